Context: an optimization exercise on an open-source flow, tuned for small area, a short achievable clock period and few clock cycles. The choices shown serve that exercise and are no tape-out recipe. Function was checked by simulation only, so behaviour that the tests miss may differ from the original. Runs are listed by start time; runs that overlapped did not see each other's results, and the first one shown may already differ from the original design. Some runs may be left out. An edit can pass the tests and still lose a function that they never use. Power and IR drop assume default switching activity.

==> design.v <==
module program_counter (
  input logic [63:0] PC_in,
  input logic clk,
  input logic reset,
  input logic stall,
  output logic [63:0] PC_out
);
  always_ff @(posedge clk)
    if (reset)
      PC_out <= 64'd0;
    else if (!stall)
      PC_out <= PC_in;
endmodule
module adder (
  input logic [63:0] p,
  input logic [63:0] q,
  output logic [63:0] out
);
  assign out = p + q;
endmodule
module twox1Mux (
  input logic [63:0] A, B,
  input logic SEL,
  output logic [63:0] Y
);
  always_comb begin
    if (SEL == 0)
      Y = A;
    else
      Y = B;
  end
endmodule
module IFID (
  input logic clk,
  input logic reset,
  input logic [31:0] instruction,
  input logic [63:0] A,  
  input logic flush,
  input logic IFIDWrite,
  output logic [31:0] inst,  
  output logic [63:0] a_out
);
  always_ff @(posedge clk) begin
    if (reset || flush) begin
      inst <= 32'b0;
      a_out <= 64'b0;
    end else if (!IFIDWrite) begin
      inst <= instruction;
      a_out <= A;
    end
  end
endmodule
module Parser(
  input [31:0] instruction,
  output [6:0] opcode,
  output [4:0] rd,
  output [2:0] funct3,
  output [4:0] rs1,
  output [4:0] rs2,
  output [6:0] funct7
  );
  assign opcode = instruction[6:0];
  assign rd = instruction[11:7];
  assign funct3 = instruction[14:12];
  assign rs1 = instruction[19:15];
  assign rs2 = instruction[24:20];
  assign funct7 = instruction[31:25];
endmodule
module registerFile (
  input logic clk,
  input logic reset,
  input logic [4:0] rs1,
  input logic [4:0] rs2,
  input logic [4:0] rd,
  input logic [63:0] writedata,
  input logic reg_write,
  output logic [63:0] readdata1,
  output logic [63:0] readdata2
);
  logic [63:0] registers [31:1];
  always @(*) begin
    if (reset) begin
      readdata1 = 64'd0;
      readdata2 = 64'd0;
    end else begin
      if (rs1 == 5'd0)
        readdata1 = 64'd0;
      else if (reg_write && rd == rs1)
        readdata1 = writedata;
      else
        readdata1 = registers[rs1];
      if (rs2 == 5'd0)
        readdata2 = 64'd0;
      else if (reg_write && rd == rs2)
        readdata2 = writedata;
      else
        readdata2 = registers[rs2];
    end
  end
  always_ff @(posedge clk) begin
    if (reg_write && rd != 5'd0)
      registers[rd] <= writedata;
  end
endmodule
module data_extractor (
  input logic [31:0] instruction,
  output logic [63:0] imm_data
);
  logic [11:0] imm12;
  always @(*) begin
    case (instruction[6:5])
      2'b00:
        imm12 = instruction[31:20];
      2'b01:
        imm12 = {instruction[31:25], instruction[11:7]};
      2'b11:
        imm12 = {instruction[31], instruction[7], instruction[30:25], instruction[11:8]};
      default:
        imm12 = 12'd0;
    endcase
    imm_data = {{52{imm12[11]}}, imm12};
  end
endmodule
module CU(
  input logic [6:0] opcode,
  input logic stall,
  output logic branch,
  output logic memread,
  output logic memtoreg,
  output logic memwrite,
  output logic aluSrc,
  output logic regwrite,
  output logic [1:0] Aluop
);
  always_comb begin
    case (opcode)
      7'b0000011:  
        begin
          aluSrc = 1'b1;
          memtoreg = 1'b1;
          regwrite = 1'b1;
          memread = 1'b1;
          memwrite = 1'b0;
          branch = 1'b0;
          Aluop = 2'b00;
        end
      7'b0100011:  
        begin
          aluSrc = 1'b1;
          memtoreg = 1'b0;
          regwrite = 1'b0;
          memread = 1'b0;
          memwrite = 1'b1;
          branch = 1'b0;
          Aluop = 2'b00;
        end
      7'b0110011:  
        begin
          aluSrc = 1'b0;
          memtoreg = 1'b0;
          regwrite = 1'b1;
          memread = 1'b0;
          memwrite = 1'b0;
          branch = 1'b0;
          Aluop = 2'b10;
        end
      7'b1100011:   
        begin
          aluSrc = 1'b0;
          memtoreg = 1'b0;
          regwrite = 1'b0;
          memread = 1'b0;
          memwrite = 1'b0;
          branch = 1'b1;
          Aluop = 2'b01;
        end
      7'b0010011:
        begin
          aluSrc = 1'b1;
          memtoreg = 1'b0;
          regwrite = 1'b1;
          memread = 1'b0;
          memwrite = 1'b0;
          branch = 1'b0;
          Aluop = 2'b00;
        end
      default:
        begin
          aluSrc = 1'b0;
          memtoreg = 1'b0;
          regwrite = 1'b0;
          memread = 1'b0;
          memwrite = 1'b0;
          branch = 1'b0;
          Aluop = 2'b00;
        end
    endcase
    if (stall == 1'b1) begin
      aluSrc = 1'b0;
      memtoreg = 1'b0;
      regwrite = 1'b0;
      memread = 1'b0;
      memwrite = 1'b0;
      branch = 1'b0;
      Aluop = 2'b00;
    end
  end
endmodule
module IDEX(
  input logic clk,
  input logic reset,
  input [3:0] funct4_in,  
  input [63:0] A_in,     
  input [63:0] readdata1_in,  
  input [63:0] readdata2_in,  
  input [63:0] imm_data_in,    
  input [4:0] rs1_in,   
  input [4:0] rs2_in,   
  input [4:0] rd_in,    
  input branch_in,
  input memread_in,
  input memtoreg_in,
  input memwrite_in,
  input aluSrc_in,
  input regwrite_in,  
  input [1:0] Aluop_in,
  input flush,
  output logic [63:0] a,
  output logic [4:0] rs1,
  output logic [4:0] rs2,
  output logic [4:0] rd,
  output logic [63:0] imm_data,
  output logic [63:0] readdata1,  
  output logic [63:0] readdata2,  
  output logic [3:0] funct4_out,
  output logic Branch,
  output logic Memread,
  output logic Memtoreg,
  output logic Memwrite,
  output logic Regwrite,
  output logic Alusrc,
  output logic [1:0] aluop
);
  always_ff @(posedge clk) begin
    if (reset || flush) begin
      a <= 64'b0;
      rs1 <= 5'b0;
      rs2 <= 5'b0;
      rd <= 5'b0;
      imm_data <= 64'b0;
      readdata1 <= 64'b0;
      readdata2 <= 64'b0;
      funct4_out <= 4'b0;
      Branch <= 1'b0;
      Memread <= 1'b0;
      Memtoreg <= 1'b0;
      Memwrite <= 1'b0;
      Regwrite <= 1'b0;
      Alusrc <= 1'b0;
      aluop <= 2'b0;
    end else begin
      a <= A_in;
      rs1 <= rs1_in;
      rs2 <= rs2_in;
      rd <= rd_in;
      imm_data <= imm_data_in;
      readdata1 <= readdata1_in;
      readdata2 <= readdata2_in;
      funct4_out <= funct4_in;
      Branch <= branch_in;
      Memread <= memread_in;
      Memtoreg <= memtoreg_in;
      Memwrite <= memwrite_in;
      Regwrite <= regwrite_in;
      Alusrc <= aluSrc_in;
      aluop <= Aluop_in;
    end
  end
endmodule
module Alu64 (
  input logic [63:0] a, b,
  input logic [3:0] ALuop,
  output logic [63:0] Result,
  output logic zero
);
  always_comb begin
    case (ALuop)
      4'b0000: Result = a & b;
      4'b0001: Result = a | b;
      4'b0010: Result = a + b;
      4'b0110: Result = a - b;
      4'b1100: Result = ~(a | b);  
      default: Result = 64'b0;  
    endcase
    zero = (Result == 64'b0) ? 1 : 0;
  end
endmodule
module alu_control (
  input logic [1:0] Aluop,
  input logic [3:0] funct,
  output logic [3:0] operation
);
  always_comb begin
    case (Aluop)
      2'b01: operation = 4'b0110;
      2'b00: operation = 4'b0010;
      2'b10: begin
        case (funct)
          4'b0000: operation = 4'b0010;
          4'b0111: operation = 4'b0000;
          4'b1000: operation = 4'b0110;
          4'b0110: operation = 4'b0001;
          default: operation = 4'b0000;  
        endcase
      end
      default: operation = 4'b0000;  
    endcase
  end
endmodule
module ThreebyOneMux (
  input logic [63:0] a,
  input logic [63:0] b,
  input logic [63:0] c,
  input logic [1:0] sel,
  output logic [63:0] out
);
  always_comb begin
    case (sel)
      2'b00: out = a;
      2'b01: out = b;
      2'b10: out = c;
      default: out = 64'b0;  
    endcase
  end
endmodule
module EXMEM (
  input logic clk, reset,
  input logic [63:0] Adder_out,      
  input logic [63:0] Result_in_alu,  
  input logic Zero_in,               
  input logic [63:0] writedata_in,    
  input logic [4:0] Rd_in,            
  input logic branch_in, memread_in, memtoreg_in, memwrite_in, regwrite_in,  
  input logic flush, 
  input logic addermuxselect_in,
  output logic [63:0] Adderout,
  output logic zero,
  output logic [63:0] result_out_alu,
  output logic [63:0] writedata_out,
  output logic [4:0] rd,
  output logic Branch, Memread, Memtoreg, Memwrite, Regwrite,
  output logic addermuxselect
);
  always_ff @(posedge clk) begin
    if (reset || flush) begin
      Adderout <= 64'b0;
      zero <= 1'b0;
      result_out_alu <= 63'b0;
      writedata_out <= 64'b0;
      rd <= 5'b0;
      Branch <= 1'b0;
      Memread <= 1'b0;
      Memtoreg <= 1'b0;
      Memwrite <= 1'b0;
      Regwrite <= 1'b0;
      addermuxselect <= 1'b0;
    end else begin
      Adderout <= Adder_out;
      zero <= Zero_in;
      result_out_alu <= Result_in_alu;
      writedata_out <= writedata_in;
      rd <= Rd_in;
      Branch <= branch_in;
      Memread <= memread_in;
      Memtoreg <= memtoreg_in;
      Memwrite <= memwrite_in;
      Regwrite <= regwrite_in;
      addermuxselect <= addermuxselect_in;
    end
  end
endmodule
module MEMWB (
  input logic clk, reset,
  input logic [63:0] read_data_in,
  input logic [63:0] result_alu_in,  
  input logic [4:0] Rd_in,  
  input logic memtoreg_in, regwrite_in,  
  output logic [63:0] readdata,  
  output logic [63:0] result_alu_out,  
  output logic [4:0] rd,
  output logic Memtoreg, Regwrite
);
  always_ff @(posedge clk)
    if (reset)
      begin
        readdata <= 64'b0;
        result_alu_out <= 64'b0;
        rd <= 5'b0;
        Memtoreg <= 1'b0;
        Regwrite <= 1'b0;
      end
    else
      begin
        readdata <= read_data_in;
        result_alu_out <= result_alu_in;
        rd <= Rd_in;
        Memtoreg <= memtoreg_in;
        Regwrite <= regwrite_in;
      end
endmodule
module branching_unit (
   input logic [2:0] funct3,
   input logic [63:0] readData1,
   input logic [63:0] b,
   output logic addermuxselect
);
  always_comb begin
    case (funct3)
      3'b000:
        addermuxselect = (readData1 == b) ? 1'b1 : 1'b0;
		3'b001:
        addermuxselect = (readData1 != b) ? 1'b1 : 1'b0;
      3'b100:
        addermuxselect = (readData1 < b) ? 1'b1 : 1'b0;
      3'b101:
        addermuxselect = (readData1 > b) ? 1'b1 : 1'b0;
      default:
        addermuxselect = 1'b0;
    endcase
  end
endmodule
module ForwardingUnit (
  input logic [4:0] RS_1,  
  input logic [4:0] RS_2,  
  input logic [4:0] rdMem,  
  input logic [4:0] rdWb,  
  input logic regWrite_Wb,  
  input logic regWrite_Mem,  
  output logic [1:0] Forward_A,
  output logic [1:0] Forward_B
);
  always_comb begin
    if ((rdMem == RS_1) && (regWrite_Mem != 0 && rdMem != 0))
      Forward_A = 2'b10;
    else begin
      if ((rdWb == RS_1) && (regWrite_Wb != 0 && rdWb != 0) && !((rdMem == RS_1) && (regWrite_Mem != 0 && rdMem != 0)))
        Forward_A = 2'b01;
      else
        Forward_A = 2'b00;
    end
    if ((rdMem == RS_2) && (regWrite_Mem != 0 && rdMem != 0))
      Forward_B = 2'b10;
    else begin
      if ((rdWb == RS_2) && (regWrite_Wb != 0 && rdWb != 0) && !((regWrite_Mem != 0 && rdMem != 0) && (rdMem == RS_2)))
        Forward_B = 2'b01;
      else
        Forward_B = 2'b00;
    end
  end
endmodule
module hazard_detection_unit (
  input logic Memread,
  input logic [31:0] inst,
  input logic [4:0] Rd,
  input logic Regwrite,       
  input logic [4:0] rdMem,    
  input logic memreadMem,     
  output logic stall
);
  logic is_branch;
  logic ex_hit, mem_hit;
  assign is_branch = (inst[6:0] == 7'b1100011);
  assign ex_hit  = (Rd != 5'd0) && ((Rd == inst[19:15]) || (Rd == inst[24:20]));
  assign mem_hit = (rdMem != 5'd0) && ((rdMem == inst[19:15]) || (rdMem == inst[24:20]));
  always_comb begin
    if (Memread && ((Rd == inst[19:15]) || (Rd == inst[24:20])))
      stall = 1'b1;
    else if (is_branch && Regwrite && ex_hit)
      stall = 1'b1;
    else if (is_branch && memreadMem && mem_hit)
      stall = 1'b1;
    else
      stall = 1'b0;
  end
endmodule
module pipeline_flush (
  input logic branch,
  output logic flush
);
  always_comb begin
    if (branch == 1'b1)
      flush = 1'b1;
    else
      flush = 1'b0;
  end
endmodule
module CPU(
	input logic clk,
	input logic reset,
	output logic [63:0] imem_addr,
	input logic [31:0] imem_rdata,
	output logic [63:0] dmem_addr,
	output logic [63:0] dmem_wdata,
	output logic dmem_we,
	output logic dmem_re,
	input logic [63:0] dmem_rdata
);
  logic [63:0] pc_in;
  logic [63:0] pc_out;
  logic [63:0] adderout1;
  logic [63:0] adderout2;
  logic [31:0] instruction;
  logic [31:0] inst_ifid_out;
  logic [6:0] opcode;
  logic [4:0] rd, rs1, rs2;
  logic [2:0] funct3;
  logic [6:0] funct7;
  logic [63:0] random;
  logic [63:0] imm_data;
  logic regwrite_memwb_out;
  logic [63:0] readdata1, readdata2;
  logic [63:0] write_data;
  logic branch;
  logic memread;
  logic memtoreg;
  logic memwrite;
  logic ALUsrc;
  logic regwrite;
  logic [1:0] ALUop;
  logic [63:0] a1;
  logic [4:0] RS1;
  logic [4:0] RS2;
  logic [4:0] RD;
  logic [63:0] d, M1, M2;
  logic Branch;
  logic Memread;
  logic Memtoreg;
  logic Memwrite;
  logic Regwrite;
  logic Alusrc;
  logic [1:0] aluop;
  logic [3:0] funct4_out;
  logic [63:0] threeby1_out1;
  logic [63:0] threeby1_out2;
  logic [63:0]  alu_64_b;
  logic [63:0] AluResult;
  logic zero;
  logic [3:0] operation;
  logic [63:0] readdata;
  logic [63:0] write_Data;
  logic [63:0] exmem_out_adder;
  logic exmem_out_zero;
  logic [63:0] exmem_out_result;
  logic [4:0] exmemrd;
  logic BRANCH,MEMREAD,MEMTOREG,MEMEWRITE,REGWRITE;  
  logic[63:0] muxin1,muxin2;
  logic [4:0] memwbrd;
  logic memwb_memtoreg;
  logic memwb_regwrite; 
  logic addermuxselect;
  logic branch_final;
  logic [1:0] forwardA;
  logic [1:0] forwardB;
  logic stall;
  logic flush;
  logic [63:0] br_a, br_b;
  pipeline_flush p_flush
  (
    .branch(addermuxselect & branch),
    .flush(flush)
  );
   hazard_detection_unit hu
  (
    .Memread(Memread),
    .inst(inst_ifid_out),
    .Rd(RD),
    .Regwrite(Regwrite),
    .rdMem(exmemrd),
    .memreadMem(MEMREAD),
    .stall(stall)
  );
 program_counter pc 
  (
    .PC_in(pc_in),
    .stall(stall),
    .clk(clk),
    .reset(reset),
    .PC_out(pc_out)
  );
  assign imem_addr = pc_out;
  assign instruction = imem_rdata;
  adder adder1
  (
    .p(pc_out),
    .q(64'd4),
    .out(adderout1)
  );
  twox1Mux mux2
  (
    .A(adderout1),.B(adderout2),.SEL(branch & addermuxselect),.Y(pc_in)  
  );
  IFID i1 
  (
    .clk(clk),
    .reset(reset),
    .IFIDWrite(stall),
    .instruction(instruction),
    .A(pc_out),
    .inst(inst_ifid_out),
    .a_out(random),
    .flush(flush)
  );
   Parser ip
  (
    .instruction(inst_ifid_out),
    .opcode(opcode),
    .rd(rd),
    .funct3(funct3),
    .rs1(rs1),
    .rs2(rs2),
    .funct7(funct7)
  );
  data_extractor immextr
  (
    .instruction(inst_ifid_out),
    .imm_data(imm_data)
  );
  registerFile regfile 
  (
    .clk(clk),
    .reset(reset),
    .rs1(rs1),
    .rs2(rs2),
    .rd(memwbrd),
    .writedata(write_data),
    .reg_write(memwb_regwrite),
    .readdata1(readdata1),
    .readdata2(readdata2)
  );
  CU cu
  (
    .opcode(opcode),
    .branch(branch),
    .memread(memread),
    .memtoreg(memtoreg),
    .memwrite(memwrite),
    .aluSrc(ALUsrc),
    .regwrite(regwrite),
    .Aluop(ALUop),
    .stall(stall)
  );
  IDEX i2
  (
    .clk(clk),
    .flush(1'b0),
    .reset(reset),
    .funct4_in({inst_ifid_out[30],inst_ifid_out[14:12]}),
    .A_in(random),
    .readdata1_in(readdata1),
    .readdata2_in(readdata2),
    .imm_data_in(imm_data),
    .rs1_in(rs1),.rs2_in(rs2),.rd_in(rd),
    .branch_in(branch),.memread_in(memread),.memtoreg_in(memtoreg),
    .memwrite_in(memwrite),.aluSrc_in(ALUsrc),.regwrite_in(regwrite),.Aluop_in(ALUop),
    .a(a1),.rs1(RS1),.rs2(RS2),.rd(RD),.imm_data(d),.readdata1(M1),.readdata2(M2),
    .funct4_out(funct4_out),.Branch(Branch),.Memread(Memread),.Memtoreg(Memtoreg),
    .Memwrite(Memwrite),.Regwrite(Regwrite),.Alusrc(Alusrc),.aluop(aluop)
  );
  adder adder2
  (
    .p(random),
    .q(imm_data << 1),
    .out(adderout2)
  );
  ThreebyOneMux m1
  (
    .a(M1),.b(write_data),.c(exmem_out_result),.sel(forwardA),.out(threeby1_out1)
  );
  ThreebyOneMux m2
  (
    .a(M2),.b(write_data),.c(exmem_out_result),.sel(forwardB),.out(threeby1_out2)
  );
  twox1Mux mux1
  (
    .A(threeby1_out2),.B(d),.SEL(Alusrc),.Y(alu_64_b)
  );
  Alu64 alu
  (
    .a(threeby1_out1),
    .b(alu_64_b),
    .ALuop(operation),
    .Result(AluResult),
    .zero(zero)
  );
   alu_control ac
  (
    .Aluop(aluop),
    .funct(funct4_out),
    .operation(operation)
  );
   EXMEM i3
  (
    .clk(clk),.reset(reset),.Adder_out(adderout2),.Result_in_alu(AluResult),.Zero_in(zero),.flush(1'b0),
    .writedata_in(threeby1_out2),.Rd_in(RD), .addermuxselect_in(addermuxselect),
    .branch_in(Branch),.memread_in(Memread),.memtoreg_in(Memtoreg),.memwrite_in(Memwrite),.regwrite_in(Regwrite),
    .Adderout( exmem_out_adder),.zero(exmem_out_zero),.result_out_alu(exmem_out_result),.writedata_out(write_Data),
    .rd(exmemrd),.Branch(BRANCH),.Memread(MEMREAD),.Memtoreg(MEMTOREG),.Memwrite(MEMEWRITE),.Regwrite(REGWRITE), .addermuxselect(branch_final)
  );
 assign dmem_addr = exmem_out_result;
 assign dmem_wdata = write_Data;
 assign dmem_we = MEMEWRITE;
 assign dmem_re = MEMREAD;
 assign readdata = dmem_rdata;
   MEMWB i4
  (
    .clk(clk),.reset(reset),.read_data_in(readdata),
    .result_alu_in(exmem_out_result),.Rd_in(exmemrd),.memtoreg_in(MEMTOREG),.regwrite_in(REGWRITE),
    .readdata(muxin1),.result_alu_out(muxin2),.rd(memwbrd),.Memtoreg(memwb_memtoreg),.Regwrite(memwb_regwrite)
  );
   twox1Mux mux3
  (
    .A(muxin2),.B(muxin1),.SEL(memwb_memtoreg),.Y(write_data)
  );
   branching_unit branc
  (
    .funct3(inst_ifid_out[14:12]),.readData1(br_a),.b(br_b),.addermuxselect(addermuxselect)
  );
  ForwardingUnit f1
  (
    .RS_1(RS1),.RS_2(RS2),.rdMem(exmemrd),
    .rdWb(memwbrd),.regWrite_Wb(memwb_regwrite),
    .regWrite_Mem(REGWRITE),
    .Forward_A(forwardA),.Forward_B(forwardB)
  );
  assign br_a = (REGWRITE && exmemrd != 5'd0 && exmemrd == rs1) ? exmem_out_result : readdata1;
  assign br_b = (REGWRITE && exmemrd != 5'd0 && exmemrd == rs2) ? exmem_out_result : readdata2;
 endmodule 
==> run.sh <==
#!/bin/bash
# synth_recipe.tcl (not shown) runs the flow's synth.tcl, then flattens the netlist and writes it again
# the make line also repeats each setting of config.mk as NAME=value (left out here)
make -C /OpenROAD-flow-scripts/flow DESIGN_CONFIG=/design/flow/config.mk WORK_HOME=/design/flow/orfs CLKGATE_MAP_FILE= SYNTH_SCRIPT=/design/flow/synth_recipe.tcl finish
==> config.mk <==
export PLATFORM = sky130hd
export DESIGN_NAME = CPU
export DESIGN_NICKNAME = CPU
export VERILOG_FILES = /design/flow/design.v
export SDC_FILE = /design/flow/constraint.sdc
export NUM_CORES = 4
export LEC_CHECK = 0
export CAP_MARGIN = 20
export CORE_MARGIN = 2
export CORE_UTILIZATION = 40
export SETUP_SLACK_MARGIN = 0.3
export SLEW_MARGIN = 20
==> constraint.sdc <==
create_clock -name core_clock -period 7.0 [get_ports {clk}]
set_input_delay 1.4000 -clock core_clock [delete_from_list [all_inputs] [get_ports {clk}]]
set_output_delay 1.4000 -clock core_clock [all_outputs]
set_load 0.01 [all_outputs]
==> run notes, run 1 <==
outcome=timing/DRC/antenna clean; maxcap violations=0; gr busiest metal=met2; synthesized area=~130000 sq um; CTS hold repair buffers=0; Cells after Synth=~9000; crit-path cells=buf_12 -> buf_12 -> mux4_2 -> mux4_2 -> mux2i_1 -> a211oi_1 -> mux2_2 -> ha_1 -> nand3_1 -> nor3_1 -> a221oi_1 -> o211ai_1 -> a211o_1 -> o21ai_0 -> buf_4 -> o22a_2 -> buf_12 -> or4_1 -> o21ai_0 -> a2111oi_0; # port buffers=291; total power draw=about 37 mW; met1 usage=0.380; Site Rows=between 200 and 250; Ys Warns=16; clk buf depth=4; met2 usage=0.423; critical path class=register to register; first-pass GRT wire length=646000 um; Core Region=321000 sq um; ANT nets after route=0; worst hold margin=between 0.4 and 0.5 ns; final wirelength=462000 um; WP data arrival=7.33 ns; Starting Density=0.402; CTS HTree Levels=5; Most Frequent Cell on Critical Path=buf_12; sequential area share after synthesis=0.555; total negative slack=0 ns; syn avg cell area=14.5 sq um; Root Buffer=clkbuf_16; period utilization=0.943; fmax=152 MHz; final setup fails=0; Peak supply drop=around 0.17 mV; critical path's top delay family=multiplexers; total CTS buffers=about 290; Most used DFF post-synth=edfxtp_1; PD cells=between 200 and 250 nW/um^2; Max Slew Vio Count=0; slowest cell delay on critical path=0.57 ns; synth unique cells=99; Worst-Skew Late Latency=0.90 ns; min-delay src=i1.a_out[57]; Critical Path Start Type=register; largest net degree at the start of global routing=173; area of the multi-input gates=55400 sq um; Comb pwr share=0.125; CP Max Fanout=31; share of layout cells above drive strength 1=0.246; Crit-path slowest cell=mux2i_1; Crit path required time=between 7 and 8 ns; TritonCTS clock tree=done; area occupied by registers=around 72000 sq um; Sw Ratio=0.257; clock share of power=0.410; DR DRC count=0; vias in the first global route=about 86000; via/cell ratio=6.38; nets=about 9600; TritonRoute pass-1 iters=9; die area=approximately 330000 sq um; met3 usage=0.0581; synthesis-to-finish area growth=16.1%; GR Overflow Total=0; Hold/Removal Path Class=register to register; DR vias=roughly 90000; Fin. Hold Viols=0; Yosys reg bits=approximately 2600; CTS Sinks=around 2600; final setup skew=about 0.05 ns; DRT iter0 DRCs=about 11000; Max-slew headroom=0.160; Critical Path End Type=register; clock edge transition at the registers on the reported setup and hold paths=roughly 0.06 ns; Worst-Margin Slew=1.25 ns; WP buf/inv=4; Psw=roughly 9.6 mW; WL/cell=between 30 and 40 um; initial antenna violation count=26; Fillers=between 20000 and 30000; finished layout cell area=roughly 150000 sq um; die height=~570 um; Post-synth ARST share=0; routability cong.=around 0.99; Internal Power=around 28 mW; setup repair after global routing missed its margin=true; post-route minimum period=around 6.6 ns; Post-synth EDFFs=1984; register share of total power=0.465; IO Pins=between 200 and 300; detailed-placement wirelength estimate=285000 um; DIE WIDTH=~570 um; leak pwr=49.8 nW; Total GRT Usage=0.275; final core utilization=0.467; placed inst area=140000 sq um
==> cell usage after synthesis (44+ instances only) <==
master | instances | area (sq um)
nor3_1 | 105 | 526
nand3_1 | 121 | 606
a21o_1 | 117 | 878
mux4_2 | 1131 | 25500
a31oi_1 | 45 | 282
a21oi_1 | 620 | 3100
xnor2_1 | 125 | 1090
nand2_1 | 555 | 2080
dfxtp_1 | 606 | 12100
nand4_1 | 51 | 319
edfxtp_1 | 1984 | 59600
mux2_2 | 134 | 1510
buf_1 | 138 | 518
inv_1 | 69 | 259
xor2_1 | 98 | 858
nor2b_1 | 178 | 1110
and2_1 | 44 | 275
ha_1 | 197 | 2460
clkbuf_1 | 499 | 1870
a211oi_1 | 195 | 1460
o21ai_0 | 254 | 1270
mux2i_1 | 419 | 4190
nor2_1 | 615 | 2310
==> tightest hold or removal path: stages (launching register included) <==
cell     delay, ns
dfxtp_1       0.31
nand2_1       0.05
a21oi_1       0.05
==> through the flow <==
| step | setup slack [ns] | cells |
|---|---|---|
| global placement | -0.443 | 13300 |
| floorplan | 0.308 | 8931 |
| finish | 0.402 | 13900 |
| detailed placement | 0.0806 | 13300 |
| CTS | 0.281 | 13800 |
| global route | 0.285 | 13900 |
==> placed cells by master (no fill, tap or decap), types with 105 or more instances in the layout <==
| cell type | count |
|---|---|
| edfxtp_1 | 1984 |
| mux4_2 | 1131 |
| a21oi_1 | 617 |
| dfxtp_1 | 594 |
| nor2_1 | 579 |
| nand2_1 | 553 |
| mux2i_1 | 407 |
| buf_4 | 375 |
| clkbuf_16 | 305 |
| clkdlybuf4s50_1 | 290 |
| o21ai_0 | 249 |
| a211oi_1 | 194 |
| ha_1 | 191 |
| nor2b_1 | 177 |
| mux2_2 | 134 |
| xnor2_1 | 123 |
| nand3_1 | 118 |
| a21o_1 | 117 |
| nor3_1 | 105 |
==> timing repair <==
action                                  CTS  global route
pin swaps                                 0            18
gates cloned                              0             4
endpoints found under the setup margin   71           114
resized for setup                         4            78
setup buffers                             3            13
==> layout make-up <==
class / count / area share
flip-flops and latches: 2590 / 0.478
multi-input cells: 5601 / 0.369
repair buffers: 774 / 0.0526
clock buffers: 355 / 0.0523
well taps: 4305 / 0.0359
clock inverters: 158 / 0.00996
inverters: 69 / 0.00173
diodes: 14 / 0.000233
==> power by group through the flow <==
stage               combinational (mW)  sequential (mW)  clock (mW)
floorplan                         2.67             17.4           0
detailed placement                4.48             17.7           0
finish                            4.64             17.3        15.3
CTS                               4.51             17.3        15.5
global placement                  4.45             17.7           0
global route                      4.89             17.3        16.1
==> state kept, by name, indices dropped and copies added, names as in the netlist, 2 cells and up, named ones only <==
signal	count
i2.readdata1	64
i2.imm_data	12
i2.rs2	5
i2.rs1	5
regfile.registers	1984
i2.funct4_out	4
i4.result_alu_out	64
i2.aluop	2
pc.PC_out	64
i1.inst	32
i2.rd	5
i2.readdata2	64
i4.rd	5
i3.result_out_alu	64
i4.readdata	64
i3.writedata_out	64
i1.a_out	64
i3.rd	5
==> cells by family after synthesis <==
| family | Yosys count | share of synthesized area |
|---|---|---|
| mux | 1684 | 0.241 |
| xor+xnor | 225 | 0.0155 |
| fa+ha+maj | 207 | 0.0200 |
| flops | 2590 | 0.555 |
| compound gates | 1609 | 0.0789 |
| buf+inv | 742 | 0.0224 |
| simple gates | 1874 | 0.0675 |
==> per-layer routing <==
layer | vias up | share of wire
li1 | 36400 | -
met1 | 45900 | 0.39
met2 | 5253 | 0.45
met3 | 899 | 0.11
met4 | 10 | 0.047
met5 | - | 0.00014
==> worst paths after layout <==
kind | end | slack (ns) | depth (start not counted)
setup reg to reg | pc.PC_out[61] | 0.40 | 20
hold / removal | i1.a_out[57] | 0.45 | 2
hold reg to reg | i1.a_out[57] | 0.45 | 2
setup / recovery | pc.PC_out[61] | 0.40 | 20
Testbench counts, summed over its fixed seeds: cycles 39,766.
==> run 2: too many edits to list; what changed since run 1 <==
design.v: 737 -> 1048 lines; modules unchanged: 0
  ks_in: new, 4 lines
  cmp_gtn: new, 3 lines
  ks_in0: new, 3 lines
  ks_np: new, 4 lines
  ks_np_g: new, 3 lines
  ks_pn: new, 4 lines
  ks_pn_g: new, 3 lines
  ks_inv: new, 3 lines
  ks_xor: new, 3 lines
  ks_xnor: new, 3 lines
  add64: new, 628 lines, shown in part
  cmp64: new, 234 lines
  CPU: edited, 241 -> 146 lines
  rf_read: new, 7 lines
  removed: program_counter, adder, twox1Mux, IFID, Parser, registerFile, data_extractor, CU, IDEX, Alu64, alu_control, ThreebyOneMux, EXMEM, MEMWB, branching_unit, ForwardingUnit, hazard_detection_unit, pipeline_flush
==> module ks_in as of run 2 <==
module ks_in (input logic a, b, output logic gn, tn);
  assign gn = ~(a & b);
  assign tn = ~(a | b);
endmodule
==> module cmp_gtn as of run 2 <==
module cmp_gtn (input logic a, b, output logic y);
  assign y = ~(a & ~b);
endmodule
==> module ks_in0 as of run 2 <==
module ks_in0 (input logic a, b, ci, output logic gn);
  assign gn = ~((a & b) | ((a | b) & ci));
endmodule
==> module ks_np as of run 2 <==
module ks_np (input logic ghn, thn, gln, tln, output logic g, t);
  assign g = ~(ghn & (thn | gln));
  assign t = ~(thn | tln);
endmodule
==> module ks_np_g as of run 2 <==
module ks_np_g (input logic ghn, thn, gln, output logic g);
  assign g = ~(ghn & (thn | gln));
endmodule
==> module ks_pn as of run 2 <==
module ks_pn (input logic gh, th, gl, tl, output logic gn, tn);
  assign gn = ~(gh | (th & gl));
  assign tn = ~(th & tl);
endmodule
==> module ks_pn_g as of run 2 <==
module ks_pn_g (input logic gh, th, gl, output logic gn);
  assign gn = ~(gh | (th & gl));
endmodule
==> module ks_inv as of run 2 <==
module ks_inv (input logic a, output logic y);
  assign y = ~a;
endmodule
==> module ks_xor as of run 2 <==
module ks_xor (input logic a, b, output logic y);
  assign y = a ^ b;
endmodule
==> module ks_xnor as of run 2 <==
module ks_xnor (input logic a, b, output logic y);
  assign y = ~(a ^ b);
endmodule
==> module add64 as of run 2, first 33 of 628 lines <==
module add64 (
  input  logic [63:0] a,
  input  logic [63:0] b,
  input  logic        ci,
  output logic [63:0] s
);
  logic [63:0] x;
  logic g0_0, g0_1, t0_1, g0_2, t0_2, g0_3, t0_3, g0_4;
  logic t0_4, g0_5, t0_5, g0_6, t0_6, g0_7, t0_7, g0_8;
  logic t0_8, g0_9, t0_9, g0_10, t0_10, g0_11, t0_11, g0_12;
  logic t0_12, g0_13, t0_13, g0_14, t0_14, g0_15, t0_15, g0_16;
  logic t0_16, g0_17, t0_17, g0_18, t0_18, g0_19, t0_19, g0_20;
  logic t0_20, g0_21, t0_21, g0_22, t0_22, g0_23, t0_23, g0_24;
  logic t0_24, g0_25, t0_25, g0_26, t0_26, g0_27, t0_27, g0_28;
  logic t0_28, g0_29, t0_29, g0_30, t0_30, g0_31, t0_31, g0_32;
  logic t0_32, g0_33, t0_33, g0_34, t0_34, g0_35, t0_35, g0_36;
  logic t0_36, g0_37, t0_37, g0_38, t0_38, g0_39, t0_39, g0_40;
  logic t0_40, g0_41, t0_41, g0_42, t0_42, g0_43, t0_43, g0_44;
  logic t0_44, g0_45, t0_45, g0_46, t0_46, g0_47, t0_47, g0_48;
  logic t0_48, g0_49, t0_49, g0_50, t0_50, g0_51, t0_51, g0_52;
  logic t0_52, g0_53, t0_53, g0_54, t0_54, g0_55, t0_55, g0_56;
  logic t0_56, g0_57, t0_57, g0_58, t0_58, g0_59, t0_59, g0_60;
  logic t0_60, g0_61, t0_61, g0_62, t0_62, g0_63, t0_63, g1_1;
  logic g1_2, t1_2, g1_3, t1_3, g1_4, t1_4, g1_5, t1_5;
  logic g1_6, t1_6, g1_7, t1_7, g1_8, t1_8, g1_9, t1_9;
  logic g1_10, t1_10, g1_11, t1_11, g1_12, t1_12, g1_13, t1_13;
  logic g1_14, t1_14, g1_15, t1_15, g1_16, t1_16, g1_17, t1_17;
  logic g1_18, t1_18, g1_19, t1_19, g1_20, t1_20, g1_21, t1_21;
  logic g1_22, t1_22, g1_23, t1_23, g1_24, t1_24, g1_25, t1_25;
  logic g1_26, t1_26, g1_27, t1_27, g1_28, t1_28, g1_29, t1_29;
  logic g1_30, t1_30, g1_31, t1_31, g1_32, t1_32, g1_33, t1_33;
  logic g1_34, t1_34, g1_35, t1_35, g1_36, t1_36, g1_37, t1_37;
  logic g1_38, t1_38, g1_39, t1_39, g1_40, t1_40, g1_41, t1_41;
==> module cmp64 as of run 2 <==
module cmp64 (
  input  logic [63:0] a,
  input  logic [63:0] b,
  output logic        gt,
  output logic        eq,
  output logic        lt
);
  logic c0_g0, c0_t0, c0_g1, c0_t1, c0_g2, c0_t2, c0_g3, c0_t3;
  logic c0_g4, c0_t4, c0_g5, c0_t5, c0_g6, c0_t6, c0_g7, c0_t7;
  logic c0_g8, c0_t8, c0_g9, c0_t9, c0_g10, c0_t10, c0_g11, c0_t11;
  logic c0_g12, c0_t12, c0_g13, c0_t13, c0_g14, c0_t14, c0_g15, c0_t15;
  logic c0_g16, c0_t16, c0_g17, c0_t17, c0_g18, c0_t18, c0_g19, c0_t19;
  logic c0_g20, c0_t20, c0_g21, c0_t21, c0_g22, c0_t22, c0_g23, c0_t23;
  logic c0_g24, c0_t24, c0_g25, c0_t25, c0_g26, c0_t26, c0_g27, c0_t27;
  logic c0_g28, c0_t28, c0_g29, c0_t29, c0_g30, c0_t30, c0_g31, c0_t31;
  logic c0_g32, c0_t32, c0_g33, c0_t33, c0_g34, c0_t34, c0_g35, c0_t35;
  logic c0_g36, c0_t36, c0_g37, c0_t37, c0_g38, c0_t38, c0_g39, c0_t39;
  logic c0_g40, c0_t40, c0_g41, c0_t41, c0_g42, c0_t42, c0_g43, c0_t43;
  logic c0_g44, c0_t44, c0_g45, c0_t45, c0_g46, c0_t46, c0_g47, c0_t47;
  logic c0_g48, c0_t48, c0_g49, c0_t49, c0_g50, c0_t50, c0_g51, c0_t51;
  logic c0_g52, c0_t52, c0_g53, c0_t53, c0_g54, c0_t54, c0_g55, c0_t55;
  logic c0_g56, c0_t56, c0_g57, c0_t57, c0_g58, c0_t58, c0_g59, c0_t59;
  logic c0_g60, c0_t60, c0_g61, c0_t61, c0_g62, c0_t62, c0_g63, c0_t63;
  logic c1_g0, c1_t0, c1_g1, c1_t1, c1_g2, c1_t2, c1_g3, c1_t3;
  logic c1_g4, c1_t4, c1_g5, c1_t5, c1_g6, c1_t6, c1_g7, c1_t7;
  logic c1_g8, c1_t8, c1_g9, c1_t9, c1_g10, c1_t10, c1_g11, c1_t11;
  logic c1_g12, c1_t12, c1_g13, c1_t13, c1_g14, c1_t14, c1_g15, c1_t15;
  logic c1_g16, c1_t16, c1_g17, c1_t17, c1_g18, c1_t18, c1_g19, c1_t19;
  logic c1_g20, c1_t20, c1_g21, c1_t21, c1_g22, c1_t22, c1_g23, c1_t23;
  logic c1_g24, c1_t24, c1_g25, c1_t25, c1_g26, c1_t26, c1_g27, c1_t27;
  logic c1_g28, c1_t28, c1_g29, c1_t29, c1_g30, c1_t30, c1_g31, c1_t31;
  logic c2_g0, c2_t0, c2_g1, c2_t1, c2_g2, c2_t2, c2_g3, c2_t3;
  logic c2_g4, c2_t4, c2_g5, c2_t5, c2_g6, c2_t6, c2_g7, c2_t7;
  logic c2_g8, c2_t8, c2_g9, c2_t9, c2_g10, c2_t10, c2_g11, c2_t11;
  logic c2_g12, c2_t12, c2_g13, c2_t13, c2_g14, c2_t14, c2_g15, c2_t15;
  logic c3_g0, c3_t0, c3_g1, c3_t1, c3_g2, c3_t2, c3_g3, c3_t3;
  logic c3_g4, c3_t4, c3_g5, c3_t5, c3_g6, c3_t6, c3_g7, c3_t7;
  logic c4_g0, c4_t0, c4_g1, c4_t1, c4_g2, c4_t2, c4_g3, c4_t3;
  logic c5_g0, c5_t0, c5_g1, c5_t1, c6_g0, c6_t0;
  cmp_gtn u_cg0 (.a(a[0]), .b(b[0]), .y(c0_g0));
  ks_xor u_cx0 (.a(a[0]), .b(b[0]), .y(c0_t0));
  cmp_gtn u_cg1 (.a(a[1]), .b(b[1]), .y(c0_g1));
  ks_xor u_cx1 (.a(a[1]), .b(b[1]), .y(c0_t1));
  cmp_gtn u_cg2 (.a(a[2]), .b(b[2]), .y(c0_g2));
  ks_xor u_cx2 (.a(a[2]), .b(b[2]), .y(c0_t2));
  cmp_gtn u_cg3 (.a(a[3]), .b(b[3]), .y(c0_g3));
  ks_xor u_cx3 (.a(a[3]), .b(b[3]), .y(c0_t3));
  cmp_gtn u_cg4 (.a(a[4]), .b(b[4]), .y(c0_g4));
  ks_xor u_cx4 (.a(a[4]), .b(b[4]), .y(c0_t4));
  cmp_gtn u_cg5 (.a(a[5]), .b(b[5]), .y(c0_g5));
  ks_xor u_cx5 (.a(a[5]), .b(b[5]), .y(c0_t5));
  cmp_gtn u_cg6 (.a(a[6]), .b(b[6]), .y(c0_g6));
  ks_xor u_cx6 (.a(a[6]), .b(b[6]), .y(c0_t6));
  cmp_gtn u_cg7 (.a(a[7]), .b(b[7]), .y(c0_g7));
  ks_xor u_cx7 (.a(a[7]), .b(b[7]), .y(c0_t7));
  cmp_gtn u_cg8 (.a(a[8]), .b(b[8]), .y(c0_g8));
  ks_xor u_cx8 (.a(a[8]), .b(b[8]), .y(c0_t8));
  cmp_gtn u_cg9 (.a(a[9]), .b(b[9]), .y(c0_g9));
  ks_xor u_cx9 (.a(a[9]), .b(b[9]), .y(c0_t9));
  cmp_gtn u_cg10 (.a(a[10]), .b(b[10]), .y(c0_g10));
  ks_xor u_cx10 (.a(a[10]), .b(b[10]), .y(c0_t10));
  cmp_gtn u_cg11 (.a(a[11]), .b(b[11]), .y(c0_g11));
  ks_xor u_cx11 (.a(a[11]), .b(b[11]), .y(c0_t11));
  cmp_gtn u_cg12 (.a(a[12]), .b(b[12]), .y(c0_g12));
  ks_xor u_cx12 (.a(a[12]), .b(b[12]), .y(c0_t12));
  cmp_gtn u_cg13 (.a(a[13]), .b(b[13]), .y(c0_g13));
  ks_xor u_cx13 (.a(a[13]), .b(b[13]), .y(c0_t13));
  cmp_gtn u_cg14 (.a(a[14]), .b(b[14]), .y(c0_g14));
  ks_xor u_cx14 (.a(a[14]), .b(b[14]), .y(c0_t14));
  cmp_gtn u_cg15 (.a(a[15]), .b(b[15]), .y(c0_g15));
  ks_xor u_cx15 (.a(a[15]), .b(b[15]), .y(c0_t15));
  cmp_gtn u_cg16 (.a(a[16]), .b(b[16]), .y(c0_g16));
  ks_xor u_cx16 (.a(a[16]), .b(b[16]), .y(c0_t16));
  cmp_gtn u_cg17 (.a(a[17]), .b(b[17]), .y(c0_g17));
  ks_xor u_cx17 (.a(a[17]), .b(b[17]), .y(c0_t17));
  cmp_gtn u_cg18 (.a(a[18]), .b(b[18]), .y(c0_g18));
  ks_xor u_cx18 (.a(a[18]), .b(b[18]), .y(c0_t18));
  cmp_gtn u_cg19 (.a(a[19]), .b(b[19]), .y(c0_g19));
  ks_xor u_cx19 (.a(a[19]), .b(b[19]), .y(c0_t19));
  cmp_gtn u_cg20 (.a(a[20]), .b(b[20]), .y(c0_g20));
  ks_xor u_cx20 (.a(a[20]), .b(b[20]), .y(c0_t20));
  cmp_gtn u_cg21 (.a(a[21]), .b(b[21]), .y(c0_g21));
  ks_xor u_cx21 (.a(a[21]), .b(b[21]), .y(c0_t21));
  cmp_gtn u_cg22 (.a(a[22]), .b(b[22]), .y(c0_g22));
  ks_xor u_cx22 (.a(a[22]), .b(b[22]), .y(c0_t22));
  cmp_gtn u_cg23 (.a(a[23]), .b(b[23]), .y(c0_g23));
  ks_xor u_cx23 (.a(a[23]), .b(b[23]), .y(c0_t23));
  cmp_gtn u_cg24 (.a(a[24]), .b(b[24]), .y(c0_g24));
  ks_xor u_cx24 (.a(a[24]), .b(b[24]), .y(c0_t24));
  cmp_gtn u_cg25 (.a(a[25]), .b(b[25]), .y(c0_g25));
  ks_xor u_cx25 (.a(a[25]), .b(b[25]), .y(c0_t25));
  cmp_gtn u_cg26 (.a(a[26]), .b(b[26]), .y(c0_g26));
  ks_xor u_cx26 (.a(a[26]), .b(b[26]), .y(c0_t26));
  cmp_gtn u_cg27 (.a(a[27]), .b(b[27]), .y(c0_g27));
  ks_xor u_cx27 (.a(a[27]), .b(b[27]), .y(c0_t27));
  cmp_gtn u_cg28 (.a(a[28]), .b(b[28]), .y(c0_g28));
  ks_xor u_cx28 (.a(a[28]), .b(b[28]), .y(c0_t28));
  cmp_gtn u_cg29 (.a(a[29]), .b(b[29]), .y(c0_g29));
  ks_xor u_cx29 (.a(a[29]), .b(b[29]), .y(c0_t29));
  cmp_gtn u_cg30 (.a(a[30]), .b(b[30]), .y(c0_g30));
  ks_xor u_cx30 (.a(a[30]), .b(b[30]), .y(c0_t30));
  cmp_gtn u_cg31 (.a(a[31]), .b(b[31]), .y(c0_g31));
  ks_xor u_cx31 (.a(a[31]), .b(b[31]), .y(c0_t31));
  cmp_gtn u_cg32 (.a(a[32]), .b(b[32]), .y(c0_g32));
  ks_xor u_cx32 (.a(a[32]), .b(b[32]), .y(c0_t32));
  cmp_gtn u_cg33 (.a(a[33]), .b(b[33]), .y(c0_g33));
  ks_xor u_cx33 (.a(a[33]), .b(b[33]), .y(c0_t33));
  cmp_gtn u_cg34 (.a(a[34]), .b(b[34]), .y(c0_g34));
  ks_xor u_cx34 (.a(a[34]), .b(b[34]), .y(c0_t34));
  cmp_gtn u_cg35 (.a(a[35]), .b(b[35]), .y(c0_g35));
  ks_xor u_cx35 (.a(a[35]), .b(b[35]), .y(c0_t35));
  cmp_gtn u_cg36 (.a(a[36]), .b(b[36]), .y(c0_g36));
  ks_xor u_cx36 (.a(a[36]), .b(b[36]), .y(c0_t36));
  cmp_gtn u_cg37 (.a(a[37]), .b(b[37]), .y(c0_g37));
  ks_xor u_cx37 (.a(a[37]), .b(b[37]), .y(c0_t37));
  cmp_gtn u_cg38 (.a(a[38]), .b(b[38]), .y(c0_g38));
  ks_xor u_cx38 (.a(a[38]), .b(b[38]), .y(c0_t38));
  cmp_gtn u_cg39 (.a(a[39]), .b(b[39]), .y(c0_g39));
  ks_xor u_cx39 (.a(a[39]), .b(b[39]), .y(c0_t39));
  cmp_gtn u_cg40 (.a(a[40]), .b(b[40]), .y(c0_g40));
  ks_xor u_cx40 (.a(a[40]), .b(b[40]), .y(c0_t40));
  cmp_gtn u_cg41 (.a(a[41]), .b(b[41]), .y(c0_g41));
  ks_xor u_cx41 (.a(a[41]), .b(b[41]), .y(c0_t41));
  cmp_gtn u_cg42 (.a(a[42]), .b(b[42]), .y(c0_g42));
  ks_xor u_cx42 (.a(a[42]), .b(b[42]), .y(c0_t42));
  cmp_gtn u_cg43 (.a(a[43]), .b(b[43]), .y(c0_g43));
  ks_xor u_cx43 (.a(a[43]), .b(b[43]), .y(c0_t43));
  cmp_gtn u_cg44 (.a(a[44]), .b(b[44]), .y(c0_g44));
  ks_xor u_cx44 (.a(a[44]), .b(b[44]), .y(c0_t44));
  cmp_gtn u_cg45 (.a(a[45]), .b(b[45]), .y(c0_g45));
  ks_xor u_cx45 (.a(a[45]), .b(b[45]), .y(c0_t45));
  cmp_gtn u_cg46 (.a(a[46]), .b(b[46]), .y(c0_g46));
  ks_xor u_cx46 (.a(a[46]), .b(b[46]), .y(c0_t46));
  cmp_gtn u_cg47 (.a(a[47]), .b(b[47]), .y(c0_g47));
  ks_xor u_cx47 (.a(a[47]), .b(b[47]), .y(c0_t47));
  cmp_gtn u_cg48 (.a(a[48]), .b(b[48]), .y(c0_g48));
  ks_xor u_cx48 (.a(a[48]), .b(b[48]), .y(c0_t48));
  cmp_gtn u_cg49 (.a(a[49]), .b(b[49]), .y(c0_g49));
  ks_xor u_cx49 (.a(a[49]), .b(b[49]), .y(c0_t49));
  cmp_gtn u_cg50 (.a(a[50]), .b(b[50]), .y(c0_g50));
  ks_xor u_cx50 (.a(a[50]), .b(b[50]), .y(c0_t50));
  cmp_gtn u_cg51 (.a(a[51]), .b(b[51]), .y(c0_g51));
  ks_xor u_cx51 (.a(a[51]), .b(b[51]), .y(c0_t51));
  cmp_gtn u_cg52 (.a(a[52]), .b(b[52]), .y(c0_g52));
  ks_xor u_cx52 (.a(a[52]), .b(b[52]), .y(c0_t52));
  cmp_gtn u_cg53 (.a(a[53]), .b(b[53]), .y(c0_g53));
  ks_xor u_cx53 (.a(a[53]), .b(b[53]), .y(c0_t53));
  cmp_gtn u_cg54 (.a(a[54]), .b(b[54]), .y(c0_g54));
  ks_xor u_cx54 (.a(a[54]), .b(b[54]), .y(c0_t54));
  cmp_gtn u_cg55 (.a(a[55]), .b(b[55]), .y(c0_g55));
  ks_xor u_cx55 (.a(a[55]), .b(b[55]), .y(c0_t55));
  cmp_gtn u_cg56 (.a(a[56]), .b(b[56]), .y(c0_g56));
  ks_xor u_cx56 (.a(a[56]), .b(b[56]), .y(c0_t56));
  cmp_gtn u_cg57 (.a(a[57]), .b(b[57]), .y(c0_g57));
  ks_xor u_cx57 (.a(a[57]), .b(b[57]), .y(c0_t57));
  cmp_gtn u_cg58 (.a(a[58]), .b(b[58]), .y(c0_g58));
  ks_xor u_cx58 (.a(a[58]), .b(b[58]), .y(c0_t58));
  cmp_gtn u_cg59 (.a(a[59]), .b(b[59]), .y(c0_g59));
  ks_xor u_cx59 (.a(a[59]), .b(b[59]), .y(c0_t59));
  cmp_gtn u_cg60 (.a(a[60]), .b(b[60]), .y(c0_g60));
  ks_xor u_cx60 (.a(a[60]), .b(b[60]), .y(c0_t60));
  cmp_gtn u_cg61 (.a(a[61]), .b(b[61]), .y(c0_g61));
  ks_xor u_cx61 (.a(a[61]), .b(b[61]), .y(c0_t61));
  cmp_gtn u_cg62 (.a(a[62]), .b(b[62]), .y(c0_g62));
  ks_xor u_cx62 (.a(a[62]), .b(b[62]), .y(c0_t62));
  cmp_gtn u_cg63 (.a(a[63]), .b(b[63]), .y(c0_g63));
  ks_xor u_cx63 (.a(a[63]), .b(b[63]), .y(c0_t63));
  ks_np u_c1_g0 (.ghn(c0_g1), .thn(c0_t1), .gln(c0_g0), .tln(c0_t0), .g(c1_g0), .t(c1_t0));
  ks_np u_c1_g1 (.ghn(c0_g3), .thn(c0_t3), .gln(c0_g2), .tln(c0_t2), .g(c1_g1), .t(c1_t1));
  ks_np u_c1_g2 (.ghn(c0_g5), .thn(c0_t5), .gln(c0_g4), .tln(c0_t4), .g(c1_g2), .t(c1_t2));
  ks_np u_c1_g3 (.ghn(c0_g7), .thn(c0_t7), .gln(c0_g6), .tln(c0_t6), .g(c1_g3), .t(c1_t3));
  ks_np u_c1_g4 (.ghn(c0_g9), .thn(c0_t9), .gln(c0_g8), .tln(c0_t8), .g(c1_g4), .t(c1_t4));
  ks_np u_c1_g5 (.ghn(c0_g11), .thn(c0_t11), .gln(c0_g10), .tln(c0_t10), .g(c1_g5), .t(c1_t5));
  ks_np u_c1_g6 (.ghn(c0_g13), .thn(c0_t13), .gln(c0_g12), .tln(c0_t12), .g(c1_g6), .t(c1_t6));
  ks_np u_c1_g7 (.ghn(c0_g15), .thn(c0_t15), .gln(c0_g14), .tln(c0_t14), .g(c1_g7), .t(c1_t7));
  ks_np u_c1_g8 (.ghn(c0_g17), .thn(c0_t17), .gln(c0_g16), .tln(c0_t16), .g(c1_g8), .t(c1_t8));
  ks_np u_c1_g9 (.ghn(c0_g19), .thn(c0_t19), .gln(c0_g18), .tln(c0_t18), .g(c1_g9), .t(c1_t9));
  ks_np u_c1_g10 (.ghn(c0_g21), .thn(c0_t21), .gln(c0_g20), .tln(c0_t20), .g(c1_g10), .t(c1_t10));
  ks_np u_c1_g11 (.ghn(c0_g23), .thn(c0_t23), .gln(c0_g22), .tln(c0_t22), .g(c1_g11), .t(c1_t11));
  ks_np u_c1_g12 (.ghn(c0_g25), .thn(c0_t25), .gln(c0_g24), .tln(c0_t24), .g(c1_g12), .t(c1_t12));
  ks_np u_c1_g13 (.ghn(c0_g27), .thn(c0_t27), .gln(c0_g26), .tln(c0_t26), .g(c1_g13), .t(c1_t13));
  ks_np u_c1_g14 (.ghn(c0_g29), .thn(c0_t29), .gln(c0_g28), .tln(c0_t28), .g(c1_g14), .t(c1_t14));
  ks_np u_c1_g15 (.ghn(c0_g31), .thn(c0_t31), .gln(c0_g30), .tln(c0_t30), .g(c1_g15), .t(c1_t15));
  ks_np u_c1_g16 (.ghn(c0_g33), .thn(c0_t33), .gln(c0_g32), .tln(c0_t32), .g(c1_g16), .t(c1_t16));
  ks_np u_c1_g17 (.ghn(c0_g35), .thn(c0_t35), .gln(c0_g34), .tln(c0_t34), .g(c1_g17), .t(c1_t17));
  ks_np u_c1_g18 (.ghn(c0_g37), .thn(c0_t37), .gln(c0_g36), .tln(c0_t36), .g(c1_g18), .t(c1_t18));
  ks_np u_c1_g19 (.ghn(c0_g39), .thn(c0_t39), .gln(c0_g38), .tln(c0_t38), .g(c1_g19), .t(c1_t19));
  ks_np u_c1_g20 (.ghn(c0_g41), .thn(c0_t41), .gln(c0_g40), .tln(c0_t40), .g(c1_g20), .t(c1_t20));
  ks_np u_c1_g21 (.ghn(c0_g43), .thn(c0_t43), .gln(c0_g42), .tln(c0_t42), .g(c1_g21), .t(c1_t21));
  ks_np u_c1_g22 (.ghn(c0_g45), .thn(c0_t45), .gln(c0_g44), .tln(c0_t44), .g(c1_g22), .t(c1_t22));
  ks_np u_c1_g23 (.ghn(c0_g47), .thn(c0_t47), .gln(c0_g46), .tln(c0_t46), .g(c1_g23), .t(c1_t23));
  ks_np u_c1_g24 (.ghn(c0_g49), .thn(c0_t49), .gln(c0_g48), .tln(c0_t48), .g(c1_g24), .t(c1_t24));
  ks_np u_c1_g25 (.ghn(c0_g51), .thn(c0_t51), .gln(c0_g50), .tln(c0_t50), .g(c1_g25), .t(c1_t25));
  ks_np u_c1_g26 (.ghn(c0_g53), .thn(c0_t53), .gln(c0_g52), .tln(c0_t52), .g(c1_g26), .t(c1_t26));
  ks_np u_c1_g27 (.ghn(c0_g55), .thn(c0_t55), .gln(c0_g54), .tln(c0_t54), .g(c1_g27), .t(c1_t27));
  ks_np u_c1_g28 (.ghn(c0_g57), .thn(c0_t57), .gln(c0_g56), .tln(c0_t56), .g(c1_g28), .t(c1_t28));
  ks_np u_c1_g29 (.ghn(c0_g59), .thn(c0_t59), .gln(c0_g58), .tln(c0_t58), .g(c1_g29), .t(c1_t29));
  ks_np u_c1_g30 (.ghn(c0_g61), .thn(c0_t61), .gln(c0_g60), .tln(c0_t60), .g(c1_g30), .t(c1_t30));
  ks_np u_c1_g31 (.ghn(c0_g63), .thn(c0_t63), .gln(c0_g62), .tln(c0_t62), .g(c1_g31), .t(c1_t31));
  ks_pn u_c2_g0 (.gh(c1_g1), .th(c1_t1), .gl(c1_g0), .tl(c1_t0), .gn(c2_g0), .tn(c2_t0));
  ks_pn u_c2_g1 (.gh(c1_g3), .th(c1_t3), .gl(c1_g2), .tl(c1_t2), .gn(c2_g1), .tn(c2_t1));
  ks_pn u_c2_g2 (.gh(c1_g5), .th(c1_t5), .gl(c1_g4), .tl(c1_t4), .gn(c2_g2), .tn(c2_t2));
  ks_pn u_c2_g3 (.gh(c1_g7), .th(c1_t7), .gl(c1_g6), .tl(c1_t6), .gn(c2_g3), .tn(c2_t3));
  ks_pn u_c2_g4 (.gh(c1_g9), .th(c1_t9), .gl(c1_g8), .tl(c1_t8), .gn(c2_g4), .tn(c2_t4));
  ks_pn u_c2_g5 (.gh(c1_g11), .th(c1_t11), .gl(c1_g10), .tl(c1_t10), .gn(c2_g5), .tn(c2_t5));
  ks_pn u_c2_g6 (.gh(c1_g13), .th(c1_t13), .gl(c1_g12), .tl(c1_t12), .gn(c2_g6), .tn(c2_t6));
  ks_pn u_c2_g7 (.gh(c1_g15), .th(c1_t15), .gl(c1_g14), .tl(c1_t14), .gn(c2_g7), .tn(c2_t7));
  ks_pn u_c2_g8 (.gh(c1_g17), .th(c1_t17), .gl(c1_g16), .tl(c1_t16), .gn(c2_g8), .tn(c2_t8));
  ks_pn u_c2_g9 (.gh(c1_g19), .th(c1_t19), .gl(c1_g18), .tl(c1_t18), .gn(c2_g9), .tn(c2_t9));
  ks_pn u_c2_g10 (.gh(c1_g21), .th(c1_t21), .gl(c1_g20), .tl(c1_t20), .gn(c2_g10), .tn(c2_t10));
  ks_pn u_c2_g11 (.gh(c1_g23), .th(c1_t23), .gl(c1_g22), .tl(c1_t22), .gn(c2_g11), .tn(c2_t11));
  ks_pn u_c2_g12 (.gh(c1_g25), .th(c1_t25), .gl(c1_g24), .tl(c1_t24), .gn(c2_g12), .tn(c2_t12));
  ks_pn u_c2_g13 (.gh(c1_g27), .th(c1_t27), .gl(c1_g26), .tl(c1_t26), .gn(c2_g13), .tn(c2_t13));
  ks_pn u_c2_g14 (.gh(c1_g29), .th(c1_t29), .gl(c1_g28), .tl(c1_t28), .gn(c2_g14), .tn(c2_t14));
  ks_pn u_c2_g15 (.gh(c1_g31), .th(c1_t31), .gl(c1_g30), .tl(c1_t30), .gn(c2_g15), .tn(c2_t15));
  ks_np u_c3_g0 (.ghn(c2_g1), .thn(c2_t1), .gln(c2_g0), .tln(c2_t0), .g(c3_g0), .t(c3_t0));
  ks_np u_c3_g1 (.ghn(c2_g3), .thn(c2_t3), .gln(c2_g2), .tln(c2_t2), .g(c3_g1), .t(c3_t1));
  ks_np u_c3_g2 (.ghn(c2_g5), .thn(c2_t5), .gln(c2_g4), .tln(c2_t4), .g(c3_g2), .t(c3_t2));
  ks_np u_c3_g3 (.ghn(c2_g7), .thn(c2_t7), .gln(c2_g6), .tln(c2_t6), .g(c3_g3), .t(c3_t3));
  ks_np u_c3_g4 (.ghn(c2_g9), .thn(c2_t9), .gln(c2_g8), .tln(c2_t8), .g(c3_g4), .t(c3_t4));
  ks_np u_c3_g5 (.ghn(c2_g11), .thn(c2_t11), .gln(c2_g10), .tln(c2_t10), .g(c3_g5), .t(c3_t5));
  ks_np u_c3_g6 (.ghn(c2_g13), .thn(c2_t13), .gln(c2_g12), .tln(c2_t12), .g(c3_g6), .t(c3_t6));
  ks_np u_c3_g7 (.ghn(c2_g15), .thn(c2_t15), .gln(c2_g14), .tln(c2_t14), .g(c3_g7), .t(c3_t7));
  ks_pn u_c4_g0 (.gh(c3_g1), .th(c3_t1), .gl(c3_g0), .tl(c3_t0), .gn(c4_g0), .tn(c4_t0));
  ks_pn u_c4_g1 (.gh(c3_g3), .th(c3_t3), .gl(c3_g2), .tl(c3_t2), .gn(c4_g1), .tn(c4_t1));
  ks_pn u_c4_g2 (.gh(c3_g5), .th(c3_t5), .gl(c3_g4), .tl(c3_t4), .gn(c4_g2), .tn(c4_t2));
  ks_pn u_c4_g3 (.gh(c3_g7), .th(c3_t7), .gl(c3_g6), .tl(c3_t6), .gn(c4_g3), .tn(c4_t3));
  ks_np u_c5_g0 (.ghn(c4_g1), .thn(c4_t1), .gln(c4_g0), .tln(c4_t0), .g(c5_g0), .t(c5_t0));
  ks_np u_c5_g1 (.ghn(c4_g3), .thn(c4_t3), .gln(c4_g2), .tln(c4_t2), .g(c5_g1), .t(c5_t1));
  ks_pn u_c6_g0 (.gh(c5_g1), .th(c5_t1), .gl(c5_g0), .tl(c5_t0), .gn(c6_g0), .tn(c6_t0));
  assign gt = ~c6_g0;
  assign eq = ~c6_t0;
  assign lt = c6_g0 & c6_t0;
endmodule
==> module CPU as of run 2 <==
module CPU(
	input logic clk,
	input logic reset,
	output logic [63:0] imem_addr,
	input logic [31:0] imem_rdata,
	output logic [63:0] dmem_addr,
	output logic [63:0] dmem_wdata,
	output logic dmem_we,
	output logic dmem_re,
	input logic [63:0] dmem_rdata
);
  logic [11:1] pc;
  logic [4:0]  x_rd;       
  logic        x_ld, x_st;
  logic [63:0] x_a, x_b;
  logic [11:0] x_imm;
  logic        x_useimm, x_sub, x_logic, x_and;
  logic        x_m_eq, x_m_ne, x_m_lt, x_m_ge, x_m_gt, x_m_le;
  logic [11:1] x_alt;      
  logic        x_fa_m, x_fb_m;
  logic [63:0] m_res, m_wd;
  logic [4:0]  m_rd;
  logic        m_we, m_re;
  logic [63:0] m_val;
  logic [63:0] rf [1:31];
  logic mp;
  logic [31:0] i;
  logic [2:0]  f3;
  logic        f_same, f_pt;
  logic [11:1] f_tgt, pc_inc;
  logic        is_ld, is_st, is_r, is_ai, is_br, wr;
  logic [4:0]  rs1, rs2, rd;
  logic [63:0] r1, r2;
  assign i = imem_rdata;
  assign imem_addr = {52'd0, pc, 1'b0};
  assign f3 = i[14:12];
  assign rs1 = i[19:15];
  assign rs2 = i[24:20];
  assign f_same = (rs1 == rs2);
  assign f_pt = is_br & (f_same ? (f3 == 3'b000) : (i[31] | (f3 == 3'b001)));
  assign f_tgt = pc + {i[7], i[30:25], i[11:8]};
  assign pc_inc = pc + 11'd2;
  always_ff @(posedge clk) begin
    if (reset)
      pc <= 11'd0;
    else if (mp)
      pc <= x_alt;
    else
      pc <= f_pt ? f_tgt : pc_inc;
  end
  assign is_ld = i[0] & ~i[6] & ~i[5] & ~i[4];
  assign is_st = i[0] & ~i[6] &  i[5] & ~i[4];
  assign is_r  = i[0] & ~i[6] &  i[5] &  i[4];
  assign is_ai = i[0] & ~i[6] & ~i[5] &  i[4];
  assign is_br = i[0] &  i[6];
  assign wr = is_ld | is_r | is_ai;
  assign rd = wr ? i[11:7] : 5'd0;
  logic [31:1] sel1, sel2;
  logic [63:0] q1, q2;
  always_comb begin
    for (int k = 1; k < 32; k++) begin
      sel1[k] = (rs1 == 5'(k));
      sel2[k] = (rs2 == 5'(k));
    end
  end
  for (genvar n = 0; n < 64; n++) begin : g_rd
    logic [31:1] col;
    for (genvar k = 1; k < 32; k++) begin : g_col
      assign col[k] = rf[k][n];
    end
    rf_read u_r1 (.d(col), .sel(sel1), .y(q1[n]));
    rf_read u_r2 (.d(col), .sel(sel2), .y(q2[n]));
  end
  assign r1 = (m_rd == rs1 && m_rd != 5'd0) ? m_val : q1;
  assign r2 = (m_rd == rs2 && m_rd != 5'd0) ? m_val : q2;
  always_ff @(posedge clk) begin
    if (reset || mp) begin
      x_rd <= 5'd0;
      x_ld <= 1'b0;
      x_st <= 1'b0;
      x_m_eq <= 1'b0;
      x_m_ne <= 1'b0;
      x_m_lt <= 1'b0;
      x_m_ge <= 1'b0;
      x_m_gt <= 1'b0;
      x_m_le <= 1'b0;
    end else begin
      x_rd <= rd;
      x_ld <= is_ld;
      x_st <= is_st;
      x_m_eq <= is_br & (f3 == 3'b000 ? !f_pt : f3 == 3'b001 ?  f_pt : 1'b0);
      x_m_ne <= is_br & (f3 == 3'b000 ?  f_pt : f3 == 3'b001 ? !f_pt : 1'b0);
      x_m_lt <= is_br & (f3 == 3'b100) & !f_pt;
      x_m_ge <= is_br & (f3 == 3'b100) &  f_pt;
      x_m_gt <= is_br & (f3 == 3'b101) & !f_pt;
      x_m_le <= is_br & (f3 == 3'b101) &  f_pt;
    end
  end
  always_ff @(posedge clk) begin
    x_a <= r1;
    x_b <= r2;
    x_imm <= is_st ? {i[31:25], i[11:7]} : i[31:20];
    x_useimm <= is_ld | is_st | is_ai;
    x_sub <= is_r & i[30] & ~i[13];
    x_logic <= is_r & i[13];
    x_and <= i[12];
    x_alt <= f_pt ? pc_inc : f_tgt;
    x_fa_m <= (x_rd != 5'd0) && (x_rd == rs1);
    x_fb_m <= (x_rd != 5'd0) && (x_rd == rs2);
  end
  logic [63:0] a, b, bi, res;
  logic [63:0] s;
  logic        lt, eq;
  assign a = x_fa_m ? m_val : x_a;
  assign b = x_fb_m ? m_val : x_b;
  assign bi = x_useimm ? {{52{x_imm[11]}}, x_imm} : b;
  add64 u_add (.a(a), .b(bi ^ {64{x_sub}}), .ci(x_sub), .s(s));
  logic        gt;
  cmp64 u_cmp (.a(a), .b(b), .gt(gt), .eq(eq), .lt(lt));
  assign mp = (x_m_eq & eq) | (x_m_ne & ~eq) | (x_m_lt & lt) | (x_m_ge & ~lt) |
              (x_m_gt & gt) | (x_m_le & ~gt);
  assign res = x_logic ? (x_and ? (a & bi) : (a | bi)) : s[63:0];
  always_ff @(posedge clk) begin
    if (reset) begin
      m_rd <= 5'd0;
      m_we <= 1'b0;
      m_re <= 1'b0;
    end else begin
      m_rd <= x_rd;
      m_we <= x_st;
      m_re <= x_ld;
    end
  end
  always_ff @(posedge clk) begin
    m_res <= res;
    m_wd <= b;
  end
  assign dmem_addr = m_res;
  assign dmem_wdata = m_wd;
  assign dmem_we = m_we;
  assign dmem_re = m_re;
  assign m_val = m_re ? dmem_rdata : m_res;
  always_ff @(posedge clk)
    if (m_rd != 5'd0)
      rf[m_rd] <= m_val;
endmodule
==> module rf_read as of run 2 <==
module rf_read (
  input  logic [31:1] d,
  input  logic [31:1] sel,
  output logic        y
);
  assign y = |(d & sel);
endmodule
--- a/config.mk
+++ b/config.mk
@@ -8,5 +8,8 @@
 export CAP_MARGIN = 20
 export CORE_MARGIN = 2
-export CORE_UTILIZATION = 40
-export SETUP_SLACK_MARGIN = 0.3
+export CORE_UTILIZATION = 50
+export CTS_BUF_LIST = sky130_fd_sc_hd__clkbuf_8
+export SETUP_SLACK_MARGIN = 3.3
 export SLEW_MARGIN = 20
+export SYNTH_HIERARCHICAL = 1
+export SYNTH_MINIMUM_KEEP_SIZE = 0
==> run notes, run 2 <==
DR vias=85100; final setup fails=0; syn avg cell area=13.5 sq um; Peak supply drop=about 0.22 mV; routability cong.=a little under 1; PD cells=~320 nW/um^2; WL/cell=40.1 um; Post-synth EDFFs=roughly 2000; setup repair after global routing missed its margin=true; Root Buffer=clkbuf_8; dominant cells by area after synthesis=edfxtp_1 (59%), a22oi_1 (11%), dfxtp_1 (6.2%); critical path class=register to register; post-route minimum period=4.13 ns; Max-slew headroom=0.130; Worst-Skew Late Latency=~1.2 ns; crit path launch=m_re; leak pwr=roughly 42 nW; Total GRT Usage=0.436; most frequent cells in the layout=edfxtp_1 (1984), a22oi_1 (1536), buf_4 (455), clkbuf_8 (439), nand2_1 (358); count leader, synth=edfxtp_1; via/cell ratio=approximately 7.3; period utilization=0.589; register with the most flip-flops=rf; number of flip-flops in the largest register=1984; sequential area share after synthesis=0.648; synth cell count leaders=edfxtp_1 (1984), a22oi_1 (1536), nor2_1 (467); commonest non-fill, non-tap cell in the layout=edfxtp_1; synth unique cells=61; Worst-Margin Slew=1.30 ns; min-delay src=x_st; post-synth top area cell=edfxtp_1; Post-synth ARST share=0; synthesized area=102000 sq um; Yosys reg bits=between 2000 and 2500; Cells after Synth=about 7500; worst r2r src=m_re; Most Frequent Cell on Critical Path=nor2_4; Fin. Hold Viols=0; fmax=242 MHz; final wirelength=~470000 um; Critical Path End Type=register; WP data arrival=between 5 and 6 ns; first-pass GRT wire length=between 600000 and 700000 um; die area=207000 sq um; clk buf depth=4; maxcap violations=0; Max Slew Vio Count=0; ANT nets after route=0; Hold/Removal Path Class=register to register; IO Pins=~290; total negative slack=0 ns; final setup skew=between 0.07 and 0.08 ns; DR DRC count=0; Site Rows=165; CTS Sinks=2300; largest net degree at the start of global routing=just over 80; share of layout cells above drive strength 1=0.257; nets=about 8700; Crit path required time=between 8 and 9 ns; Most used DFF post-synth=edfxtp_1; WP buf/inv=6; CP Max Fanout=8; initial antenna violation count=34; Ys Warns=7; Critical Path Start Type=register; Core Region=a little over 200000 sq um; vias in the first global route=roughly 80000; CTS HTree Levels=5; TritonRoute pass-1 iters=14; Yosys top cell area share=0.585; DIE WIDTH=455 um; crit-path cells=buf_8 -> buf_16 -> mux2i_1 -> buf_4 -> a21o_1 -> inv_2 -> xor2_2 -> nor2_1 -> nand2_2 -> nor2_4 -> nand2_4 -> nor2_4 -> a21oi_4 -> and2_4 -> mux2i_4 -> buf_6 -> nand3_4 -> nor2_4 -> buf_6 -> and3_1 -> a311o_1; worst hold margin=0.448 ns; slowest cell delay on critical path=between 0.4 and 0.5 ns; GR Overflow Total=0; die height=between 400 and 500 um; critical path's top delay family=simple AND/OR/NAND/NOR gates; CTS hold repair buffers=0; TritonCTS clock tree=done; detailed-placement wirelength estimate=277000 um; synthesis-to-finish area growth=22.8%; Starting Density=0.503; # port buffers=about 240; Crit-path slowest cell=dfxtp_4; clock edge transition at the registers on the reported setup and hold paths=approximately 0.06 ns; DRT iter0 DRCs=about 13000; outcome=timing/DRC/antenna clean; total CTS buffers=393
[run 2: layer usage]
metal | up-vias | GRT usage | part of all wire
li1 | 33300 | - | -
met1 | 42000 | 0.534 | 0.34
met2 | 7727 | 0.623 | 0.42
met3 | 2074 | 0.190 | 0.16
met4 | 36 | 0.295 | 0.082
met5 | - | 0.00643 | 0.00091
[run 2: where the power goes]
group	internal, mW	leakage (nW)	switching (mW)	total (mW)
Combinational	3.13	17.3	6.69	9.82
Clock	6.01	4.29	5.64	11.6
Sequential	17.2	20.5	0.720	17.9
[run 2: modules after synthesis, one instance, submodules excluded, a selection]
module | copies in the design | cell area, sq um | flip-flops and latches | cells inside
rf_read | 128 | 154 | 0 | 20
cmp64 | 1 | 13.8 | 0 | 3
ks_pn | 127 | 12.5 | 0 | 2
ks_xor | 150 | 8.76 | 0 | 1
ks_pn_g | 41 | 8.76 | 0 | 1
ks_xnor | 42 | 8.76 | 0 | 1
ks_in | 62 | 7.51 | 0 | 2
ks_np_g | 21 | 5.00 | 0 | 1
ks_inv | 16 | 3.75 | 0 | 1
[run 2: what timing repair did]
item	in CTS	in global routing
setup endpoints to repair	239	131
pin swaps	51	131
gates resized for setup	548	532
gates cloned	7	4
endpoints found under the hold margin	0	0
setup buffers	145	110
[run 2: final timing paths]
kind,to,slack [ns],cells after the start
setup / recovery,pc[5],2.87,21
hold / removal,m_we,0.45,1
setup reg to reg,pc[5],2.87,21
hold reg to reg,m_we,0.45,1
[run 2: layout make-up]
cell class                 count  area, sq um
antenna                       24         60.1
clock buffer                 439         6040
clock inverter               265         1300
fill                       15800        77300
inverter                     155          603
multi-input combinational   4954        39800
sequential                  2300        66000
tap                         2672         3340
timing repair buffer         805         7840
[run 2: cells by family after synthesis]
kind of cell	after synthesis	synth area share
other	1	0.0000368
AOI/OAI and AO/OA	2683	0.209
DFF	2300	0.648
and+or+nand+nor	1708	0.0814
buffers and inverters	346	0.0154
muxes	142	0.0140
adders and majority gates	65	0.00676
xor gates and xnor gates	297	0.0256
[run 2: through the flow]
stage / cells / instance area [sq um] / total power, mW / setup WS (ns) / util
4_1_cts: 11500 / 121000 / 38.1 / 2.94 / 0.600
5_1_grt: 11600 / 125000 / 40.4 / 2.84 / 0.618
3_3_place_gp: 10600 / 110000 / 25.6 / 0.833 / 0.545
6_report: 11600 / 125000 / 39.4 / 2.87 / 0.618
3_5_place_dp: 10600 / 110000 / 25.7 / 0.790 / 0.546
2_1_floorplan: 7594 / 102000 / 21.8 / 2.57 / -
Testbench counts for the RTL of run 2, summed over its fixed seeds: cycles 30,837.
==> inputs of run 3 (changes only) <==
--- a/design.v
+++ b/design.v
@@ -3,6 +3,6 @@
   assign tn = ~(a | b);
 endmodule
-module cmp_gtn (input logic a, b, output logic y);
-  assign y = ~(a & ~b);
+module cmp_gtn (input logic an, bn, output logic y);
+  assign y = an | ~bn;
 endmodule
 module ks_in0 (input logic a, b, ci, output logic gn);
@@ -661,9 +661,8 @@
 endmodule
 module cmp64 (
-  input  logic [63:0] a,
-  input  logic [63:0] b,
-  output logic        gt,
-  output logic        eq,
-  output logic        lt
+  input  logic [63:0] an,
+  input  logic [63:0] bn,
+  output logic        gtn,
+  output logic        eqn
 );
   logic c0_g0, c0_t0, c0_g1, c0_t1, c0_g2, c0_t2, c0_g3, c0_t3;
@@ -699,132 +698,132 @@
   logic c4_g0, c4_t0, c4_g1, c4_t1, c4_g2, c4_t2, c4_g3, c4_t3;
   logic c5_g0, c5_t0, c5_g1, c5_t1, c6_g0, c6_t0;
-  cmp_gtn u_cg0 (.a(a[0]), .b(b[0]), .y(c0_g0));
-  ks_xor u_cx0 (.a(a[0]), .b(b[0]), .y(c0_t0));
-  cmp_gtn u_cg1 (.a(a[1]), .b(b[1]), .y(c0_g1));
-  ks_xor u_cx1 (.a(a[1]), .b(b[1]), .y(c0_t1));
-  cmp_gtn u_cg2 (.a(a[2]), .b(b[2]), .y(c0_g2));
-  ks_xor u_cx2 (.a(a[2]), .b(b[2]), .y(c0_t2));
-  cmp_gtn u_cg3 (.a(a[3]), .b(b[3]), .y(c0_g3));
-  ks_xor u_cx3 (.a(a[3]), .b(b[3]), .y(c0_t3));
-  cmp_gtn u_cg4 (.a(a[4]), .b(b[4]), .y(c0_g4));
-  ks_xor u_cx4 (.a(a[4]), .b(b[4]), .y(c0_t4));
-  cmp_gtn u_cg5 (.a(a[5]), .b(b[5]), .y(c0_g5));
-  ks_xor u_cx5 (.a(a[5]), .b(b[5]), .y(c0_t5));
-  cmp_gtn u_cg6 (.a(a[6]), .b(b[6]), .y(c0_g6));
-  ks_xor u_cx6 (.a(a[6]), .b(b[6]), .y(c0_t6));
-  cmp_gtn u_cg7 (.a(a[7]), .b(b[7]), .y(c0_g7));
-  ks_xor u_cx7 (.a(a[7]), .b(b[7]), .y(c0_t7));
-  cmp_gtn u_cg8 (.a(a[8]), .b(b[8]), .y(c0_g8));
-  ks_xor u_cx8 (.a(a[8]), .b(b[8]), .y(c0_t8));
-  cmp_gtn u_cg9 (.a(a[9]), .b(b[9]), .y(c0_g9));
-  ks_xor u_cx9 (.a(a[9]), .b(b[9]), .y(c0_t9));
-  cmp_gtn u_cg10 (.a(a[10]), .b(b[10]), .y(c0_g10));
-  ks_xor u_cx10 (.a(a[10]), .b(b[10]), .y(c0_t10));
-  cmp_gtn u_cg11 (.a(a[11]), .b(b[11]), .y(c0_g11));
-  ks_xor u_cx11 (.a(a[11]), .b(b[11]), .y(c0_t11));
-  cmp_gtn u_cg12 (.a(a[12]), .b(b[12]), .y(c0_g12));
-  ks_xor u_cx12 (.a(a[12]), .b(b[12]), .y(c0_t12));
-  cmp_gtn u_cg13 (.a(a[13]), .b(b[13]), .y(c0_g13));
-  ks_xor u_cx13 (.a(a[13]), .b(b[13]), .y(c0_t13));
-  cmp_gtn u_cg14 (.a(a[14]), .b(b[14]), .y(c0_g14));
-  ks_xor u_cx14 (.a(a[14]), .b(b[14]), .y(c0_t14));
-  cmp_gtn u_cg15 (.a(a[15]), .b(b[15]), .y(c0_g15));
-  ks_xor u_cx15 (.a(a[15]), .b(b[15]), .y(c0_t15));
-  cmp_gtn u_cg16 (.a(a[16]), .b(b[16]), .y(c0_g16));
-  ks_xor u_cx16 (.a(a[16]), .b(b[16]), .y(c0_t16));
-  cmp_gtn u_cg17 (.a(a[17]), .b(b[17]), .y(c0_g17));
-  ks_xor u_cx17 (.a(a[17]), .b(b[17]), .y(c0_t17));
-  cmp_gtn u_cg18 (.a(a[18]), .b(b[18]), .y(c0_g18));
-  ks_xor u_cx18 (.a(a[18]), .b(b[18]), .y(c0_t18));
-  cmp_gtn u_cg19 (.a(a[19]), .b(b[19]), .y(c0_g19));
-  ks_xor u_cx19 (.a(a[19]), .b(b[19]), .y(c0_t19));
-  cmp_gtn u_cg20 (.a(a[20]), .b(b[20]), .y(c0_g20));
-  ks_xor u_cx20 (.a(a[20]), .b(b[20]), .y(c0_t20));
-  cmp_gtn u_cg21 (.a(a[21]), .b(b[21]), .y(c0_g21));
-  ks_xor u_cx21 (.a(a[21]), .b(b[21]), .y(c0_t21));
-  cmp_gtn u_cg22 (.a(a[22]), .b(b[22]), .y(c0_g22));
-  ks_xor u_cx22 (.a(a[22]), .b(b[22]), .y(c0_t22));
-  cmp_gtn u_cg23 (.a(a[23]), .b(b[23]), .y(c0_g23));
-  ks_xor u_cx23 (.a(a[23]), .b(b[23]), .y(c0_t23));
-  cmp_gtn u_cg24 (.a(a[24]), .b(b[24]), .y(c0_g24));
-  ks_xor u_cx24 (.a(a[24]), .b(b[24]), .y(c0_t24));
-  cmp_gtn u_cg25 (.a(a[25]), .b(b[25]), .y(c0_g25));
-  ks_xor u_cx25 (.a(a[25]), .b(b[25]), .y(c0_t25));
-  cmp_gtn u_cg26 (.a(a[26]), .b(b[26]), .y(c0_g26));
-  ks_xor u_cx26 (.a(a[26]), .b(b[26]), .y(c0_t26));
-  cmp_gtn u_cg27 (.a(a[27]), .b(b[27]), .y(c0_g27));
-  ks_xor u_cx27 (.a(a[27]), .b(b[27]), .y(c0_t27));
-  cmp_gtn u_cg28 (.a(a[28]), .b(b[28]), .y(c0_g28));
-  ks_xor u_cx28 (.a(a[28]), .b(b[28]), .y(c0_t28));
-  cmp_gtn u_cg29 (.a(a[29]), .b(b[29]), .y(c0_g29));
-  ks_xor u_cx29 (.a(a[29]), .b(b[29]), .y(c0_t29));
-  cmp_gtn u_cg30 (.a(a[30]), .b(b[30]), .y(c0_g30));
-  ks_xor u_cx30 (.a(a[30]), .b(b[30]), .y(c0_t30));
-  cmp_gtn u_cg31 (.a(a[31]), .b(b[31]), .y(c0_g31));
-  ks_xor u_cx31 (.a(a[31]), .b(b[31]), .y(c0_t31));
-  cmp_gtn u_cg32 (.a(a[32]), .b(b[32]), .y(c0_g32));
-  ks_xor u_cx32 (.a(a[32]), .b(b[32]), .y(c0_t32));
-  cmp_gtn u_cg33 (.a(a[33]), .b(b[33]), .y(c0_g33));
-  ks_xor u_cx33 (.a(a[33]), .b(b[33]), .y(c0_t33));
-  cmp_gtn u_cg34 (.a(a[34]), .b(b[34]), .y(c0_g34));
-  ks_xor u_cx34 (.a(a[34]), .b(b[34]), .y(c0_t34));
-  cmp_gtn u_cg35 (.a(a[35]), .b(b[35]), .y(c0_g35));
-  ks_xor u_cx35 (.a(a[35]), .b(b[35]), .y(c0_t35));
-  cmp_gtn u_cg36 (.a(a[36]), .b(b[36]), .y(c0_g36));
-  ks_xor u_cx36 (.a(a[36]), .b(b[36]), .y(c0_t36));
-  cmp_gtn u_cg37 (.a(a[37]), .b(b[37]), .y(c0_g37));
-  ks_xor u_cx37 (.a(a[37]), .b(b[37]), .y(c0_t37));
-  cmp_gtn u_cg38 (.a(a[38]), .b(b[38]), .y(c0_g38));
-  ks_xor u_cx38 (.a(a[38]), .b(b[38]), .y(c0_t38));
-  cmp_gtn u_cg39 (.a(a[39]), .b(b[39]), .y(c0_g39));
-  ks_xor u_cx39 (.a(a[39]), .b(b[39]), .y(c0_t39));
-  cmp_gtn u_cg40 (.a(a[40]), .b(b[40]), .y(c0_g40));
-  ks_xor u_cx40 (.a(a[40]), .b(b[40]), .y(c0_t40));
-  cmp_gtn u_cg41 (.a(a[41]), .b(b[41]), .y(c0_g41));
-  ks_xor u_cx41 (.a(a[41]), .b(b[41]), .y(c0_t41));
-  cmp_gtn u_cg42 (.a(a[42]), .b(b[42]), .y(c0_g42));
-  ks_xor u_cx42 (.a(a[42]), .b(b[42]), .y(c0_t42));
-  cmp_gtn u_cg43 (.a(a[43]), .b(b[43]), .y(c0_g43));
-  ks_xor u_cx43 (.a(a[43]), .b(b[43]), .y(c0_t43));
-  cmp_gtn u_cg44 (.a(a[44]), .b(b[44]), .y(c0_g44));
-  ks_xor u_cx44 (.a(a[44]), .b(b[44]), .y(c0_t44));
-  cmp_gtn u_cg45 (.a(a[45]), .b(b[45]), .y(c0_g45));
-  ks_xor u_cx45 (.a(a[45]), .b(b[45]), .y(c0_t45));
-  cmp_gtn u_cg46 (.a(a[46]), .b(b[46]), .y(c0_g46));
-  ks_xor u_cx46 (.a(a[46]), .b(b[46]), .y(c0_t46));
-  cmp_gtn u_cg47 (.a(a[47]), .b(b[47]), .y(c0_g47));
-  ks_xor u_cx47 (.a(a[47]), .b(b[47]), .y(c0_t47));
-  cmp_gtn u_cg48 (.a(a[48]), .b(b[48]), .y(c0_g48));
-  ks_xor u_cx48 (.a(a[48]), .b(b[48]), .y(c0_t48));
-  cmp_gtn u_cg49 (.a(a[49]), .b(b[49]), .y(c0_g49));
-  ks_xor u_cx49 (.a(a[49]), .b(b[49]), .y(c0_t49));
-  cmp_gtn u_cg50 (.a(a[50]), .b(b[50]), .y(c0_g50));
-  ks_xor u_cx50 (.a(a[50]), .b(b[50]), .y(c0_t50));
-  cmp_gtn u_cg51 (.a(a[51]), .b(b[51]), .y(c0_g51));
-  ks_xor u_cx51 (.a(a[51]), .b(b[51]), .y(c0_t51));
-  cmp_gtn u_cg52 (.a(a[52]), .b(b[52]), .y(c0_g52));
-  ks_xor u_cx52 (.a(a[52]), .b(b[52]), .y(c0_t52));
-  cmp_gtn u_cg53 (.a(a[53]), .b(b[53]), .y(c0_g53));
-  ks_xor u_cx53 (.a(a[53]), .b(b[53]), .y(c0_t53));
-  cmp_gtn u_cg54 (.a(a[54]), .b(b[54]), .y(c0_g54));
-  ks_xor u_cx54 (.a(a[54]), .b(b[54]), .y(c0_t54));
-  cmp_gtn u_cg55 (.a(a[55]), .b(b[55]), .y(c0_g55));
-  ks_xor u_cx55 (.a(a[55]), .b(b[55]), .y(c0_t55));
-  cmp_gtn u_cg56 (.a(a[56]), .b(b[56]), .y(c0_g56));
-  ks_xor u_cx56 (.a(a[56]), .b(b[56]), .y(c0_t56));
-  cmp_gtn u_cg57 (.a(a[57]), .b(b[57]), .y(c0_g57));
-  ks_xor u_cx57 (.a(a[57]), .b(b[57]), .y(c0_t57));
-  cmp_gtn u_cg58 (.a(a[58]), .b(b[58]), .y(c0_g58));
-  ks_xor u_cx58 (.a(a[58]), .b(b[58]), .y(c0_t58));
-  cmp_gtn u_cg59 (.a(a[59]), .b(b[59]), .y(c0_g59));
-  ks_xor u_cx59 (.a(a[59]), .b(b[59]), .y(c0_t59));
-  cmp_gtn u_cg60 (.a(a[60]), .b(b[60]), .y(c0_g60));
-  ks_xor u_cx60 (.a(a[60]), .b(b[60]), .y(c0_t60));
-  cmp_gtn u_cg61 (.a(a[61]), .b(b[61]), .y(c0_g61));
-  ks_xor u_cx61 (.a(a[61]), .b(b[61]), .y(c0_t61));
-  cmp_gtn u_cg62 (.a(a[62]), .b(b[62]), .y(c0_g62));
-  ks_xor u_cx62 (.a(a[62]), .b(b[62]), .y(c0_t62));
-  cmp_gtn u_cg63 (.a(a[63]), .b(b[63]), .y(c0_g63));
-  ks_xor u_cx63 (.a(a[63]), .b(b[63]), .y(c0_t63));
+  cmp_gtn u_cg0 (.an(an[0]), .bn(bn[0]), .y(c0_g0));
+  ks_xor u_cx0 (.a(an[0]), .b(bn[0]), .y(c0_t0));
+  cmp_gtn u_cg1 (.an(an[1]), .bn(bn[1]), .y(c0_g1));
+  ks_xor u_cx1 (.a(an[1]), .b(bn[1]), .y(c0_t1));
+  cmp_gtn u_cg2 (.an(an[2]), .bn(bn[2]), .y(c0_g2));
+  ks_xor u_cx2 (.a(an[2]), .b(bn[2]), .y(c0_t2));
+  cmp_gtn u_cg3 (.an(an[3]), .bn(bn[3]), .y(c0_g3));
+  ks_xor u_cx3 (.a(an[3]), .b(bn[3]), .y(c0_t3));
+  cmp_gtn u_cg4 (.an(an[4]), .bn(bn[4]), .y(c0_g4));
+  ks_xor u_cx4 (.a(an[4]), .b(bn[4]), .y(c0_t4));
+  cmp_gtn u_cg5 (.an(an[5]), .bn(bn[5]), .y(c0_g5));
+  ks_xor u_cx5 (.a(an[5]), .b(bn[5]), .y(c0_t5));
+  cmp_gtn u_cg6 (.an(an[6]), .bn(bn[6]), .y(c0_g6));
+  ks_xor u_cx6 (.a(an[6]), .b(bn[6]), .y(c0_t6));
+  cmp_gtn u_cg7 (.an(an[7]), .bn(bn[7]), .y(c0_g7));
+  ks_xor u_cx7 (.a(an[7]), .b(bn[7]), .y(c0_t7));
+  cmp_gtn u_cg8 (.an(an[8]), .bn(bn[8]), .y(c0_g8));
+  ks_xor u_cx8 (.a(an[8]), .b(bn[8]), .y(c0_t8));
+  cmp_gtn u_cg9 (.an(an[9]), .bn(bn[9]), .y(c0_g9));
+  ks_xor u_cx9 (.a(an[9]), .b(bn[9]), .y(c0_t9));
+  cmp_gtn u_cg10 (.an(an[10]), .bn(bn[10]), .y(c0_g10));
+  ks_xor u_cx10 (.a(an[10]), .b(bn[10]), .y(c0_t10));
+  cmp_gtn u_cg11 (.an(an[11]), .bn(bn[11]), .y(c0_g11));
+  ks_xor u_cx11 (.a(an[11]), .b(bn[11]), .y(c0_t11));
+  cmp_gtn u_cg12 (.an(an[12]), .bn(bn[12]), .y(c0_g12));
+  ks_xor u_cx12 (.a(an[12]), .b(bn[12]), .y(c0_t12));
+  cmp_gtn u_cg13 (.an(an[13]), .bn(bn[13]), .y(c0_g13));
+  ks_xor u_cx13 (.a(an[13]), .b(bn[13]), .y(c0_t13));
+  cmp_gtn u_cg14 (.an(an[14]), .bn(bn[14]), .y(c0_g14));
+  ks_xor u_cx14 (.a(an[14]), .b(bn[14]), .y(c0_t14));
+  cmp_gtn u_cg15 (.an(an[15]), .bn(bn[15]), .y(c0_g15));
+  ks_xor u_cx15 (.a(an[15]), .b(bn[15]), .y(c0_t15));
+  cmp_gtn u_cg16 (.an(an[16]), .bn(bn[16]), .y(c0_g16));
+  ks_xor u_cx16 (.a(an[16]), .b(bn[16]), .y(c0_t16));
+  cmp_gtn u_cg17 (.an(an[17]), .bn(bn[17]), .y(c0_g17));
+  ks_xor u_cx17 (.a(an[17]), .b(bn[17]), .y(c0_t17));
+  cmp_gtn u_cg18 (.an(an[18]), .bn(bn[18]), .y(c0_g18));
+  ks_xor u_cx18 (.a(an[18]), .b(bn[18]), .y(c0_t18));
+  cmp_gtn u_cg19 (.an(an[19]), .bn(bn[19]), .y(c0_g19));
+  ks_xor u_cx19 (.a(an[19]), .b(bn[19]), .y(c0_t19));
+  cmp_gtn u_cg20 (.an(an[20]), .bn(bn[20]), .y(c0_g20));
+  ks_xor u_cx20 (.a(an[20]), .b(bn[20]), .y(c0_t20));
+  cmp_gtn u_cg21 (.an(an[21]), .bn(bn[21]), .y(c0_g21));
+  ks_xor u_cx21 (.a(an[21]), .b(bn[21]), .y(c0_t21));
+  cmp_gtn u_cg22 (.an(an[22]), .bn(bn[22]), .y(c0_g22));
+  ks_xor u_cx22 (.a(an[22]), .b(bn[22]), .y(c0_t22));
+  cmp_gtn u_cg23 (.an(an[23]), .bn(bn[23]), .y(c0_g23));
+  ks_xor u_cx23 (.a(an[23]), .b(bn[23]), .y(c0_t23));
+  cmp_gtn u_cg24 (.an(an[24]), .bn(bn[24]), .y(c0_g24));
+  ks_xor u_cx24 (.a(an[24]), .b(bn[24]), .y(c0_t24));
+  cmp_gtn u_cg25 (.an(an[25]), .bn(bn[25]), .y(c0_g25));
+  ks_xor u_cx25 (.a(an[25]), .b(bn[25]), .y(c0_t25));
+  cmp_gtn u_cg26 (.an(an[26]), .bn(bn[26]), .y(c0_g26));
+  ks_xor u_cx26 (.a(an[26]), .b(bn[26]), .y(c0_t26));
+  cmp_gtn u_cg27 (.an(an[27]), .bn(bn[27]), .y(c0_g27));
+  ks_xor u_cx27 (.a(an[27]), .b(bn[27]), .y(c0_t27));
+  cmp_gtn u_cg28 (.an(an[28]), .bn(bn[28]), .y(c0_g28));
+  ks_xor u_cx28 (.a(an[28]), .b(bn[28]), .y(c0_t28));
+  cmp_gtn u_cg29 (.an(an[29]), .bn(bn[29]), .y(c0_g29));
+  ks_xor u_cx29 (.a(an[29]), .b(bn[29]), .y(c0_t29));
+  cmp_gtn u_cg30 (.an(an[30]), .bn(bn[30]), .y(c0_g30));
+  ks_xor u_cx30 (.a(an[30]), .b(bn[30]), .y(c0_t30));
+  cmp_gtn u_cg31 (.an(an[31]), .bn(bn[31]), .y(c0_g31));
+  ks_xor u_cx31 (.a(an[31]), .b(bn[31]), .y(c0_t31));
+  cmp_gtn u_cg32 (.an(an[32]), .bn(bn[32]), .y(c0_g32));
+  ks_xor u_cx32 (.a(an[32]), .b(bn[32]), .y(c0_t32));
+  cmp_gtn u_cg33 (.an(an[33]), .bn(bn[33]), .y(c0_g33));
+  ks_xor u_cx33 (.a(an[33]), .b(bn[33]), .y(c0_t33));
+  cmp_gtn u_cg34 (.an(an[34]), .bn(bn[34]), .y(c0_g34));
+  ks_xor u_cx34 (.a(an[34]), .b(bn[34]), .y(c0_t34));
+  cmp_gtn u_cg35 (.an(an[35]), .bn(bn[35]), .y(c0_g35));
+  ks_xor u_cx35 (.a(an[35]), .b(bn[35]), .y(c0_t35));
+  cmp_gtn u_cg36 (.an(an[36]), .bn(bn[36]), .y(c0_g36));
+  ks_xor u_cx36 (.a(an[36]), .b(bn[36]), .y(c0_t36));
+  cmp_gtn u_cg37 (.an(an[37]), .bn(bn[37]), .y(c0_g37));
+  ks_xor u_cx37 (.a(an[37]), .b(bn[37]), .y(c0_t37));
+  cmp_gtn u_cg38 (.an(an[38]), .bn(bn[38]), .y(c0_g38));
+  ks_xor u_cx38 (.a(an[38]), .b(bn[38]), .y(c0_t38));
+  cmp_gtn u_cg39 (.an(an[39]), .bn(bn[39]), .y(c0_g39));
+  ks_xor u_cx39 (.a(an[39]), .b(bn[39]), .y(c0_t39));
+  cmp_gtn u_cg40 (.an(an[40]), .bn(bn[40]), .y(c0_g40));
+  ks_xor u_cx40 (.a(an[40]), .b(bn[40]), .y(c0_t40));
+  cmp_gtn u_cg41 (.an(an[41]), .bn(bn[41]), .y(c0_g41));
+  ks_xor u_cx41 (.a(an[41]), .b(bn[41]), .y(c0_t41));
+  cmp_gtn u_cg42 (.an(an[42]), .bn(bn[42]), .y(c0_g42));
+  ks_xor u_cx42 (.a(an[42]), .b(bn[42]), .y(c0_t42));
+  cmp_gtn u_cg43 (.an(an[43]), .bn(bn[43]), .y(c0_g43));
+  ks_xor u_cx43 (.a(an[43]), .b(bn[43]), .y(c0_t43));
+  cmp_gtn u_cg44 (.an(an[44]), .bn(bn[44]), .y(c0_g44));
+  ks_xor u_cx44 (.a(an[44]), .b(bn[44]), .y(c0_t44));
+  cmp_gtn u_cg45 (.an(an[45]), .bn(bn[45]), .y(c0_g45));
+  ks_xor u_cx45 (.a(an[45]), .b(bn[45]), .y(c0_t45));
+  cmp_gtn u_cg46 (.an(an[46]), .bn(bn[46]), .y(c0_g46));
+  ks_xor u_cx46 (.a(an[46]), .b(bn[46]), .y(c0_t46));
+  cmp_gtn u_cg47 (.an(an[47]), .bn(bn[47]), .y(c0_g47));
+  ks_xor u_cx47 (.a(an[47]), .b(bn[47]), .y(c0_t47));
+  cmp_gtn u_cg48 (.an(an[48]), .bn(bn[48]), .y(c0_g48));
+  ks_xor u_cx48 (.a(an[48]), .b(bn[48]), .y(c0_t48));
+  cmp_gtn u_cg49 (.an(an[49]), .bn(bn[49]), .y(c0_g49));
+  ks_xor u_cx49 (.a(an[49]), .b(bn[49]), .y(c0_t49));
+  cmp_gtn u_cg50 (.an(an[50]), .bn(bn[50]), .y(c0_g50));
+  ks_xor u_cx50 (.a(an[50]), .b(bn[50]), .y(c0_t50));
+  cmp_gtn u_cg51 (.an(an[51]), .bn(bn[51]), .y(c0_g51));
+  ks_xor u_cx51 (.a(an[51]), .b(bn[51]), .y(c0_t51));
+  cmp_gtn u_cg52 (.an(an[52]), .bn(bn[52]), .y(c0_g52));
+  ks_xor u_cx52 (.a(an[52]), .b(bn[52]), .y(c0_t52));
+  cmp_gtn u_cg53 (.an(an[53]), .bn(bn[53]), .y(c0_g53));
+  ks_xor u_cx53 (.a(an[53]), .b(bn[53]), .y(c0_t53));
+  cmp_gtn u_cg54 (.an(an[54]), .bn(bn[54]), .y(c0_g54));
+  ks_xor u_cx54 (.a(an[54]), .b(bn[54]), .y(c0_t54));
+  cmp_gtn u_cg55 (.an(an[55]), .bn(bn[55]), .y(c0_g55));
+  ks_xor u_cx55 (.a(an[55]), .b(bn[55]), .y(c0_t55));
+  cmp_gtn u_cg56 (.an(an[56]), .bn(bn[56]), .y(c0_g56));
+  ks_xor u_cx56 (.a(an[56]), .b(bn[56]), .y(c0_t56));
+  cmp_gtn u_cg57 (.an(an[57]), .bn(bn[57]), .y(c0_g57));
+  ks_xor u_cx57 (.a(an[57]), .b(bn[57]), .y(c0_t57));
+  cmp_gtn u_cg58 (.an(an[58]), .bn(bn[58]), .y(c0_g58));
+  ks_xor u_cx58 (.a(an[58]), .b(bn[58]), .y(c0_t58));
+  cmp_gtn u_cg59 (.an(an[59]), .bn(bn[59]), .y(c0_g59));
+  ks_xor u_cx59 (.a(an[59]), .b(bn[59]), .y(c0_t59));
+  cmp_gtn u_cg60 (.an(an[60]), .bn(bn[60]), .y(c0_g60));
+  ks_xor u_cx60 (.a(an[60]), .b(bn[60]), .y(c0_t60));
+  cmp_gtn u_cg61 (.an(an[61]), .bn(bn[61]), .y(c0_g61));
+  ks_xor u_cx61 (.a(an[61]), .b(bn[61]), .y(c0_t61));
+  cmp_gtn u_cg62 (.an(an[62]), .bn(bn[62]), .y(c0_g62));
+  ks_xor u_cx62 (.a(an[62]), .b(bn[62]), .y(c0_t62));
+  cmp_gtn u_cg63 (.an(an[63]), .bn(bn[63]), .y(c0_g63));
+  ks_xor u_cx63 (.a(an[63]), .b(bn[63]), .y(c0_t63));
   ks_np u_c1_g0 (.ghn(c0_g1), .thn(c0_t1), .gln(c0_g0), .tln(c0_t0), .g(c1_g0), .t(c1_t0));
   ks_np u_c1_g1 (.ghn(c0_g3), .thn(c0_t3), .gln(c0_g2), .tln(c0_t2), .g(c1_g1), .t(c1_t1));
@@ -890,7 +889,9 @@
   ks_np u_c5_g1 (.ghn(c4_g3), .thn(c4_t3), .gln(c4_g2), .tln(c4_t2), .g(c5_g1), .t(c5_t1));
   ks_pn u_c6_g0 (.gh(c5_g1), .th(c5_t1), .gl(c5_g0), .tl(c5_t0), .gn(c6_g0), .tn(c6_t0));
-  assign gt = ~c6_g0;
-  assign eq = ~c6_t0;
-  assign lt = c6_g0 & c6_t0;
+  assign gtn = c6_g0;
+  assign eqn = c6_t0;
+endmodule
+module br_mp (input logic gtn, eqn, fgt, feq, flt, output logic mp);
+  assign mp = (fgt & ~gtn) | (feq & ~eqn) | (flt & gtn & eqn);
 endmodule
 module CPU(
@@ -906,4 +907,5 @@
 );
   logic [11:1] pc;
+  logic        x_kill;
   logic [4:0]  x_rd;       
   logic        x_ld, x_st;
@@ -911,10 +913,11 @@
   logic [11:0] x_imm;
   logic        x_useimm, x_sub, x_logic, x_and;
-  logic        x_m_eq, x_m_ne, x_m_lt, x_m_ge, x_m_gt, x_m_le;
+  logic        x_f_gt, x_f_eq, x_f_lt;
   logic [11:1] x_alt;      
-  logic        x_fa_m, x_fb_m;
+  logic        x_fa_ld, x_fa_alu, x_fa_rf, x_fb_ld, x_fb_alu, x_fb_rf;
   logic [63:0] m_res, m_wd;
   logic [4:0]  m_rd;
   logic        m_we, m_re;
+  logic        m_ldw;      
   logic [63:0] m_val;
   logic [63:0] rf [1:31];
@@ -936,12 +939,9 @@
   assign f_tgt = pc + {i[7], i[30:25], i[11:8]};
   assign pc_inc = pc + 11'd2;
-  always_ff @(posedge clk) begin
-    if (reset)
-      pc <= 11'd0;
-    else if (mp)
-      pc <= x_alt;
-    else
-      pc <= f_pt ? f_tgt : pc_inc;
-  end
+  logic [11:1] pc_norm, pc_alt;
+  assign pc_norm = reset ? 11'd0 : f_pt ? f_tgt : pc_inc;
+  assign pc_alt = reset ? 11'd0 : x_alt;
+  always_ff @(posedge clk)
+    pc <= mp ? pc_alt : pc_norm;
   assign is_ld = i[0] & ~i[6] & ~i[5] & ~i[4];
   assign is_st = i[0] & ~i[6] &  i[5] & ~i[4];
@@ -969,26 +969,30 @@
   assign r1 = (m_rd == rs1 && m_rd != 5'd0) ? m_val : q1;
   assign r2 = (m_rd == rs2 && m_rd != 5'd0) ? m_val : q2;
+  logic xw, fa_hit, fb_hit;
+  assign xw = !x_kill && (x_rd != 5'd0);
+  assign fa_hit = xw && (x_rd == rs1);
+  assign fb_hit = xw && (x_rd == rs2);
+  always_ff @(posedge clk)
+    x_kill <= reset || mp;
+  logic m_eq, m_ne, m_lt, m_ge, m_gt, m_le;
+  assign m_eq = is_br & (f3 == 3'b000 ? !f_pt : f3 == 3'b001 ?  f_pt : 1'b0);
+  assign m_ne = is_br & (f3 == 3'b000 ?  f_pt : f3 == 3'b001 ? !f_pt : 1'b0);
+  assign m_lt = is_br & (f3 == 3'b100) & !f_pt;
+  assign m_ge = is_br & (f3 == 3'b100) &  f_pt;
+  assign m_gt = is_br & (f3 == 3'b101) & !f_pt;
+  assign m_le = is_br & (f3 == 3'b101) &  f_pt;
+  logic f_gt, f_eq, f_lt;
+  assign f_gt = !reset & (m_ne | m_ge | m_gt);
+  assign f_eq = !reset & (m_eq | m_ge | m_le);
+  assign f_lt = !reset & (m_ne | m_lt | m_le);
   always_ff @(posedge clk) begin
-    if (reset || mp) begin
-      x_rd <= 5'd0;
-      x_ld <= 1'b0;
-      x_st <= 1'b0;
-      x_m_eq <= 1'b0;
-      x_m_ne <= 1'b0;
-      x_m_lt <= 1'b0;
-      x_m_ge <= 1'b0;
-      x_m_gt <= 1'b0;
-      x_m_le <= 1'b0;
-    end else begin
-      x_rd <= rd;
-      x_ld <= is_ld;
-      x_st <= is_st;
-      x_m_eq <= is_br & (f3 == 3'b000 ? !f_pt : f3 == 3'b001 ?  f_pt : 1'b0);
-      x_m_ne <= is_br & (f3 == 3'b000 ?  f_pt : f3 == 3'b001 ? !f_pt : 1'b0);
-      x_m_lt <= is_br & (f3 == 3'b100) & !f_pt;
-      x_m_ge <= is_br & (f3 == 3'b100) &  f_pt;
-      x_m_gt <= is_br & (f3 == 3'b101) & !f_pt;
-      x_m_le <= is_br & (f3 == 3'b101) &  f_pt;
-    end
+    x_f_gt <= f_gt & !mp;
+    x_f_eq <= f_eq & !mp;
+    x_f_lt <= f_lt & !mp;
+  end
+  always_ff @(posedge clk) begin
+    x_rd <= rd;
+    x_ld <= is_ld;
+    x_st <= is_st;
   end
   always_ff @(posedge clk) begin
@@ -1001,28 +1005,35 @@
     x_and <= i[12];
     x_alt <= f_pt ? pc_inc : f_tgt;
-    x_fa_m <= (x_rd != 5'd0) && (x_rd == rs1);
-    x_fb_m <= (x_rd != 5'd0) && (x_rd == rs2);
+    x_fa_ld <= fa_hit && x_ld;
+    x_fa_alu <= fa_hit && !x_ld;
+    x_fa_rf <= !fa_hit;
+    x_fb_ld <= fb_hit && x_ld;
+    x_fb_alu <= fb_hit && !x_ld;
+    x_fb_rf <= !fb_hit;
   end
   logic [63:0] a, b, bi, res;
   logic [63:0] s;
-  logic        lt, eq;
-  assign a = x_fa_m ? m_val : x_a;
-  assign b = x_fb_m ? m_val : x_b;
+  logic [63:0] an, bn;
+  assign an = ~(({64{x_fa_ld}} & dmem_rdata) | ({64{x_fa_alu}} & m_res) | ({64{x_fa_rf}} & x_a));
+  assign bn = ~(({64{x_fb_ld}} & dmem_rdata) | ({64{x_fb_alu}} & m_res) | ({64{x_fb_rf}} & x_b));
+  assign a = ~an;
+  assign b = ~bn;
   assign bi = x_useimm ? {{52{x_imm[11]}}, x_imm} : b;
   add64 u_add (.a(a), .b(bi ^ {64{x_sub}}), .ci(x_sub), .s(s));
-  logic        gt;
-  cmp64 u_cmp (.a(a), .b(b), .gt(gt), .eq(eq), .lt(lt));
-  assign mp = (x_m_eq & eq) | (x_m_ne & ~eq) | (x_m_lt & lt) | (x_m_ge & ~lt) |
-              (x_m_gt & gt) | (x_m_le & ~gt);
+  logic        gtn, eqn;
+  cmp64 u_cmp (.an(an), .bn(bn), .gtn(gtn), .eqn(eqn));
+  br_mp u_mp (.gtn(gtn), .eqn(eqn), .fgt(x_f_gt), .feq(x_f_eq), .flt(x_f_lt), .mp(mp));
   assign res = x_logic ? (x_and ? (a & bi) : (a | bi)) : s[63:0];
   always_ff @(posedge clk) begin
-    if (reset) begin
+    if (reset || x_kill) begin
       m_rd <= 5'd0;
       m_we <= 1'b0;
       m_re <= 1'b0;
+      m_ldw <= 1'b0;
     end else begin
       m_rd <= x_rd;
       m_we <= x_st;
       m_re <= x_ld;
+      m_ldw <= x_ld && (x_rd != 5'd0);
     end
   end
@@ -1035,5 +1046,5 @@
   assign dmem_we = m_we;
   assign dmem_re = m_re;
-  assign m_val = m_re ? dmem_rdata : m_res;
+  assign m_val = m_ldw ? dmem_rdata : m_res;
   always_ff @(posedge clk)
     if (m_rd != 5'd0)
--- a/config.mk
+++ b/config.mk
@@ -7,6 +7,8 @@
 export LEC_CHECK = 0
 export CAP_MARGIN = 20
+export CELL_PAD_IN_SITES_DETAIL_PLACEMENT = 1
+export CELL_PAD_IN_SITES_GLOBAL_PLACEMENT = 1
 export CORE_MARGIN = 2
-export CORE_UTILIZATION = 50
+export CORE_UTILIZATION = 45
 export CTS_BUF_LIST = sky130_fd_sc_hd__clkbuf_8
 export SETUP_SLACK_MARGIN = 3.3
==> run notes, run 3 <==
outcome=timing/DRC/antenna clean; Crit path required time=around 8 ns; DIE WIDTH=around 480 um; area of the multi-input gates=roughly 38000 sq um; DR vias=approximately 86000; die area=around 230000 sq um; critical path class=input pin to register; total negative slack=0 ns; Hold/Removal Path Class=register to register; Fillers=around 22000; Post-synth EDFFs=1985; final setup skew=around 0.098 ns; first-pass GRT wire length=about 680000 um; CP Max Fanout=50; share of layout cells above drive strength 1=0.234; final core utilization=0.539; Worst-Margin Slew=approximately 1.3 ns; register share of total power=0.467; WP data arrival=around 4.9 ns; CTS HTree Levels=5; Cells after Synth=between 7000 and 8000; post-route minimum period=3.86 ns; Ys Warns=7; post-route setup slack=around 3.1 ns; IO Pins=about 300; most frequent cells in the layout=edfxtp_1 (1985), a22oi_1 (1599), clkbuf_8 (451), inv_1 (367), buf_4 (315); Sw Ratio=0.321; synthesis-to-finish area growth=19.0%; clock share of power=0.316; worst hold margin=around 0.45 ns; nets=roughly 8400; TritonCTS clock tree=done; Fin. Hold Viols=0; # port buffers=about 240; length in cells of the worst reg-to-reg path=16; DRT iter0 DRCs=approximately 14000; register with the most flip-flops=rf; vias in the first global route=between 80000 and 90000; Max Slew Vio Count=0; Worst-Skew Late Latency=~1.1 ns; period utilization=0.552; Critical Path Start Type=input pin; Post-Place Cells=about 11000; number of flip-flops in the largest register=1984; Starting Density=0.453; clock edge transition at the registers on the reported setup and hold paths=about 0.06 ns; Hold Crit Depth=2; Setup WS pre-CTS=around 1.2 ns; finished layout cell area=about 120000 sq um; leak pwr=between 40 and 50 nW; sequential area share after synthesis=0.640; Site Rows=around 180; detailed-placement wirelength estimate=~300000 um; GR Overflow Total=0; TritonRoute pass-1 iters=10; Critical Path End Type=register; final setup fails=0; Total GRT Usage=0.430; WHS Endpoint=pc[4]; maxcap violations=0; final wirelength=516000 um; clk buf depth=4; post-synth top area cell=edfxtp_1; total CTS buffers=about 400; die height=slightly below 500 um; min-delay src=x_alt[4]; CTS Sinks=2303; Psw=between 10 and 15 mW; total power draw=roughly 38 mW; routability cong.=1.03; setup repair after global routing missed its margin=true; Max-slew headroom=0.149; via/cell ratio=roughly 7.3; synth unique cells=63; Post-synth ARST share=0; Internal Power=26.1 mW; ANT nets after route=0; Root Buffer=clkbuf_8; Most used DFF post-synth=edfxtp_1; WL/cell=44.1 um; PD cells=313 nW/um^2; Peak supply drop=slightly above 0.3 mV; synthesized area=103000 sq um; initial antenna violation count=36; syn avg cell area=approximately 14 sq um; Yosys reg bits=2303; DR DRC count=0; placed inst area=112000 sq um; largest net degree at the start of global routing=65; count leader, synth=edfxtp_1; dominant cells by area after synthesis=edfxtp_1 (58%), a22oi_1 (12%), dfxtp_1 (6.2%); r2r setup slk=~3.2 ns; worst r2r src=x_fa_alu; synth cell count leaders=edfxtp_1 (1985), a22oi_1 (1600), nor2_1 (354); commonest non-fill, non-tap cell in the layout=edfxtp_1; Yosys top cell area share=0.578; area occupied by registers=66000 sq um; fmax=259 MHz; RR Endpoint=x_f_eq; Core Region=roughly 230000 sq um; Layout Cells excl Fill=between 10000 and 15000; Comb pwr share=0.217
==> run 3: cell types whose count changed in the layout (fill, tap and decap cells not counted), sizes merged, moves of 18 or more <==
cell and delta:
mux2 +193, o21ai -149, buf -147, nor2 -116, inv +79, nand2 -76
a21oi -71, a222oi +64, a22oi +64, a21o -50, mux2i -50, clkdlybuf4s50 -27
dlymetal6s2s +18
==> run 3: layout make-up <==
class | instances | area share
Antenna cell | 34 | 0.000693
Clock buffer | 451 | 0.0506
Clock inverter | 274 | 0.0121
Inverter | 220 | 0.00673
Multi-Input combinational cell | 4751 | 0.307
Sequential cell | 2303 | 0.538
Tap cell | 3009 | 0.0307
Timing Repair Buffer | 658 | 0.0547
==> run 3: per-layer routing <==
metal / share of wire / global-route usage / routed length [um] / vias up
met5: 0.0011 / 0.00633 / 578 / -
met4: 0.067 / 0.241 / 34400 / 22
li1: - / - / - / 32700
met1: 0.37 / 0.569 / 192000 / 43700
met2: 0.42 / 0.627 / 219000 / 7207
met3: 0.14 / 0.133 / 70000 / 1961
==> run 3: cells by family (layout without fill, tap and decap cells) <==
family | Yosys count | in the layout | synth area share
xor gates and xnor gates | 296 | 296 | 0.0251
muxes | 285 | 285 | 0.0344
adders and majority gates | 76 | 76 | 0.00774
DFF | 2303 | 2303 | 0.640
other | 1 | 87 | 0.0000364
buffers and inverters | 397 | 1603 | 0.0177
AOI/OAI and AO/OA | 2531 | 2531 | 0.202
and+or+nand+nor | 1509 | 1510 | 0.0729
==> run 3: power groups by stage <==
| stage | combinational [mW] | sequential, mW | clock [mW] |
|---|---|---|---|
| after floorplan | 4.29 | 17.8 | 0 |
| after global placement | 7.41 | 18.1 | 0 |
| after detailed placement | 7.58 | 18.1 | 0 |
| after CTS | 7.88 | 17.9 | 12.1 |
| after global routing | 8.77 | 17.9 | 12.7 |
| final | 8.35 | 17.9 | 12.1 |
==> run 3: Yosys stat by module, one instance, submodules excluded, excerpt <==
module	flops+latches	copies in the design	cells	area [sq um]
CPU	2303	1	3742	76400
rf_read	0	128	20	154
br_mp	0	1	4	27.5
ks_np	0	189	2	12.5
ks_pn	0	127	2	12.5
ks_pn_g	0	41	1	8.76
ks_xnor	0	42	1	8.76
ks_in	0	62	2	7.51
cmp_gtn	0	64	1	6.26
ks_np_g	0	21	1	5.00
ks_inv	0	16	1	3.75
==> run 3: critical path: stages <==
cell and delay, ns:
clkdlybuf4s15_1 0.49, or3_1 0.65, nor2_4 0.91, buf_12 0.52, a22oi_1 0.14, nand4_1 0.22
or4_1 0.15, mux2_4 0.13
==> run 3: worst max-delay path by stage <==
stage	start	endpoint	depth (start not counted)
2_1_floorplan	imem_rdata[23]	x_b[10]	8
3_3_place_gp	dmem_rdata[6]	pc[4]	13
3_5_place_dp	dmem_rdata[27]	pc[4]	13
4_1_cts	x_fb_alu	m_res[58]	17
5_1_grt	x_fa_ld	x_f_eq	16
6_report	imem_rdata[22]	x_b[34]	8
==> run 3: repair_timing <==
| action | 4_1_cts | 5_1_grt |
|---|---|---|
| hold buffers | 0 | 0 |
| endpoints found under the hold margin | 0 | 0 |
| pin swaps | 67 | 62 |
| buffers inserted | 123 | 51 |
| resized for setup | 189 | 274 |
| gates cloned | 0 | 2 |
| endpoints found under the setup margin | 208 | 107 |
Testbench counts for the RTL of run 3, summed over its fixed seeds: cycles 30,837.
==> inputs of run 4 (changes only) <==
--- a/design.v
+++ b/design.v
@@ -942,6 +942,10 @@
   assign pc_norm = reset ? 11'd0 : f_pt ? f_tgt : pc_inc;
   assign pc_alt = reset ? 11'd0 : x_alt;
+  logic [11:1] pc_d;
+  for (genvar n = 1; n < 12; n++) begin : g_pc
+    sel2 u_pc (.s(mp), .d0(pc_norm[n]), .d1(pc_alt[n]), .y(pc_d[n]));
+  end
   always_ff @(posedge clk)
-    pc <= mp ? pc_alt : pc_norm;
+    pc <= pc_d;
   assign is_ld = i[0] & ~i[6] & ~i[5] & ~i[4];
   assign is_st = i[0] & ~i[6] &  i[5] & ~i[4];
@@ -952,5 +956,5 @@
   assign rd = wr ? i[11:7] : 5'd0;
   logic [31:1] sel1, sel2;
-  logic [63:0] q1, q2;
+  logic [63:0] q1n, q2n;
   always_comb begin
     for (int k = 1; k < 32; k++) begin
@@ -964,9 +968,9 @@
       assign col[k] = rf[k][n];
     end
-    rf_read u_r1 (.d(col), .sel(sel1), .y(q1[n]));
-    rf_read u_r2 (.d(col), .sel(sel2), .y(q2[n]));
+    rf_read u_r1 (.d(col), .sel(sel1), .yn(q1n[n]));
+    rf_read u_r2 (.d(col), .sel(sel2), .yn(q2n[n]));
   end
-  assign r1 = (m_rd == rs1 && m_rd != 5'd0) ? m_val : q1;
-  assign r2 = (m_rd == rs2 && m_rd != 5'd0) ? m_val : q2;
+  assign r1 = (m_rd == rs1 && m_rd != 5'd0) ? m_val : ~q1n;
+  assign r2 = (m_rd == rs2 && m_rd != 5'd0) ? m_val : ~q2n;
   logic xw, fa_hit, fb_hit;
   assign xw = !x_kill && (x_rd != 5'd0);
@@ -1054,6 +1058,14 @@
   input  logic [31:1] d,
   input  logic [31:1] sel,
-  output logic        y
+  output logic        yn
+);
+  assign yn = ~|(d & sel);
+endmodule
+module sel2 (
+  input  logic s,
+  input  logic d0,
+  input  logic d1,
+  output logic y
 );
-  assign y = |(d & sel);
+  assign y = s ? d1 : d0;
 endmodule
--- a/config.mk
+++ b/config.mk
@@ -10,5 +10,5 @@
 export CELL_PAD_IN_SITES_GLOBAL_PLACEMENT = 1
 export CORE_MARGIN = 2
-export CORE_UTILIZATION = 45
+export CORE_UTILIZATION = 50
 export CTS_BUF_LIST = sky130_fd_sc_hd__clkbuf_8
 export SETUP_SLACK_MARGIN = 3.3
==> run notes, run 4 <==
Post-synth ARST share=0; worst hold margin=around 0.44 ns; Worst-Skew Late Latency=1.16 ns; first-pass GRT wire length=684000 um; die area=roughly 210000 sq um; Worst-Margin Slew=around 1.3 ns; leak pwr=about 43 nW; clock share of power=0.312; CTS HTree Levels=5; Max Slew Vio Count=0; PD cells=between 300 and 400 nW/um^2; CP Max Fanout=28; most frequent cells in the layout=edfxtp_1 (1984), a22oi_1 (1088), clkbuf_8 (465), inv_1 (427), buf_4 (425); fmax=256 MHz; Yosys reg bits=between 2000 and 2500; Comb pwr share=0.220; met2 WL post-DR=around 220000 um; synth unique cells=60; Critical Path End Type=register; # port buffers=between 200 and 250; r2r setup slk=3.22 ns; DR vias=85800; total power draw=38.8 mW; initial antenna violation count=27; GR Overflow Total=0; Critical Path Start Type=input pin; placed inst area=around 110000 sq um; share of layout cells above drive strength 1=0.267; TritonRoute pass-1 iters=9; Highest Signal Layer=met5; synthesized area=105000 sq um; outcome=timing/DRC/antenna clean; die height=~460 um; TritonCTS clock tree=done; Psw=approximately 13 mW; CTS Sinks=between 2000 and 2500; Fin. Hold Viols=0; Starting Density=0.502; Max-slew headroom=0.117; detailed-placement wirelength estimate=between 300000 and 400000 um; Most used DFF post-synth=edfxtp_1; syn avg cell area=roughly 14 sq um; final setup fails=0; register with the most flip-flops=rf; slowest cell delay on critical path=roughly 1.1 ns; Peak supply drop=between 0.2 and 0.25 mV; setup repair after global routing missed its margin=true; Core Region=about 210000 sq um; number of flip-flops in the largest register=1984; count leader, synth=edfxtp_1; Site Rows=168; largest net degree at the start of global routing=65; finished layout cell area=roughly 120000 sq um; Crit path required time=8.00 ns; register share of total power=0.468; Cells after Synth=around 7300; maxcap violations=0; DIE WIDTH=462 um; metal3 WL=73100 um; Post-synth EDFFs=roughly 2000; sequential area share after synthesis=0.628; nets=8500; Internal Power=26.0 mW; Ys Warns=7; Total GRT Usage=0.469; post-synth top area cell=edfxtp_1; commonest non-fill, non-tap cell in the layout=edfxtp_1; Fillers=between 15000 and 20000; routability cong.=0.956; final setup skew=0.0961 ns; synthesis-to-finish area growth=19.0%; ANT nets after route=0; DR DRC count=0; Yosys top cell area share=0.567; synth cell count leaders=edfxtp_1 (1984), a22oi_1 (1088), nand4_1 (388); vias in the first global route=between 80000 and 90000; period utilization=0.558; Crit-path slowest cell=nor2_4; Hold/Removal Path Class=register to register; WP data arrival=4.90 ns; DRT iter0 DRCs=14000; critical path class=input pin to register; Met1 Wirelength=approximately 170000 um; clk buf depth=4; total negative slack=0 ns; via/cell ratio=approximately 7.4; total CTS buffers=405; WL/cell=around 44 um; dominant cells by area after synthesis=edfxtp_1 (57%), a22oi_1 (7.8%), dfxtp_1 (6.1%); IO Pins=about 290; Root Buffer=clkbuf_8; crit-path cells=clkdlybuf4s15_1 -> buf_6 -> nand3b_1 -> nor2_4 -> buf_12 -> a22oi_1 -> nand4_1 -> nor3_2 -> mux2i_1; clock edge transition at the registers on the reported setup and hold paths=roughly 0.060 ns; post-route minimum period=around 4 ns; Sw Ratio=0.330; final wirelength=512000 um
## run 4: changes by cell type after synthesis, moves of 130 or more
cell | before | now
a22o_1 | 128 | 384
mux2i_1 | 86 | 280
a221oi_2 | 128 | 384
a22oi_1 | 1600 | 1088
or4_1 | 132 | 2
nand3_1 | 266 | 13
## run 4: cell type report
type,instances,area (sq um),share of cell area
flip-flops and latches,2303,66100,0.529
multi-input cells,4633,39100,0.313
diodes,12,30.0,0.000240
repair buffers,764,7490,0.0600
well taps,2805,3510,0.0281
inverters,283,1070,0.00853
clock inverters,260,1250,0.0100
clock buffers,465,6400,0.0512
## run 4: layer usage
metal,global-route usage,vias to the layer above
met1,0.572,43300
met5,0.00339,-
met2,0.695,7445
met3,0.167,2244
li1,-,32800
met4,0.323,30
## run 4: cells by family after synthesis
group,after synthesis,share of synthesized area
AO/OA/AOI/OAI,2513,0.218
XOR/XNOR,299,0.0251
adder cells (fa/ha/maj),76,0.00760
buffers and inverters,460,0.0209
flip-flops,2303,0.628
multiplexers,302,0.0294
other,1,0.0000357
AND/OR/NAND/NOR,1387,0.0705
## run 4: worst paths after layout
path                                     start  depth (start not counted)   endpoint
worst min-delay path                      x_st                          1       m_we
worst min register to register            x_st                          1       m_we
worst max register to register        x_fb_alu                         16  m_res[39]
worst max-delay path            imem_rdata[24]                          9    x_b[28]
## run 4: worst max-delay path, delay by kind of cell
family | cells | cell delay (ns)
AO/OA/AOI/OAI | 1 | 0.11
buffers and inverters | 3 | 1.26
multiplexers | 1 | 0.34
AND/OR/NAND/NOR | 4 | 1.74
## run 4: power groups by stage
stage	registers, mW	clock network [mW]	logic, mW
floorplan	17.8	0	4.29
global placement	18.3	0	7.56
detailed placement	18.3	0	7.76
CTS	18.1	12.1	8.08
global route	18.1	12.7	8.95
finish	18.2	12.1	8.54
## run 4: what timing repair did
item                       4_1_cts  5_1_grt
buffers inserted               139       42
pin swaps                       74       38
gates resized for setup        267      189
cloned                           4        0
hold buffers                     0        0
setup endpoints to repair      257      164
## run 4: Yosys stat by module, one instance, submodules excluded, a selection
module / flops+latches / cell area, sq um / copies in the design / cells inside
ks_np_g: 0 / 5.00 / 21 / 1
cmp_gtn: 0 / 6.26 / 64 / 1
ks_in: 0 / 7.51 / 62 / 2
ks_in0: 0 / 12.5 / 1 / 2
ks_pn_g: 0 / 8.76 / 41 / 1
br_mp: 0 / 27.5 / 1 / 4
ks_xor: 0 / 8.76 / 150 / 1
ks_xnor: 0 / 8.76 / 42 / 1
ks_inv: 0 / 3.75 / 16 / 1
ks_np: 0 / 12.5 / 189 / 2
sel2: 0 / 15.0 / 11 / 1
## run 4: through the flow
step,std cells,utilization,setup slack (ns)
after floorplan,7393,-,2.57
after global placement,10600,0.545,0.755
after detailed placement,10600,0.546,0.714
after CTS,11500,0.592,3.25
after global routing,11500,0.597,3.16
final,11500,0.597,3.09
Testbench counts for the RTL of run 4, summed over its fixed seeds: cycles 30,837.
==> inputs of run 5 (changes only) <==
--- a/design.v
+++ b/design.v
@@ -942,10 +942,6 @@
   assign pc_norm = reset ? 11'd0 : f_pt ? f_tgt : pc_inc;
   assign pc_alt = reset ? 11'd0 : x_alt;
-  logic [11:1] pc_d;
-  for (genvar n = 1; n < 12; n++) begin : g_pc
-    sel2 u_pc (.s(mp), .d0(pc_norm[n]), .d1(pc_alt[n]), .y(pc_d[n]));
-  end
   always_ff @(posedge clk)
-    pc <= pc_d;
+    pc <= mp ? pc_alt : pc_norm;
   assign is_ld = i[0] & ~i[6] & ~i[5] & ~i[4];
   assign is_st = i[0] & ~i[6] &  i[5] & ~i[4];
@@ -956,5 +952,5 @@
   assign rd = wr ? i[11:7] : 5'd0;
   logic [31:1] sel1, sel2;
-  logic [63:0] q1n, q2n;
+  logic [63:0] q1, q2;
   always_comb begin
     for (int k = 1; k < 32; k++) begin
@@ -968,9 +964,9 @@
       assign col[k] = rf[k][n];
     end
-    rf_read u_r1 (.d(col), .sel(sel1), .yn(q1n[n]));
-    rf_read u_r2 (.d(col), .sel(sel2), .yn(q2n[n]));
+    rf_read u_r1 (.d(col), .sel(sel1), .y(q1[n]));
+    rf_read u_r2 (.d(col), .sel(sel2), .y(q2[n]));
   end
-  assign r1 = (m_rd == rs1 && m_rd != 5'd0) ? m_val : ~q1n;
-  assign r2 = (m_rd == rs2 && m_rd != 5'd0) ? m_val : ~q2n;
+  assign r1 = (m_rd == rs1 && m_rd != 5'd0) ? m_val : q1;
+  assign r2 = (m_rd == rs2 && m_rd != 5'd0) ? m_val : q2;
   logic xw, fa_hit, fb_hit;
   assign xw = !x_kill && (x_rd != 5'd0);
@@ -1058,14 +1054,6 @@
   input  logic [31:1] d,
   input  logic [31:1] sel,
-  output logic        yn
-);
-  assign yn = ~|(d & sel);
-endmodule
-module sel2 (
-  input  logic s,
-  input  logic d0,
-  input  logic d1,
-  output logic y
+  output logic        y
 );
-  assign y = s ? d1 : d0;
+  assign y = |(d & sel);
 endmodule
--- a/config.mk
+++ b/config.mk
@@ -10,5 +10,5 @@
 export CELL_PAD_IN_SITES_GLOBAL_PLACEMENT = 1
 export CORE_MARGIN = 2
-export CORE_UTILIZATION = 50
+export CORE_UTILIZATION = 55
 export CTS_BUF_LIST = sky130_fd_sc_hd__clkbuf_8
 export SETUP_SLACK_MARGIN = 3.3
==> run notes, run 5 <==
CTS Sinks=~2300; WHS Endpoint=pc[10]; first-pass GRT wire length=669000 um; period utilization=0.550; dominant cells by area after synthesis=edfxtp_1 (58%), a22oi_1 (12%), dfxtp_1 (6.2%); synth cell count leaders=edfxtp_1 (1985), a22oi_1 (1600), nor2_1 (354); CTS hold repair buffers=0; Yosys reg bits=approximately 2300; # port buffers=235; Root Buffer=clkbuf_8; largest net degree at the start of global routing=65; via/cell ratio=between 7 and 8; RR Endpoint=x_f_eq; Fillers=~17000; Peak supply drop=about 0.22 mV; Most used DFF post-synth=edfxtp_1; WP data arrival=4.94 ns; clock edge transition at the registers on the reported setup and hold paths=about 0.07 ns; count leader, synth=edfxtp_1; fmax=~260 MHz; final setup skew=roughly 0.10 ns; Worst-Margin Slew=1.31 ns; detailed-placement wirelength estimate=between 200000 and 300000 um; Max-slew headroom=0.128; GR Overflow Total=0; final wirelength=497000 um; number of flip-flops in the largest register=1984; Max Slew Vio Count=0; Critical Path End Type=register; synthesized area=about 100000 sq um; Crit path required time=slightly above 8 ns; sequential area share after synthesis=0.640; Cells after Synth=roughly 7400; worst r2r src=x_fa_alu; PD cells=approximately 310 nW/um^2; nets=roughly 8400; Hold Crit Depth=2; CTS HTree Levels=5; initial antenna violation count=between 40 and 50; CP Max Fanout=22; WL/cell=around 45 um; ANT nets after route=0; DR DRC count=0; Hold/Removal Path Class=register to register; outcome=timing/DRC/antenna clean; maxcap violations=0; Yosys top cell area share=0.578; Critical Path Start Type=input pin; r2r setup slk=roughly 3.2 ns; Total GRT Usage=0.504; syn avg cell area=~14 sq um; length in cells of the worst reg-to-reg path=18; routability cong.=approximately 1.0; Ys Warns=7; TritonCTS clock tree=done; IO Pins=a little under 300; final setup fails=0; synth unique cells=63; DR vias=around 88000; Site Rows=~160; clk buf depth=4; total CTS buffers=about 390; Layout Cells excl Fill=around 11000; register with the most flip-flops=rf; TritonRoute pass-1 iters=14; die height=between 400 and 500 um; most frequent cells in the layout=edfxtp_1 (1985), a22oi_1 (1600), clkbuf_8 (422), inv_1 (359), buf_4 (318); Worst-Skew Late Latency=approximately 1.2 ns; min-delay src=x_alt[10]; Starting Density=0.555; leak pwr=slightly above 40 nW; total negative slack=0 ns; die area=191000 sq um; Fin. Hold Viols=0; post-synth top area cell=edfxtp_1; setup repair after global routing missed its margin=true; Post-synth ARST share=0; DRT iter0 DRCs=17100; Post-synth EDFFs=slightly below 2000; synthesis-to-finish area growth=17.8%; Core Region=186000 sq um; critical path class=input pin to register; DIE WIDTH=around 440 um; vias in the first global route=87000; post-route minimum period=a little under 4 ns; Post-Place Cells=~10000; share of layout cells above drive strength 1=0.223; commonest non-fill, non-tap cell in the layout=edfxtp_1
==> run 5: cell types whose count changed in the layout (fill, tap and decap cells not counted), moves of 64 or more <==
cell      before   now
a221oi_2     384   128
a22o_1       384   128
a22oi_1     1088  1600
buf_4        425   318
inv_1        427   359
mux2_2         7    71
mux2_4        11   120
mux2i_1      267    83
nand3_1       12   265
nand4_1      388   260
nor3_2       123     0
or4_1          1   129
==> run 5: kinds of logic (layout without fill, tap and decap cells) <==
group / Yosys count / after routing / share of synthesized area
buffers and inverters: 397 / 1574 / 0.0177
muxes: 285 / 285 / 0.0344
DFF: 2303 / 2303 / 0.640
adders and majority gates: 76 / 76 / 0.00774
and+or+nand+nor: 1509 / 1510 / 0.0729
AOI/OAI and AO/OA: 2531 / 2531 / 0.202
xor gates and xnor gates: 296 / 296 / 0.0251
other: 1 / 80 / 0.0000364
==> run 5: worst max-delay path: stages <==
cell,delay [ns]
clkdlybuf4s50_1,0.48
buf_6,0.28
nand2_1,0.31
nor2_4,0.83
buf_4,0.64
a22oi_1,0.19
nand4_1,0.28
or4_1,0.29
mux2_4,0.19
==> run 5: metrics by stage <==
stage / util / power, mW / hold WS [ns] / cell area [sq um] / setup WS (ns)
after global placement: 0.596 / 25.2 / 0.433 / 111000 / 1.31
after global routing: 0.653 / 38.5 / 0.475 / 121000 / 3.18
after CTS: 0.644 / 36.9 / 0.453 / 120000 / 3.12
after detailed placement: 0.597 / 25.4 / 0.439 / 111000 / 1.16
after floorplan: - / 22.1 / 0.406 / 104000 / 2.52
final: 0.654 / 37.7 / 0.455 / 121000 / 3.15
==> run 5: worst max path at each step <==
stage	from	to	slack [ns]	cells after the start
6_report	imem_rdata[19]	x_a[38]	3.15	9
5_1_grt	x_fb_rf	m_res[49]	3.18	16
2_1_floorplan	imem_rdata[23]	x_b[10]	2.52	8
3_5_place_dp	dmem_rdata[7]	pc[4]	1.16	13
4_1_cts	x_fb_rf	x_f_eq	3.12	17
3_3_place_gp	dmem_rdata[7]	pc[7]	1.31	13
==> run 5: per-layer routing <==
layer | GRT usage | up-vias | part of all wire
met1 | 0.612 | 43300 | 0.32
met3 | 0.212 | 2626 | 0.17
met4 | 0.363 | 36 | 0.087
met2 | 0.719 | 8996 | 0.42
met5 | 0.0106 | - | 0.0016
li1 | - | 32700 | -
==> run 5: power breakdown <==
group	internal [mW]	switching, mW
clock	5.92	5.71
sequential	17.2	0.785
combinational	2.49	5.58
total	25.6	12.1
==> run 5: what timing repair did <==
item / 4_1_cts / 5_1_grt
setup endpoints to repair: 223 / 162
buffers inserted: 129 / 69
gates resized for setup: 109 / 271
cloned: 1 / 5
pin swaps: 61 / 75
==> run 5: area by class of cell <==
cell class | count | area [sq um] | share of cell area
flip-flops and latches | 2303 | 66000 | 0.544
multi-input cells | 4751 | 37300 | 0.307
clock inverters | 264 | 1380 | 0.0113
repair buffers | 668 | 6970 | 0.0574
inverters | 220 | 826 | 0.00680
diodes | 27 | 67.6 | 0.000556
clock buffers | 422 | 5810 | 0.0478
well taps | 2480 | 3100 | 0.0255
==> run 5: modules after synthesis (local to each module, per instance), excerpt <==
module,flip-flops and latches,copies in the design
cmp_gtn,0,64
rf_read,0,128
ks_pn,0,127
ks_xor,0,150
ks_in,0,62
ks_in0,0,1
CPU,2303,1
br_mp,0,1
ks_inv,0,16
ks_np_g,0,21
ks_xnor,0,42
ks_np,0,189
ks_pn_g,0,41
Testbench counts for the RTL of run 5, summed over its fixed seeds: cycles 30,837.

[afterwards: timing with drivers on the ports]
Ports are ideal in the flow. The routed layouts listed here were re-timed in OpenROAD. Step 1: set_driving_cell puts a clkbuf_16 on clk and a buf_2 on each other input, an assumption about the parent block. Step 2 times the ports against the registers' clock, not the clock port: input delays grow and output delays shrink by t, the midpoint of the rising clock arrivals with the driver on. Three values: no drivers, after step 1, after step 2; two values: the first two.
| run | shift t [ns] | setup WS [ns] | worst hold slack (ns) | worst data-port slew with drivers (ns) |
|---|---|---|---|---|
| run 1 | 0.976 | 0.402 / 0.402 / 0.327 | 0.454 / 0.454 / 0.454 | 0.23 |
| run 2 | 1.207 | 2.874 / 2.874 / 1.788 | 0.448 / 0.448 / 0.448 | 0.06 |
| run 3 | 1.188 | 3.138 / 3.163 / 2.008 | 0.448 / 0.448 / 0.448 | 0.21 |
| run 4 | 1.215 | 3.092 / 3.157 / 1.943 | 0.436 / 0.436 / 0.436 | 0.24 |
| run 5 | 1.213 | 3.149 / 3.154 / 1.983 | 0.455 / 0.455 / 0.455 | 0.13 |
After both steps every run listed still meets setup and hold. For run 5, which loses most, drivers alone change the setup slack by +0.005 ns; drivers and shift together by -1.166 ns.
